This design comes from an exercise in tuning for a short achievable clock period and few clock cycles on the open sky130 flow, not from production work. The RTL was checked by simulation tests, not by an equivalence proof against the original design. Runs are listed by start time; runs that overlapped did not see each other's results, and the first one shown may already differ from the original design. The series may have gaps, and a smaller design here may also do less where the tests do not look. Power figures rest on the tool's default switching activity, not on a simulated workload.

==> flow/run.sh <==
#!/bin/bash
# synth_recipe.tcl (not shown) runs the flow's synth.tcl, then flattens the netlist and writes it again
# the make line also repeats each setting of config.mk as NAME=value (left out here)
make -C /OpenROAD-flow-scripts/flow DESIGN_CONFIG=/design/flow/config.mk WORK_HOME=/design/flow/orfs CLKGATE_MAP_FILE= SYNTH_SCRIPT=/design/flow/synth_recipe.tcl finish
==> flow/config.mk <==
export PLATFORM = sky130hd
export DESIGN_NAME = riscvsingle
export DESIGN_NICKNAME = riscvsingle
export VERILOG_FILES = /design/flow/design.v
export SDC_FILE = /design/flow/constraint.sdc
export NUM_CORES = 4
export LEC_CHECK = 0
export CAP_MARGIN = 20
export CORE_MARGIN = 2
export CORE_UTILIZATION = 40
export SETUP_SLACK_MARGIN = 1.0
export SLEW_MARGIN = 20
==> flow/constraint.sdc <==
create_clock -name core_clock -period 29.0 [get_ports {clk}]
set_input_delay 5.8000 -clock core_clock [delete_from_list [all_inputs] [get_ports {clk}]]
set_output_delay 5.8000 -clock core_clock [all_outputs]
set_load 0.01 [all_outputs]
==> flow/design.v <==
module adder(
    a, 
    b, 
    ci, 
    sum,
    N,
    Z,
    C,
    V
);
    input [31:0] a, b;
    input ci;
    output [31:0] sum;
    output N, Z, C, V;
    wire c_msb;
    wire c_30;
    wire [2:0] w_carry;
    cla_8bit CLA_8bit_01 (.a(a[7:0]), .b(b[7:0]), .ci(ci), .s(sum[7:0]), .co(w_carry[0]), .c_30());
    cla_8bit CLA_8bit_02 (.a(a[15:8]),  .b(b[15:8]),  .ci(w_carry[0]), .s(sum[15:8]), .co(w_carry[1]), .c_30());
    cla_8bit CLA_8bit_03 (.a(a[23:16]), .b(b[23:16]), .ci(w_carry[1]), .s(sum[23:16]), .co(w_carry[2]), .c_30());
    cla_8bit CLA_8bit_04 (.a(a[31:24]), .b(b[31:24]), .ci(w_carry[2]), .s(sum[31:24]), .co(c_msb), .c_30(c_30));
    assign N = sum[31];
    assign Z = (sum == 32'h0) ? 1'b1 : 1'b0;
    assign C = c_msb;
    assign V = c_msb ^ c_30;
endmodule
module cla_8bit(
    a, 
    b, 
    ci, 
    s, 
    co,
    c_30
);
    input [7:0] a, b;
    input ci;
    output [7:0] s;
    output co, c_30;
    wire [7:0] g, p;
    wire [7:0] c;
    full_adder fa0(.a(a[0]), .b(b[0]), .ci(ci), .s(s[0]), .g(g[0]), .p(p[0]));
    full_adder fa1(.a(a[1]), .b(b[1]), .ci(c[0]), .s(s[1]), .g(g[1]), .p(p[1]));
    full_adder fa2(.a(a[2]), .b(b[2]), .ci(c[1]), .s(s[2]), .g(g[2]), .p(p[2]));
    full_adder fa3(.a(a[3]), .b(b[3]), .ci(c[2]), .s(s[3]), .g(g[3]), .p(p[3]));
    full_adder fa4(.a(a[4]), .b(b[4]), .ci(c[3]), .s(s[4]), .g(g[4]), .p(p[4]));
    full_adder fa5(.a(a[5]), .b(b[5]), .ci(c[4]), .s(s[5]), .g(g[5]), .p(p[5]));
    full_adder fa6(.a(a[6]), .b(b[6]), .ci(c[5]), .s(s[6]), .g(g[6]), .p(p[6]));
    full_adder fa7(.a(a[7]), .b(b[7]), .ci(c[6]), .s(s[7]), .g(g[7]), .p(p[7]));
    cla_unit_8bit u_cla_unit(
        .g(g), 
        .p(p), 
        .ci(ci), 
        .c(c)
    );
    assign co = c[7];
    assign c_30 = c[6];
endmodule
module cla_unit_8bit(
    g, 
    p, 
    ci, 
    c
);
    input [7:0] g, p;
    input ci;
    output [7:0] c;
    assign c[0] = g[0] | (p[0]&ci);
    assign c[1] = g[1] | (p[1]&c[0]);
    assign c[2] = g[2] | (p[2]&c[1]);
    assign c[3] = g[3] | (p[3]&c[2]);   
    assign c[4] = g[4] | (p[4]&c[3]);   
    assign c[5] = g[5] | (p[5]&c[4]);   
    assign c[6] = g[6] | (p[6]&c[5]);   
    assign c[7] = g[7] | (p[7]&c[6]); 
endmodule 
module full_adder(
    a, 
    b, 
    ci, 
    s, 
    g, 
    p
);
    input a, b, ci;
    output s, g, p;
    assign s = p^ci;
    assign g = a&b;
    assign p = a^b;
endmodule
module extend(
    ImmSrc,
    in,
    out
);
    input [2:0] ImmSrc;
    input [24:0] in;      
    output reg [31:0] out;
    always@(*) begin
        if (ImmSrc == 3'b000)                                          
            out = {{20{in[24]}}, in[24:13]};		 
        else if (ImmSrc == 3'b001)                                     
            out = {{20{in[24]}}, in[24:18], in[4:0]};		
        else if (ImmSrc == 3'b010)                                     
            out = {{20{in[24]}}, in[0], in[23:18], in[4:1], 1'b0};	 
        else if (ImmSrc == 3'b011)                                     
            out = {{12{in[24]}}, in[12:5], in[13], in[23:14], 1'b0};
		else if (ImmSrc == 3'b100)									   
			out = {in[24:5],12'h0};
		else if(ImmSrc == 3'b111)						   
			out = {{27{1'h0}},in[12:8]};							  
		else
            out = 32'h0;
    end
endmodule
module flopr(
    clk,
    n_rst,
    d,
    en,
    q
);
  parameter RESET_VALUE = 32'h0000_0033;
	input clk, n_rst;
    input [31:0] d;
    input en;
    output reg [31:0] q;	
    always@(posedge clk or negedge n_rst) begin 
        if(!n_rst) begin
            q <= RESET_VALUE;
        end
        else begin
            if(en)
                q <= d;
        end		
    end
endmodule
module mux2(
    in0,
    in1,
    sel,
    out
);
    input [31:0] in0, in1; 
    input sel;
    output [31:0] out;
	assign out = (sel) ? in1 : in0;
endmodule
module mux3(
    in0,
    in1,
    in2,
    sel,
    out
);
    input [31:0] in0, in1, in2; 
    input [1:0] sel;
    output reg [31:0] out;
    always@(*)begin
        if(sel == 2'b00)
            out = in0;
        else if(sel == 2'b01)
            out = in1;
        else if(sel == 2'b10)
            out = in2;
        else
            out = 32'h0;
    end
endmodule
module be_logic_load(
    RD,
    Addr_Last2,
    funct3,
    BE_RD
);
 input [31:0] RD;
 input [1:0] Addr_Last2;
 input [2:0] funct3;
output reg [31:0] BE_RD; 
	 always@(*) 
    begin
            if(funct3 == 3'b000)   
            begin
                if(Addr_Last2 == 2'b00) begin
                    BE_RD = {{24{RD[7]}},RD[7:0]};
                end
                else if(Addr_Last2 == 2'b01) begin
                    BE_RD = {{24{RD[15]}},RD[15:8]};
                end
                else if(Addr_Last2 == 2'b10) begin
                    BE_RD = {{24{RD[23]}},RD[23:16]};
                end
                else if(Addr_Last2 == 2'b11) begin
                    BE_RD = {{24{RD[31]}},RD[31:24]};
                end
                else begin
                    BE_RD = 32'b0;
                end
            end
            else if(funct3 == 3'b001 ) begin  
                if(Addr_Last2 == 2'b00) begin
                    BE_RD = {{16{RD[15]}},RD[15:0]};
                end
                else if(Addr_Last2 == 2'b10) begin
                    BE_RD = {{16{RD[31]}},RD[31:16]};
                end
                 else begin
                    BE_RD = 32'b0;
                end
            end
            else if(funct3 == 3'b010) begin  
                BE_RD = RD; 
            end
            else if(funct3 == 3'b100) begin  
                if(Addr_Last2 == 2'b00) begin
                    BE_RD = {24'h0,RD[7:0]}; 
				end
                else if(Addr_Last2 == 2'b01) begin
                    BE_RD = {24'h0,RD[15:8]}; 
                end
                else if(Addr_Last2 == 2'b10) begin
                    BE_RD = {24'h0,RD[23:16]}; 
                end
                else if(Addr_Last2 == 2'b11) begin
                    BE_RD = {24'h0,RD[31:24]}; 
                end
                 else begin
                    BE_RD = 32'b0;
                end
            end
            else if(funct3 == 3'b101) begin   
                if(Addr_Last2 == 2'b00) begin
                    BE_RD = {16'h0,RD[15:0]};
                end
                else if(Addr_Last2 == 2'b10) begin
                    BE_RD = {16'h0,RD[31:16]};
                 end
                 else begin
                    BE_RD = 32'b0;
                end
            end
            else begin
                BE_RD = RD;
               end      
    end
endmodule
module be_logic_store(
    WD,
    Addr_Last2,
    funct3,
    BE_WD,
	ByteEnable
);
 input [31:0] WD;
 input [1:0] Addr_Last2;
 input [2:0] funct3;
output reg [31:0] BE_WD;
output reg [3:0] ByteEnable; 
	always@(*)
	begin
		if(funct3 == 3'b000)begin  
			if(Addr_Last2 == 2'b00)begin
				BE_WD = {24'h0,WD[7:0]};
				ByteEnable = 4'b0001;
			end
			else if(Addr_Last2 == 2'b01)begin
                BE_WD = {16'h0,WD[7:0],8'h0};
				ByteEnable = 4'b0010;	
			end
			else if(Addr_Last2 == 2'b10)begin
                BE_WD = {8'h0,WD[7:0],16'h0};
				ByteEnable = 4'b0100;
			end
			else if(Addr_Last2 == 2'b11)begin
                BE_WD = {WD[7:0],24'h0};
				ByteEnable =4'b1000;
			end
			else begin
				BE_WD = 32'b0;
				ByteEnable = 4'b0000;
			end
		 end
 	   else if(funct3 == 3'b001)begin  
		   if(Addr_Last2 == 2'b00)begin
                BE_WD = {16'h0,WD[15:0]};
				ByteEnable = 4'b0011;
		   end
		   else if(Addr_Last2 == 2'b10)begin
                BE_WD = {WD[15:0],16'h0};
			    ByteEnable = 4'b1100;
		   end
		   else begin
			    BE_WD = 32'b0;
				ByteEnable = 4'b0000;
		   end
	   end
	  else if(funct3 == 3'b010)begin  
				BE_WD = WD;
				ByteEnable = 4'b1111;
	  end
	  else begin
		BE_WD = 32'b0;
		ByteEnable = 4'b0000;
	  end
	end
endmodule
module D_E_DFF #(
    parameter WIDTH = 32,
    parameter RESET_VALUE = 0
)
(
    clk,
    n_rst,
    en,
    Flush,
    din,
    dout
);
    input clk;
    input n_rst;
    input en;
    input Flush;
    input [WIDTH-1:0]din;
    output reg[WIDTH-1:0]dout;
always@(posedge clk or negedge n_rst)
begin
    if(!n_rst) 
    begin
        dout <= RESET_VALUE;
    end
    else 
    begin
        if(Flush)begin
            dout <= RESET_VALUE;
        end
        else if  (en) begin
            dout <= din;
        end
    end
end
endmodule
module E_M_DFF #(
    parameter WIDTH = 32,
    parameter RESET_VALUE = 0
)
(
    clk,
    n_rst,
    din,
    dout
);
    input clk;
    input n_rst;
    input [WIDTH-1:0]din;
    output reg[WIDTH-1:0]dout;
always@(posedge clk or negedge n_rst)
begin
    if(!n_rst) 
    begin
        dout <= RESET_VALUE;
    end
    else 
    begin
        dout <= din;
    end
end
endmodule
module F_D_DFF #(
    parameter WIDTH = 32,
    parameter RESET_VALUE = 0
)
(
    clk,
    n_rst,
    en,
    Flush,
    din,
    dout
);
    input clk;
    input n_rst;
    input en;
    input Flush;
    input [WIDTH-1:0]din;
    output reg[WIDTH-1:0]dout;
always@(posedge clk or negedge n_rst)
begin
    if(!n_rst) 
    begin
        dout <= RESET_VALUE;
    end
    else 
    begin
       if(Flush)begin
            dout <= RESET_VALUE;
        end
        else if(en)begin
            dout <= din;
        end
    end
end
endmodule
module M_W_DFF #(
    parameter WIDTH = 32,
    parameter RESET_VALUE = 0
)
(
    clk,
    n_rst,
    din,
    dout
);
    input clk;
    input n_rst;
    input [WIDTH-1:0]din;
    output reg[WIDTH-1:0]dout;
always@(posedge clk or negedge n_rst)
begin
    if(!n_rst) 
    begin
        dout <= RESET_VALUE;
    end
    else 
    begin
        dout <= din;
    end
end
endmodule
module delay #(
    parameter WIDTH = 32,
    parameter RESET_VALUE = 32'h0
)
(
    clk,
    n_rst,
    din,
    dout
);
    input clk;
    input n_rst;
    input [WIDTH-1:0]din;
    output reg[WIDTH-1:0]dout;
always@(posedge clk or negedge n_rst)
begin
    if(!n_rst) 
    begin
        dout <= RESET_VALUE;
    end
    else
    begin 
        dout <= din;
    end
end
endmodule
module sync_block (
		input [31:0]instr_temp,
		input [31:0]instr_temp_1d,
		input [31:0]PC,
		input FlushD_1d,
		input stall_1d,
		output reg[31:0]InstrD
);
always@(*)
begin
	if(FlushD_1d || PC == 32'h1000_0000)
	begin
		InstrD <= 32'h0000_0033;
	end
	else if(stall_1d)
	begin
		InstrD <= instr_temp_1d;
	end
	else
	begin 
		InstrD <= instr_temp;
	end
end
endmodule
module hazard_unit(
    input [4:0] rs1,
    input [4:0] rs2,
    input [4:0] rdm,
    input [4:0] rdw,
    input RegWriteM,
    input RegWriteW,
    output reg [1:0] ForwardAE,
    output reg [1:0] ForwardBE
);
always@(*)
begin
    if(((rs1 == rdm) && (RegWriteM)) &&(rs1 != 0))
    begin
        ForwardAE = 2'b10;
    end
    else if(((rs1 == rdw) && (RegWriteW)) &&(rs1 != 0))
    begin
        ForwardAE = 2'b01;
    end
    else
    begin
        ForwardAE = 2'b00;
    end
end
always@(*)
begin
    if(((rs2 == rdm) && (RegWriteM)) &&(rs2 != 0))
    begin
        ForwardBE = 2'b10;
    end
    else if(((rs2 == rdw) && (RegWriteW)) &&(rs2 != 0))
    begin
        ForwardBE = 2'b01;
    end
    else
    begin
        ForwardBE = 2'b00;
    end
end
endmodule
module stall(
    input [4:0] rs1,
    input [4:0] rs2,
    input [4:0] rde,
    input [1:0]ResultSrc,
    output reg  stall
);
always@(*)
begin
    if(((rs1 == rde) || (rs2 == rde)) &&(ResultSrc[0]))
    begin
        stall = 1'b1;
    end
    else
    begin
        stall = 1'b0;
    end
end
endmodule
module flush(
    input[1:0]PCSrc,
    input stall,
    output FlushD,
    output FlushE
);
assign FlushD = (PCSrc == 2'b01 || PCSrc ==2'b10)? 1'b1 : 1'b0;
assign FlushE = ((PCSrc == 2'b01 || PCSrc ==2'b10)|| (stall ==1'b1))? 1'b1 : 1'b0;
endmodule
module reg_file_async (
    input clk,
    input clkb,
    input we,
    input [4:0] ra1, ra2, wa,
    input [31:0] wd,
    output [31:0] rd1, rd2
);
    parameter DEPTH = 32;
    reg [31:0] mem [0:31];
    assign rd1 = (ra1 != 5'd0) ? mem[ra1] : 32'd0;
    assign rd2 = (ra2 != 5'd0) ? mem[ra2] : 32'd0;
    genvar i;
    generate
        for(i = 1; i < 32 ; i = i+1) begin : REG_FILE
            always @(posedge clkb) begin
                if(i == wa && we) begin
                    mem[i] <= wd;                    
                end
            end
        end
    endgenerate
endmodule
module Csr_Logic(
	input clk,
	input [6:0]opcode,
	input [2:0]funct3,
	input Csr,
	output [31:0] RD1_path,
	output [31:0] ImmExt_path,
	output reg [31:0] tohost_csr
);
always @(posedge clk)
begin
	if(Csr ==1'b1)
		begin
		case(funct3)
			3'b001: tohost_csr <= RD1_path;
			3'b101: tohost_csr <= ImmExt_path;
			default : tohost_csr <= 32'h0;
		endcase
		end
	else
		tohost_csr <= 32'h0;
end
endmodule
module alu(
    a_in,
    b_in,
    ALUControl,
    result,
    aZ,
	aN,
	aC,
	aV
);
    input [31:0] a_in, b_in;
    input [4:0] ALUControl;
    output reg [31:0] result; 
    output reg aZ,aN,aC,aV;  
    wire N, Z, C, V;
    wire [31:0] add_sub_b;
    wire [31:0] adder_result, and_result, or_result, SLT_result;
	wire [31:0] xor_result;
	wire [31:0] sll_result;
	wire [31:0] srl_result;
	wire sltu_result;
    wire signed [31:0] sra_result;
    wire signed [31:0] sra_a_in;
	wire ci;
	assign sra_a_in = a_in;
	assign add_sub_b = (ALUControl == 5'b00001 || ALUControl == 5'b00101 || ALUControl == 5'b01001) ? ~b_in : b_in;
	assign ci = (ALUControl == 5'b00001 || ALUControl == 5'b00101 || ALUControl == 5'b01001) ? 1'b1 : 1'b0;
	adder u_add_32bit_add(
        .a(a_in),
        .b(add_sub_b),
        .ci(ci),
        .sum(adder_result),
        .N(N),
        .Z(Z),
        .C(C),
        .V(V)
    );    
    always@(*)begin
        if (ALUControl == 5'b00000 || ALUControl == 5'b00001 || ALUControl == 5'b00101 || ALUControl == 5'b01001) begin
            {aN, aZ, aC, aV} = {N, Z, C, V};
        end
        else if (ALUControl == 5'b00010) begin
            aN = and_result[31];
            aZ = (and_result == 32'h0) ? 1'b1 : 1'b0;
            aC = 1'b0;
            aV = 1'b0;
        end
        else if (ALUControl == 5'b00011) begin
            aN = or_result[31];
            aZ = (or_result == 32'h0) ? 1'b1 : 1'b0;
            aC = 1'b0;
            aV = 1'b0;
        end
        else begin
            {aN, aZ, aC, aV} = 4'h0;	
        end
    end
    assign and_result = a_in & b_in;
    assign or_result = a_in | b_in;
    assign SLT_result = aN ^ aV;
	assign xor_result = a_in ^ b_in;
	assign sll_result = a_in << b_in[4:0];
	assign srl_result = a_in >> b_in[4:0];
	assign sra_result = sra_a_in >>> b_in[4:0];
	assign sltu_result = ~aC;
	always@(*) begin
        case(ALUControl)
            5'b00000 : result = adder_result;         
            5'b00001 : result = adder_result;         
            5'b00010 : result = and_result;           
            5'b00011 : result = or_result;            
		    5'b00101 : result = SLT_result;           
            5'b00100 : result = xor_result;           
            5'b00110 : result = sll_result;           
			5'b00111 : result = srl_result;           
			5'b01000 : result = sra_result;           
			5'b01001 : result ={31'b0,sltu_result};		  
			default : result = 32'h0;
        endcase
    end
endmodule
module aludec(
    opcode,
    funct3,
    funct7,
    ALUop,
    ALUControl
);
    input [6:0] opcode;
    input [2:0] funct3;
    input [1:0] ALUop;
    input funct7;
    output reg [4:0] ALUControl;
    always@(*)begin                 
        if(ALUop == 2'b00)
            ALUControl = 5'b00000;                                                                                                    
        else if(ALUop == 2'b01)begin
           	ALUControl = 5'b00001;                 
		end 						 
        else if(ALUop == 2'b10) begin
            if (funct3 == 3'b000 && ({opcode[5], funct7} == 2'b00 || {opcode[5], funct7} == 2'b01 || {opcode[5], funct7} == 2'b10))   
                ALUControl = 5'b00000;
            else if (funct3 == 3'b000 && {opcode[5], funct7} == 2'b11)																  
                ALUControl = 5'b00001;
            else if (funct3 == 3'b010)																								  
                ALUControl = 5'b00101;
            else if (funct3 == 3'b110)																								  
                ALUControl = 5'b00011;
            else if (funct3 == 3'b111)																							      
                ALUControl = 5'b00010;
			else if (funct3 == 3'b100)
				ALUControl = 5'b00100;
			else if (funct3 == 3'b001)
				ALUControl = 5'b00110;
			else if (funct3 == 3'b101 && ({opcode[5],funct7}==2'b00 || {opcode[5],funct7}==2'b10))
				ALUControl = 5'b00111;																								  
			else if (funct3 == 3'b101 && funct7 == 1'b1)
				ALUControl = 5'b01000;																							      
			else if (funct3 == 3'b011)
				ALUControl = 5'b01001;																								  
			else
                ALUControl = 5'h0;
		end
		else begin  
			if(funct3 == 3'b001)
				ALUControl = 5'b00110;																							      
			else if(funct3 == 3'b101 && funct7 == 1'b1)
				ALUControl = 5'b01000;																								  
			else if(funct3 == 3'b000 && ({opcode[5],funct7}==2'b00 || {opcode[5],funct7} == 2'b01 || {opcode[5],funct7} ==2'b10))  
				ALUControl = 5'b00000;
            else if (funct3 == 3'b000 && {opcode[5], funct7} == 2'b11)																  
                ALUControl = 5'b00001;
            else if (funct3 == 3'b010)																								  
                ALUControl = 5'b00101;
            else if (funct3 == 3'b110)																								  
				ALUControl = 5'b00011;
            else if (funct3 == 3'b111)																							      
                ALUControl = 5'b00010;
			else if (funct3 == 3'b100)
				ALUControl = 5'b00100;
			else if (funct3 == 3'b101 && ({opcode[5],funct7}==2'b00 || {opcode[5],funct7}==2'b10))
				ALUControl = 5'b00111;																								  
			else if(funct3 == 3'b011)
				ALUControl = 5'b01001;																								  
			else
				ALUControl = 5'h0;
		end
    end
endmodule
module maindec(
    opcode,
	Branch,
    ResultSrc,
    MemWrite,
    ALUSrcA,
	ALUSrcB,
    ImmSrc,
    RegWrite,
    Jump,
	Csr,
    ALUop
);
   	input [6:0] opcode;
    output reg [1:0]Jump;
    output reg Branch, MemWrite, ALUSrcB, RegWrite,Csr;
    output reg [1:0] ResultSrc,ALUSrcA;
	output reg [2:0] ImmSrc;
    output reg [1:0] ALUop;
    always@(*)begin
		if(opcode == 7'b111_0011)begin
			Csr = 1'b1;
		end
		else begin 
			Csr = 1'b0;
		end
	end
    always@(*) begin     
        case(opcode)
            7'b000_0011 : {RegWrite, ImmSrc, ALUSrcA, ALUSrcB, MemWrite, ResultSrc, Branch, ALUop, Jump} = 15'b10_0000_1001_00000;      
            7'b010_0011 : {RegWrite, ImmSrc, ALUSrcA, ALUSrcB, MemWrite, ResultSrc, Branch, ALUop, Jump} = 15'b00_0100_1100_00000;      
            7'b011_0011 : {RegWrite, ImmSrc, ALUSrcA, ALUSrcB, MemWrite, ResultSrc, Branch, ALUop, Jump} = 15'b10_0000_0000_01000;      
            7'b110_0011 : {RegWrite, ImmSrc, ALUSrcA, ALUSrcB, MemWrite, ResultSrc, Branch, ALUop, Jump} = 15'b00_1000_0000_10100;      
            7'b001_0011 : {RegWrite, ImmSrc, ALUSrcA, ALUSrcB, MemWrite, ResultSrc, Branch, ALUop, Jump} = 15'b10_0000_1000_01100;      
            7'b110_1111 : {RegWrite, ImmSrc, ALUSrcA, ALUSrcB, MemWrite, ResultSrc, Branch, ALUop, Jump} = 15'b10_1100_0010_00010;      
            7'b110_0111 : {RegWrite, ImmSrc, ALUSrcA, ALUSrcB, MemWrite, ResultSrc, Branch, ALUop, Jump} = 15'b10_0000_1010_00001;      
            7'b011_0111 : {RegWrite, ImmSrc, ALUSrcA, ALUSrcB, MemWrite, ResultSrc, Branch, ALUop, Jump} = 15'b11_0010_1000_00000;      
            7'b001_0111 : {RegWrite, ImmSrc, ALUSrcA, ALUSrcB, MemWrite, ResultSrc, Branch, ALUop, Jump} = 15'b11_0001_1000_00000;      
            7'b111_0011 : {RegWrite, ImmSrc, ALUSrcA, ALUSrcB, MemWrite, ResultSrc, Branch, ALUop, Jump} = 15'b01_1100_0000_00000;      
			default : {RegWrite, ImmSrc, ALUSrcA, ALUSrcB, MemWrite, ResultSrc, Branch, ALUop, Jump} = 15'h0;
        endcase
    end
endmodule
module controller(
    opcode,
    funct3,
    funct7,
    Branch,
	ResultSrc,
    MemWrite,
    ALUSrcA,
	ALUSrcB,
    ImmSrc,
    RegWrite,
    ALUControl,
	Csr,
    Jump
);
    input [6:0] opcode;
    input [2:0] funct3;
    input funct7;
    output Branch, MemWrite, ALUSrcB, RegWrite;
    output Csr;
    output [1:0] ResultSrc, ALUSrcA,Jump;
	output [2:0] ImmSrc;
    output [4:0] ALUControl;
    wire [1:0] ALUop;
    maindec mdec(
		.Branch(Branch),
		.opcode(opcode),
        .ResultSrc(ResultSrc),
        .MemWrite(MemWrite),
        .ALUSrcA(ALUSrcA),
		.ALUSrcB(ALUSrcB),
        .ImmSrc(ImmSrc),
        .RegWrite(RegWrite),
        .Jump(Jump),
		.Csr(Csr),
        .ALUop(ALUop)
    );
    aludec adec(
        .opcode(opcode),
        .funct3(funct3),
        .funct7(funct7),
        .ALUop(ALUop),
        .ALUControl(ALUControl)
    );
endmodule
module Branch_Logic(
    funct3,
    N,
    Z,
    C,
    V,
    Branch,
    Jump,
    PCSrc
);
    input [2:0] funct3;
    input N,Z,C,V;
    input Branch;
    input [1:0]Jump;
    reg Btaken;
    output reg [1:0] PCSrc;
    always@(*) begin
        if(Branch == 1'h1) begin
            if((funct3 == 3'b000) && (Z == 1'h1)) begin  
                Btaken = 1'h1;
            end  
            else if((funct3 == 3'b001) && (Z == 1'h0)) begin  
                Btaken = 1'h1;
            end  
			else if((funct3 == 3'b100) &&(N!=V))begin
				Btaken =1'h1;
			end  
			else if((funct3 == 3'b110) && (C== 1'h0))begin
				Btaken = 1'h1;
			end  
			else if((funct3 == 3'b111) && (C == 1'h1))begin
				Btaken = 1'h1;
			end  
			else if((funct3 == 3'b101) && (N==V))begin
				Btaken = 1'h1;
			end 
            else begin
                Btaken = 1'h0;
            end
        end
        else begin
            Btaken = 1'h0;
        end
    end
always@(*)
begin
	if(Btaken == 1'h1 || (Jump == 2'b10))begin
		PCSrc = 2'b01;
	end
	else if (Jump == 2'b01)begin
		PCSrc = 2'b10;
	end
	else begin
		PCSrc = 2'b00;
	end 
end
endmodule
module datapath(
    clk,
    n_rst,
    Instr,          
    ReadData,       
    PCSrc,          
    ResultSrc,
    ALUControl,
    ALUSrcA,
    ALUSrcB,
    ImmSrc,
    RegWrite,
    PC,             
    ALUResult,      
    WriteData,
    ByteEnable,
	N,
    Z,
    C,
    V,
    stall,
    FlushD,
    FlushE,
	Csr
);
	parameter RESET_PC = 32'h1000_0000;
    input clk, n_rst,  ALUSrcB, RegWrite;
    input [31:0] Instr, ReadData;
    input [1:0] ResultSrc, ALUSrcA, PCSrc; 
    input [2:0] ImmSrc;
    input [4:0] ALUControl;
    input Csr;
    input FlushD;
    input FlushE;
    output [31:0] PC, ALUResult;
    output [31:0] WriteData;
    output N,Z,C,V;
    output [3:0] ByteEnable;
    output stall;
    wire [31:0] PC_next, PC_target, PC_plus4;
    wire [31:0] ImmExt;                       
    wire [31:0] SrcA, bef_SrcB;
    wire [31:0] bef_SrcA, SrcB;
    wire [31:0] Result;
    wire [31:0] BE_WD,BE_RD;
	wire [31:0] tohost_csr;
    assign WriteData = BE_WD;
    wire [31:0] PCD;
    wire [31:0] PCE;
    wire [31:0] InstrE;
    wire [31:0] ImmExtE;
    wire [31:0] bef_SrcAE;
    wire [31:0] bef_SrcBE;
    wire [31:0] RdE;
    wire RegWriteE;
    wire [1:0] ResultSrcE;
    wire CsrE;
	wire [31:0] PC_plus4M;
    wire [31:0] InstrM;
    wire [31:0] WriteDataM;
    wire [31:0] ALUResultM;
    wire [31:0] RdM;
    wire RegWriteM;
    wire [1:0]ResultSrcM;
    wire [31:0]PCM;
    wire [31:0] PC_plus4W;
    wire [31:0] InstrW;
    wire [31:0] ALUResultW;
    wire [31:0] RdW;
    wire RegWriteW;
    wire [1:0]ResultSrcW;
    wire [1:0] ForwardAE;
    wire [1:0] ForwardBE;
    wire [1:0] ForwardAD;
    wire [1:0] ForwardBD;
    wire [31:0] bef_SrcAhz;
    wire [31:0] bef_SrcBhz;
    wire [31:0] hz_SrcA;
    wire [31:0] hz_SrcB;
    wire stall;
    mux3 u_pc_next_mux3(
        .in0(PC_plus4),
        .in1(PC_target),
        .in2(ALUResult),
        .sel(PCSrc),
        .out(PC_next)
    );
    flopr #(
		.RESET_VALUE(RESET_PC)
	)	u_pc_register(
        .clk(clk),
        .n_rst(n_rst),
        .en(~stall),
        .d(PC_next),
        .q(PC)
    );
    adder u_pc_plus4(
        .a(PC), 
        .b(32'h4), 
        .ci(1'b0), 
        .sum(PC_plus4),
        .N(),
        .Z(),
        .C(),
        .V()
    );
    F_D_DFF #(.WIDTH(32),.RESET_VALUE(RESET_PC)) PCF_D(.clk(clk),.n_rst(n_rst),.en(~stall),.Flush(FlushD),.din(PC),.dout(PCD));
    D_E_DFF #(.WIDTH(32),.RESET_VALUE(RESET_PC)) PCD_E(.clk(clk),.n_rst(n_rst),.en(~stall),.Flush(FlushE),.din(PCD),.dout(PCE));
    D_E_DFF #(.WIDTH(32),.RESET_VALUE(32'h0000_0033)) InstrD_E(.clk(clk),.n_rst(n_rst),.en(~stall),.Flush(FlushE),.din(Instr),.dout(InstrE));
    D_E_DFF #(.WIDTH(32),.RESET_VALUE(32'h0)) ImmExtD_E(.clk(clk),.n_rst(n_rst),.en(~stall),.Flush(FlushE),.din(ImmExt),.dout(ImmExtE));
    D_E_DFF #(.WIDTH(32),.RESET_VALUE(32'h0)) bef_SrcAD_E(.clk(clk),.n_rst(n_rst),.en(~stall),.Flush(FlushE),.din(bef_SrcAhz),.dout(bef_SrcAE)); 
    D_E_DFF #(.WIDTH(32),.RESET_VALUE(32'h0)) bef_SrcBD_E(.clk(clk),.n_rst(n_rst),.en(~stall),.Flush(FlushE),.din(bef_SrcBhz),.dout(bef_SrcBE)); 
    D_E_DFF #(.WIDTH(32),.RESET_VALUE(32'h0000_0033)) RdD_E(.clk(clk),.n_rst(n_rst),.en(~stall),.Flush(FlushE),.din(Instr),.dout(RdE));
    D_E_DFF #(.WIDTH(1),.RESET_VALUE(1'h0)) RegWriteD_E(.clk(clk),.n_rst(n_rst),.en(~stall),.Flush(FlushE),.din(RegWrite),.dout(RegWriteE));
    D_E_DFF #(.WIDTH(2),.RESET_VALUE(2'h0)) ResultSrcD_E(.clk(clk),.n_rst(n_rst),.en(~stall),.Flush(FlushE),.din(ResultSrc),.dout(ResultSrcE));
    D_E_DFF #(.WIDTH(1),.RESET_VALUE(1'h0)) CsrD_E(.clk(clk),.n_rst(n_rst),.en(~stall),.Flush(FlushE),.din(Csr),.dout(CsrE));
    E_M_DFF #(.WIDTH(32),.RESET_VALUE(32'h0000_0033)) InstrE_M(.clk(clk),.n_rst(n_rst),.din(InstrE),.dout(InstrM));
    E_M_DFF #(.WIDTH(32),.RESET_VALUE(32'h0)) WriteDataE_M(.clk(clk),.n_rst(n_rst),.din(hz_SrcB),.dout(WriteDataM));
    E_M_DFF #(.WIDTH(32),.RESET_VALUE(32'h0)) ALUResultE_M(.clk(clk),.n_rst(n_rst),.din(ALUResult),.dout(ALUResultM));
    E_M_DFF #(.WIDTH(32),.RESET_VALUE(32'h0000_0033)) RdE_M(.clk(clk),.n_rst(n_rst),.din(RdE),.dout(RdM));
    E_M_DFF #(.WIDTH(1),.RESET_VALUE(1'h0)) RegWriteE_M(.clk(clk),.n_rst(n_rst),.din(RegWriteE),.dout(RegWriteM));
    E_M_DFF #(.WIDTH(2),.RESET_VALUE(2'h0)) ResultSrcE_M(.clk(clk),.n_rst(n_rst),.din(ResultSrcE),.dout(ResultSrcM));
    E_M_DFF #(.WIDTH(32),.RESET_VALUE(RESET_PC)) PCE_M(.clk(clk),.n_rst(n_rst),.din(PCE),.dout(PCM));
    M_W_DFF #(.WIDTH(32),.RESET_VALUE(32'h0)) PC_plus4M_W(.clk(clk),.n_rst(n_rst),.din(PC_plus4M),.dout(PC_plus4W));
    M_W_DFF #(.WIDTH(32),.RESET_VALUE(32'h0)) ALUResultM_W(.clk(clk),.n_rst(n_rst),.din(ALUResultM),.dout(ALUResultW));
    M_W_DFF #(.WIDTH(32),.RESET_VALUE(32'h0000_0033)) InstrM_W(.clk(clk),.n_rst(n_rst),.din(InstrM),.dout(InstrW));
    M_W_DFF #(.WIDTH(32),.RESET_VALUE(32'h0000_0033)) RdM_W(.clk(clk),.n_rst(n_rst),.din(RdM),.dout(RdW));
    M_W_DFF #(.WIDTH(1),.RESET_VALUE(1'h0)) RegWriteM_W(.clk(clk),.n_rst(n_rst),.din(RegWriteM),.dout(RegWriteW));
    M_W_DFF #(.WIDTH(2),.RESET_VALUE(2'h0)) ResultSrcM_W(.clk(clk),.n_rst(n_rst),.din(ResultSrcM),.dout(ResultSrcW));
    hazard_unit u_hazardD_unit(.rs1(Instr[19:15]),.rs2(Instr[24:20]),.rdm(RdM[11:7]),.rdw(RdW[11:7]),.RegWriteM(RegWriteM),.RegWriteW(RegWriteW),.ForwardAE(ForwardAD),.ForwardBE(ForwardBD));
    mux3 hzD_alu_mux3(.in0(bef_SrcA),.in1(Result),.in2(ALUResultM),.sel(ForwardAD),.out(bef_SrcAhz));
    mux3 hzD_alu_mux2(.in0(bef_SrcB),.in1(Result),.in2(ALUResultM),.sel(ForwardBD),.out(bef_SrcBhz));
    mux3 hzE_alu_mux3(.in0(bef_SrcAE),.in1(Result),.in2(ALUResultM),.sel(ForwardAE),.out(hz_SrcA));
    mux3 hzE_alu_mux2(.in0(bef_SrcBE),.in1(Result),.in2(ALUResultM),.sel(ForwardBE),.out(hz_SrcB));
    hazard_unit u_hazardE_unit(.rs1(InstrE[19:15]),.rs2(InstrE[24:20]),.rdm(RdM[11:7]),.rdw(RdW[11:7]),.RegWriteM(RegWriteM),.RegWriteW(RegWriteW),.ForwardAE(ForwardAE),.ForwardBE(ForwardBE));
    stall u_stall(.rs1(Instr[19:15]),.rs2(Instr[24:20]),.rde(RdE[11:7]),.ResultSrc(ResultSrcE),.stall(stall));
    extend u_Extend(
        .ImmSrc(ImmSrc),
        .in(Instr[31:7]),
        .out(ImmExt)
    );
	Csr_Logic u_Csr_Logic(
        .clk(clk),
		.opcode(InstrE[6:0]),
		.funct3(InstrE[14:12]),
		.Csr(CsrE),
		.RD1_path(hz_SrcA),
		.ImmExt_path(ImmExtE),
		.tohost_csr(tohost_csr)
	);
	adder u_pc_target(
        .a(PCE), 
        .b(ImmExtE), 
        .ci(1'b0), 
        .sum(PC_target),
        .N(),
        .Z(),
        .C(),
        .V()
    );
    adder u_pc_plus4M(
        .a(PCM), 
        .b(32'h4), 
        .ci(1'b0), 
        .sum(PC_plus4M),
        .N(),
        .Z(),
        .C(),
        .V()
    );
    reg_file_async rf(
        .clk(clk),
		.clkb(clk),
        .ra1(Instr[19:15]),
        .ra2(Instr[24:20]),
        .we(RegWriteW),
        .wa(RdW[11:7]),
        .wd(Result),
        .rd1(bef_SrcA),
        .rd2(bef_SrcB)
    );
    mux3 u_alu_mux3(
        .in0(hz_SrcA),
        .in1(PCE),
        .in2(32'h0),
        .sel(ALUSrcA),
        .out(SrcA)
    );
    mux2 u_alu_mux2(
        .in0(hz_SrcB),
        .in1(ImmExtE),
        .sel(ALUSrcB),
        .out(SrcB)
    );
    alu u_ALU(
        .a_in(SrcA),
        .b_in(SrcB),
        .ALUControl(ALUControl),
        .result(ALUResult),
        .aN(N),
        .aZ(Z),
        .aC(C),
        .aV(V)
    );
    be_logic_load u_be_load(
        .RD(ReadData),
        .Addr_Last2(ALUResultW[1:0]),
        .funct3(InstrW[14:12]),
        .BE_RD(BE_RD)
    );
    be_logic_store u_be_store(
        .WD(WriteDataM),
        .Addr_Last2(ALUResultM[1:0]),
        .funct3(InstrM[14:12]),
        .BE_WD(BE_WD),
		.ByteEnable(ByteEnable)
    );
    mux3 u_result_mux3(
        .in0(ALUResultW),
        .in1(BE_RD),
        .in2(PC_plus4W),
        .sel(ResultSrcW),
        .out(Result)
    );
endmodule
module riscvsingle(
    clk,
    n_rst,
    PC,
    Instr,
    MemWriteE,
    ALUResult,
    WriteData,
	ByteEnable,
    ReadData
);
	parameter RESET_PC = 32'h1000_0000;
    input clk, n_rst;
    input [31:0] Instr, ReadData;
    output [31:0] PC, ALUResult, WriteData;
    output [3:0]ByteEnable;
	wire Branch, ALUSrcB, RegWrite, MemWrite, N, Z, C ,V;
    wire Csr; 
    wire [1:0] PCSrc,ALUSrcA,Jump;  
    wire [1:0] ResultSrc;
    wire [2:0] ImmSrc;
	wire [4:0] ALUControl;
    wire [31:0] InstrD;
    wire stall_1d;
    wire FlushD_1d;
    wire [31:0]instr_temp_1d;
    output MemWriteE;
    wire [31:0] InstrE;
    wire BranchE;
    wire [1:0] JumpE;
    wire [4:0]ALUControlE;
    wire [1:0] ALUSrcAE;
    wire ALUSrcBE;
    wire stall;
    wire FlushD;
    wire FlushE;
flush u_flush(.PCSrc(PCSrc),.stall(stall),.FlushD(FlushD),.FlushE(FlushE));
sync_block u_sync_block(.instr_temp(Instr),.instr_temp_1d(instr_temp_1d),.PC(PC),.FlushD_1d(FlushD_1d),.stall_1d(stall_1d),.InstrD(InstrD));
delay #(.WIDTH(1),.RESET_VALUE(1'h0)) u_stall_1d(.clk(clk),.n_rst(n_rst),.din(stall),.dout(stall_1d));
delay #(.WIDTH(1),.RESET_VALUE(1'h0)) u_FlushD_1d(.clk(clk),.n_rst(n_rst),.din(FlushD),.dout(FlushD_1d));
delay #(.WIDTH(32),.RESET_VALUE(32'h0000_0033)) InstrD_1d(.clk(clk),.n_rst(n_rst),.din(Instr),.dout(instr_temp_1d));
    controller u_controller(
		.Branch(Branch),
        .opcode(InstrD[6:0]),
        .funct3(InstrD[14:12]),
        .funct7(InstrD[30]),
        .ResultSrc(ResultSrc),
        .MemWrite(MemWrite),
        .ALUSrcA(ALUSrcA),
		.ALUSrcB(ALUSrcB),
        .ImmSrc(ImmSrc),
        .RegWrite(RegWrite),
        .ALUControl(ALUControl),
        .Csr(Csr),
		.Jump(Jump)
    );
D_E_DFF #(.WIDTH(32),.RESET_VALUE(32'h0000_0033)) InstrD_E(.clk(clk),.n_rst(n_rst),.en(~stall),.Flush(FlushE),.din(InstrD),.dout(InstrE));
D_E_DFF #(.WIDTH(1),.RESET_VALUE(1'h0)) BranchD_E(.clk(clk),.n_rst(n_rst),.en(~stall),.Flush(FlushE),.din(Branch),.dout(BranchE));
D_E_DFF #(.WIDTH(2),.RESET_VALUE(2'h0)) JumpD_E(.clk(clk),.n_rst(n_rst),.en(~stall),.Flush(FlushE),.din(Jump),.dout(JumpE));
D_E_DFF #(.WIDTH(1),.RESET_VALUE(1'h0)) MemWriteD_E(.clk(clk),.n_rst(n_rst),.en(~stall),.Flush(FlushE),.din(MemWrite),.dout(MemWriteE));
D_E_DFF #(.WIDTH(5),.RESET_VALUE(5'h0)) ALUControlD_E(.clk(clk),.n_rst(n_rst),.en(~stall),.Flush(FlushE),.din(ALUControl),.dout(ALUControlE));
D_E_DFF #(.WIDTH(2),.RESET_VALUE(2'h0)) ALUSrcAD_E(.clk(clk),.n_rst(n_rst),.en(~stall),.Flush(FlushE),.din(ALUSrcA),.dout(ALUSrcAE));
D_E_DFF #(.WIDTH(1),.RESET_VALUE(1'h0)) ALUSrcBD_E(.clk(clk),.n_rst(n_rst),.en(~stall),.Flush(FlushE),.din(ALUSrcB),.dout(ALUSrcBE));
	Branch_Logic u_branch(
		.funct3(InstrE[14:12]),
		.N(N),
		.Z(Z),
		.C(C),
		.V(V),
		.Branch(BranchE),
        .Jump(JumpE),
        .PCSrc(PCSrc)
	);
    datapath #(
			.RESET_PC(RESET_PC)
	) i_datapath(
        .clk(clk),
        .n_rst(n_rst),
        .Instr(InstrD),        
        .ReadData(ReadData),    
        .PCSrc(PCSrc),      
        .ResultSrc(ResultSrc),
        .ALUControl(ALUControlE),
        .ALUSrcA(ALUSrcAE),
        .ALUSrcB(ALUSrcBE),
		.ImmSrc(ImmSrc),
        .RegWrite(RegWrite),
        .PC(PC),            
        .ALUResult(ALUResult),   
        .WriteData(WriteData),      
        .ByteEnable(ByteEnable),
		.N(N),
        .Z(Z),
        .C(C),
        .V(V),
        .stall(stall),
        .FlushD(FlushD),
        .FlushE(FlushE),
		.Csr(Csr)
    );
endmodule
==> results of run 1 <==
==> worst max-delay path, delay by kind of cell <==
family	cells	cell delay, ps
and+or+nand+nor	4	710
AOI/OAI and AO/OA	9	1940
buffers and inverters	4	880
adders and majority gates	31	12080
xor gates and xnor gates	1	190
==> placed cells by master (no fill, tap or decap), drive strengths merged, types with 79 or more instances in the layout <==
cell type / n
nand3: 115
ha: 123
o21ai: 161
a21oi: 227
edfxtp: 992
nor2: 323
a22oi: 491
a221oi: 257
buf: 300
a22o: 219
clkbuf: 201
mux2i: 187
clkdlybuf4s50: 164
nand2: 313
dfrtp: 432
a211oi: 79
inv: 123
nand4: 175
==> routing by layer <==
metal  share of wire [%]  global-route usage [%]  wire [µm]  vias up
met3                  15                    16.7      58400     1998
met4                  11                    33.9      40700       40
met1                  33                    48.9     127000    30775
met2                  41                    59.6     157000     6344
met5               0.098                   0.242        375        -
li1                    -                       -          -    23350
==> flip-flops by register name, summed over array words and instances (netlist names), 18 cells and up <==
signal                        cells
InstrD_1d.dout                   32
i_datapath.ALUResultE_M.dout     32
i_datapath.ALUResultM_W.dout     32
i_datapath.ImmExtD_E.dout        32
i_datapath.InstrD_E.dout         18
i_datapath.PCD_E.dout            32
i_datapath.PCE_M.dout            32
i_datapath.PCF_D.dout            32
i_datapath.PC_plus4M_W.dout      32
i_datapath.WriteDataE_M.dout     32
i_datapath.bef_SrcAD_E.dout      32
i_datapath.bef_SrcBD_E.dout      32
i_datapath.rf.mem               992
i_datapath.u_pc_register.q       32
==> cells by family after synthesis <==
group,Yosys count
buffers and inverters,585
XOR/XNOR,73
flip-flops,1432
multiplexers,265
AND/OR/NAND/NOR,1259
adder cells (fa/ha/maj),185
AO/OA/AOI/OAI,1927
==> report_power, final <==
part / internal, mW / total (mW) / switching (mW)
Combinational: 0.584 / 1.93 / 1.35
Clock: 1.15 / 2.05 / 0.902
Sequential: 2.57 / 2.82 / 0.242
==> path summary, 6_finish.rpt <==
path                                            startpoint                         endpoint  slack (ps)
max                                           ReadData[24]                     ALUResult[0]        1570
min                               i_datapath.PCE_M.dout[0]   i_datapath.PC_plus4M_W.dout[0]         350
max reg2reg                i_datapath.ResultSrcM_W.dout[1]   i_datapath.bef_SrcBD_E.dout[7]        9360
min reg2reg                       i_datapath.PCE_M.dout[0]   i_datapath.PC_plus4M_W.dout[0]         350
max in group asynchronous                            n_rst  i_datapath.bef_SrcBD_E.dout[10]       22020
min in group asynchronous                            n_rst   i_datapath.PC_plus4M_W.dout[0]        4960
==> area by class of cell <==
type	count	area, µm²
well taps	2325	2910
inverters	119	453
fillers	15625	92600
clock buffers	201	4230
multi-input cells	3709	28200
flip-flops and latches	1432	40800
repair buffers	465	3950
diodes	15	37.5
clock inverters	79	956
==> timing repair <==
| item | 4_1_cts | 5_1_grt |
|---|---|---|
| gates cloned | 0 | 0 |
| resized for setup | 24 | 10 |
| endpoints found under the hold margin | 0 | 0 |
| buffers inserted | 1 | 0 |
| setup endpoints to repair | 3 | 2 |
| pin swaps | 10 | 9 |
==> impl_results.md, run 1 <==
- Final WS setup: around 1600 ps
- I/O pins: 167
- Main combinational cell family by area after synthesis: compound AO/OA/AOI/OAI gates
- Critical path arrival: between 20,000 and 25,000 ps
- Antenna-violating nets left: 0
- Outcome: complete, no violations
- Slowest cell on crit path: fa_1
- Root buf cell: clkbuf_16
- Final worst path period need: 27,430 ps
- # hold bufs at CTS: 0
- Die Width: 423 µm
- CTS buffer count: 157
- Yosys warnings: 65
- Primary FF master, synth: edfxtp_1
- Wire per inst: 45.9 µm
- Final core occ: ~47%
- CTS tree: yes
- GRT Util Overall: 41.5%
- Layout area overhead: 16.2%
- Most common cell in the netlist: edfxtp_1
- DRC: 0
- Final Hold Slack: 351 ps
- Remaining global-route overflow: 0
- Fin. Hold Viols: 0
- Via count: 62,507
- Fin Setup TNS: 0 ps
- Share of the synthesized area in the top cell type: 42.4%
- Largest net degree at the start of global routing: 85
- Crit-path max FO: 3
- First drt pass iteration count: 10
- Adder-Cell Fraction of Synth Area: 3.94%
- Detailed placer's ending HPWL: 240,000 µm
- Floorplan core area: 174,000 µm²
- Yosys reg bits: 1,432
- Synth Area in Compound Gates: between 20% and 30%
- # nets final: 6,134
- H-tree Lvls: 4
- Most instantiated cells after synthesis: edfxtp_1 (992), a22oi_1 (491), dfrtp_1 (432)
- Synth area leader: edfxtp_1
- Leak: roughly 29 nW
- RePlAce Congestion: between 1 and 1.5
- Row count: 153
- Min-Delay Path Class: register to register
- Avg Inst Size Synth: 12.3 µm²
- Synth area leaders: edfxtp_1 (42%), dfrtp_1 (15%), a22oi_1 (5.2%)
- Clock buffer depth: 3
- CP max stage delay: 470 ps
- Final instance area: 81,600 µm²
- Clock Skew: about 88 ps
- Cell Area, Synth: 70,200 µm²
- Quantity of I/O buffers inserted on ports: 166
- Reg clk slew, reported paths: around 50 ps
- Tot Pwr: 6.80 mW
- Worst slew margin: 11.1%
- Fmax: 0.0365 GHz
- Initial Util: about two fifths
- Initial DRC count: approximately 13,000
- Power per cell area: 83.4 nW/µm²
- Slew @ Worst Pin: 1320 ps
- Max cap viols: 0
- Worst reg2reg path depth: 54
- CP dominant cell by count: fa_2
- Vias in the first global route: 58,728
- Clk sinks: 1,432
- Later-pin clock latency in the skew report: 880 ps
- Final period utilization: 94.6%
- Setup violators final: 0
- Critical path data required time: 23,200 ps
- Antenna violations before repair: 34
- Worst Hold Depth: 0
- Vias per inst: approximately 7.5
- Final std cells w/o fill: 8,345
- Fraction of registers with async set/reset: 30.7%
- Crit end category: output pin
- Post-Syn Instances: around 5,700
- Post-synthesis sequential area ratio: 58.1%
- Pins Over Slew Limit: 0
- Crit start category: input pin
- Post-synth EDFFs: just under 1,000
- First-pass GRT wire length: 510,000 µm
- Yosys cell types: 94
- RSZ-0062 raised after global routing: false
- Placed Instance Area: 76,100 µm²
- Pre-CTS WS: -286 ps
- XOR/XNOR share of the synthesized area: less than 1%
- Vert. Die Dim: 423 µm
- Placed Cells incl. Taps: between 8,000 and 9,000
- CP Class: input pin to output pin
- Die Area: 179,000 µm²
- Mux contribution to synthesized area: 3.95%
- Wirelength, routed: 383,000 µm
- Share of layout cells above drive strength 1: 14.1%
- Synth Area in Simple Gates: 8.84%
- VDD IR max: 54.9 µV
Testbench counts, summed over its fixed seeds: cycles 274,908.
==> run 2: changes to the inputs <==
==> flow/design.v (replaced) <==
module riscvsingle(
    clk,
    n_rst,
    PC,
    Instr,
    MemWriteE,
    ALUResult,
    WriteData,
    ByteEnable,
    ReadData
);
    parameter RESET_PC = 32'h1000_0000;
    input clk, n_rst;
    input [31:0] Instr, ReadData;
    output [31:0] PC, ALUResult, WriteData;
    output [3:0] ByteEnable;
    output MemWriteE;
    localparam [6:0] OP_LUI = 7'b0110111, OP_AUIPC = 7'b0010111,
                     OP_JAL = 7'b1101111, OP_JALR = 7'b1100111,
                     OP_BR = 7'b1100011, OP_LOAD = 7'b0000011,
                     OP_STORE = 7'b0100011, OP_IMM = 7'b0010011,
                     OP_REG = 7'b0110011;
    reg  [31:0] pc_f;           
    reg  [31:0] pc_i;           
    reg         kill_i;         
    reg  [31:0] sk, pc_sk;      
    reg         sk_v;
    reg         stall_1d;
    reg  [31:0] ir, pc_x;       
    reg         v_x;
    wire        stall;
    wire        redirect;
    wire [31:0] target;
    assign PC = pc_f;
    always @(posedge clk or negedge n_rst) begin
        if (!n_rst) begin
            pc_f     <= RESET_PC;
            pc_i     <= RESET_PC;
            kill_i   <= 1'b1;
            stall_1d <= 1'b0;
            sk_v     <= 1'b0;
            v_x      <= 1'b0;
        end else begin
            if (redirect)   pc_f <= target;
            else if (!stall) pc_f <= pc_f + 32'd4;
            pc_i     <= pc_f;
            kill_i   <= redirect;
            stall_1d <= stall;
            if (!stall_1d) sk_v <= ~kill_i;
            if (redirect)      v_x <= 1'b0;
            else if (!stall)   v_x <= stall_1d ? sk_v : ~kill_i;
        end
    end
    always @(posedge clk) begin
        if (!stall_1d) begin
            sk    <= Instr;
            pc_sk <= pc_i;
        end
        if (!stall) begin
            ir   <= stall_1d ? sk : Instr;
            pc_x <= stall_1d ? pc_sk : pc_i;
        end
    end
    wire [6:0] opc = ir[6:0];
    wire [2:0] f3  = ir[14:12];
    wire [4:0] rs1 = ir[19:15];
    wire [4:0] rs2 = ir[24:20];
    wire [4:0] rd  = ir[11:7];
    wire is_lui   = opc == OP_LUI;
    wire is_auipc = opc == OP_AUIPC;
    wire is_jal   = opc == OP_JAL;
    wire is_jalr  = opc == OP_JALR;
    wire is_br    = opc == OP_BR;
    wire is_load  = opc == OP_LOAD;
    wire is_store = opc == OP_STORE;
    wire is_imm   = opc == OP_IMM;
    wire is_reg   = opc == OP_REG;
    wire use1 = is_jalr | is_br | is_load | is_store | is_imm | is_reg;
    wire use2 = is_br | is_store | is_reg;
    wire wr_rd = (is_lui | is_auipc | is_jal | is_jalr | is_imm | is_reg) & (rd != 5'd0);
    wire ld_rd = is_load & (rd != 5'd0);
    wire [31:0] imm_i = {{20{ir[31]}}, ir[31:20]};
    wire [31:0] imm_s = {{20{ir[31]}}, ir[31:25], ir[11:7]};
    wire [31:0] imm_b = {{20{ir[31]}}, ir[7], ir[30:25], ir[11:8], 1'b0};
    wire [31:0] imm_j = {{12{ir[31]}}, ir[19:12], ir[20], ir[30:21], 1'b0};
    wire [31:0] imm_u = {ir[31:12], 12'h0};
    reg        m1_ld, m2_ld, m3_ld, m4_ld;
    reg [4:0]  m1_rd, m2_rd, m3_rd, m4_rd;
    reg [2:0]  m1_f3, m2_f3, m3_f3, m4_f3;
    reg [1:0]  m2_a, m3_a, m4_a;
    reg [31:0] rd_q;
    reg  [31:0] ld_data;
    wire [31:0] ld_w = rd_q >> {m4_a, 3'b000};
    always @(*) begin
        case (m4_f3)
            3'b000: ld_data = {{24{ld_w[7]}}, ld_w[7:0]};
            3'b001: ld_data = {{16{ld_w[15]}}, ld_w[15:0]};
            3'b100: ld_data = {24'h0, ld_w[7:0]};
            3'b101: ld_data = {16'h0, ld_w[15:0]};
            default: ld_data = rd_q;
        endcase
    end
    reg [31:0] rf [1:31];
    wire [31:0] rf1 = (rs1 == 5'd0) ? 32'h0 : rf[rs1];
    wire [31:0] rf2 = (rs2 == 5'd0) ? 32'h0 : rf[rs2];
    wire fw1 = m4_ld & (m4_rd == rs1);
    wire fw2 = m4_ld & (m4_rd == rs2);
    wire [31:0] a = fw1 ? ld_data : rf1;
    wire [31:0] b = fw2 ? ld_data : rf2;
    function automatic pend(input [4:0] r, input l1, input [4:0] r1,
                            input l2, input [4:0] r2, input l3, input [4:0] r3);
        pend = (r != 5'd0) & ((l1 & (r1 == r)) | (l2 & (r2 == r)) | (l3 & (r3 == r)));
    endfunction
    assign stall = v_x & ((use1 & pend(rs1, m1_ld, m1_rd, m2_ld, m2_rd, m3_ld, m3_rd)) |
                          (use2 & pend(rs2, m1_ld, m1_rd, m2_ld, m2_rd, m3_ld, m3_rd)));
    wire fire = v_x & ~stall;
    wire [31:0] opb = is_reg ? b : imm_i;
    wire        sub = is_reg & ir[30];
    wire [31:0] sum = a + (sub ? ~opb : opb) + {31'h0, sub};
    wire        lt  = {~a[31], a[30:0]} < {~opb[31], opb[30:0]};
    wire        ltu = a < opb;
    wire [4:0]  sh  = opb[4:0];
    wire [63:0] sra64 = {{32{a[31]}}, a} >> sh;
    wire [31:0] sra = sra64[31:0];
    wire [31:0] srl = a >> sh;
    reg  [31:0] alu;
    always @(*) begin
        case (f3)
            3'b000: alu = sum;
            3'b001: alu = a << sh;
            3'b010: alu = {31'h0, lt};
            3'b011: alu = {31'h0, ltu};
            3'b100: alu = a ^ opb;
            3'b101: alu = ir[30] ? sra : srl;
            3'b110: alu = a | opb;
            default: alu = a & opb;
        endcase
    end
    wire [31:0] pc4 = pc_x + 32'd4;
    reg  [31:0] res;
    always @(*) begin
        if (is_lui)                 res = imm_u;
        else if (is_auipc)          res = pc_x + imm_u;
        else if (is_jal | is_jalr)  res = pc4;
        else                        res = alu;
    end
    wire beq  = a == b;
    wire blt  = {~a[31], a[30:0]} < {~b[31], b[30:0]};
    wire bltu = a < b;
    reg  taken;
    always @(*) begin
        case (f3)
            3'b000: taken = beq;
            3'b001: taken = ~beq;
            3'b100: taken = blt;
            3'b101: taken = ~blt;
            3'b110: taken = bltu;
            3'b111: taken = ~bltu;
            default: taken = 1'b0;
        endcase
    end
    wire [31:0] jalr_t = a + imm_i;
    assign target = is_jalr ? {jalr_t[31:1], 1'b0} : pc_x + (is_jal ? imm_j : imm_b);
    assign redirect = fire & (is_jal | is_jalr | (is_br & taken));
    wire x_we = fire & wr_rd;
    wire x_wl = fire & (wr_rd | ld_rd);    
    genvar gi;
    generate
        for (gi = 1; gi < 32; gi = gi + 1) begin : RF
            always @(posedge clk) begin
                if (x_we && rd == gi)
                    rf[gi] <= res;
                else if (m4_ld && m4_rd == gi)
                    rf[gi] <= ld_data;
            end
        end
    endgenerate
    reg [31:0] addr_q;
    reg        mwe_q;
    reg [31:0] sd_q;
    reg [2:0]  sf3_q;
    reg [31:0] wd_q;
    reg [3:0]  be_q;
    assign ALUResult = addr_q;
    assign MemWriteE = mwe_q;
    assign WriteData = wd_q;
    assign ByteEnable = be_q;
    wire [31:0] addr_x = a + (is_store ? imm_s : imm_i);
    always @(posedge clk or negedge n_rst) begin
        if (!n_rst) begin
            mwe_q <= 1'b0;
            m1_ld <= 1'b0;
            m2_ld <= 1'b0;
            m3_ld <= 1'b0;
            m4_ld <= 1'b0;
        end else begin
            mwe_q <= fire & is_store;
            m1_ld <= fire & ld_rd;
            m2_ld <= m1_ld & ~(x_wl & (rd == m1_rd));
            m3_ld <= m2_ld & ~(x_wl & (rd == m2_rd));
            m4_ld <= m3_ld & ~(x_wl & (rd == m3_rd));
        end
    end
    always @(posedge clk) begin
        addr_q <= addr_x;
        sd_q   <= b;
        sf3_q  <= f3;
        m1_rd  <= rd;
        m1_f3  <= f3;
        m2_rd  <= m1_rd;  m2_f3 <= m1_f3;  m2_a <= addr_q[1:0];
        m3_rd  <= m2_rd;  m3_f3 <= m2_f3;  m3_a <= m2_a;
        m4_rd  <= m3_rd;  m4_f3 <= m3_f3;  m4_a <= m3_a;
        rd_q   <= ReadData;
        case (sf3_q)
            3'b000: begin
                wd_q <= {24'h0, sd_q[7:0]} << {addr_q[1:0], 3'b000};
                be_q <= 4'b0001 << addr_q[1:0];
            end
            3'b001: begin
                wd_q <= addr_q[1] ? {sd_q[15:0], 16'h0} : {16'h0, sd_q[15:0]};
                be_q <= addr_q[1] ? 4'b1100 : 4'b0011;
            end
            3'b010: begin
                wd_q <= sd_q;
                be_q <= 4'b1111;
            end
            default: begin
                wd_q <= 32'h0;
                be_q <= 4'b0000;
            end
        endcase
    end
endmodule
==> run 2 against run 1 <==
Still clean. Combinational power shrank 9%. Final cell count grew 38%. Critical path depth shrank 23. Sequential power shrank 15%. Sequential share of layout area shrank 9.3 points. Core utilization shrank 1.4 points. Global-route usage grew 4.2 points.
==> impl_results.md, run 2 <==
- Outcome: complete, no violations
- Worst reg2reg path depth: 26
- Max cap viols: 0
- Leak: 35.6 nW
- Yosys cell types: approximately 110
- Largest Register: rf
- CTS tree: yes
- Post-CTS setup repair buffer count: 0
- Adder-Cell Fraction of Synth Area: 3.85%
- Placed Cells incl. Taps: 11,218
- Yosys warnings: 34
- Vias per inst: 7.35
- Setup violators final: 0
- Avg Inst Size Synth: 9.42 µm²
- Wirelength, routed: 499,000 µm
- XOR/XNOR share of the synthesized area: between 2 and 2.5%
- Synth area leader: edfxtp_1
- Worst slew margin: 9.12%
- First drt pass iteration count: 14
- Final period utilization: 36.4%
- Share of layout cells above drive strength 1: between 10% and 20%
- Vert. Die Dim: 459 µm
- Antenna-violating nets left: 0
- Resize count post-CTS: 0
- Max reg flops: 992
- Post-synthesis sequential area ratio: 46.1%
- Floorplan core area: roughly 210,000 µm²
- First-pass GRT wire length: about 660,000 µm
- I/O pins: 167
- Crit start category: register
- Min-Delay Path Class: register to register
- CP Class: register to register
- Reg clk slew, reported paths: approximately 60 ps
- Largest net degree at the start of global routing: 66
- CP startpoint: ir[16]
- Final std cells w/o fill: around 12,000
- Later-pin clock latency in the skew report: 920 ps
- GR Util met2: 64.1%
- GRT Util Overall: between 40% and 50%
- Worst Hold Depth: 0
- Clk sinks: 1,363
- Crit-path max FO: 65
- Clock buffer depth: 3
- Final worst path period need: 10,560 ps
- Initial DRC count: 18,620
- Share of the synthesized area in the top cell type: 38.2%
- Fin Setup TNS: 0 ps
- Startpoint of the worst hold path: m3_f3[1]
- Via count: 84,889
- Most common cell after layout, fill and taps aside: edfxtp_1
- CTS buffer count: ~160
- Die Area: 211,000 µm²
- GRT busiest layer: met2
- Clock Skew: 104 ps
- Grt met3 use: 19.8%
- Pins Over Slew Limit: 0
- Synth Area in Compound Gates: about 22%
- Synth area leaders: edfxtp_1 (38%), a22oi_1 (6.0%), dfxtp_1 (5.7%)
- # hold bufs at CTS: 0
- Yosys reg bits: 1,363
- Main combinational cell family by area after synthesis: compound AO/OA/AOI/OAI gates
- Mux contribution to synthesized area: between 5 and 6%
- Worst r2r src: ir[16]
- Most frequent cells in the layout: edfxtp_1 (1,056), nand2_1 (850), a21oi_1 (792), nor2_1 (683), a22oi_1 (662)
- Cell Area, Synth: slightly above 80,000 µm²
- Quantity of I/O buffers inserted on ports: 166
- Detailed placer's ending HPWL: 322,000 µm
- Slew @ Worst Pin: around 1400 ps
- Fraction of registers with async set/reset: between 5 and 6%
- DRC: 0
- Root buf cell: clkbuf_16
- Row count: 167
- Fin. Hold Viols: 0
- H-tree Lvls: 4
- # nets final: 8,993
- Fmax: approximately 0.095 GHz
- Wire per inst: around 43 µm
- Antenna violations before repair: 41
- Layout area overhead: 13.2%
- RSZ-0062 raised after global routing: false
- Post-Syn Instances: approximately 8,800
- VDD IR max: 68.9 µV
- Post-synth EDFFs: 1,056
- Crit end category: register
- RePlAce Congestion: 1.08
- Primary FF master, synth: edfxtp_1
- Remaining global-route overflow: 0
- Critical path arrival: 11,240 ps
- Initial Util: between 40% and 50%
- Most instantiated cells after synthesis: edfxtp_1 (1,056), nand2_1 (853), a21oi_1 (804)
- Vias in the first global route: 77,504
- Power per cell area: about 66 nW/µm²
- Critical path data required time: 29,680 ps
- Die Width: between 400 and 500 µm
- Global routing met1 resource utilization: a little under three fifths
- Synth Area in Simple Gates: 15.1%
- Most common cell in the netlist: edfxtp_1
[run 2: routing by layer]
layer,share of wire [%],up-vias
met1,35,40570
met3,16,2760
met2,40,8803
li1,-,32726
met4,10,30
met5,0.057,-
[run 2: layout make-up]
cell class	instances	area [µm²]
fillers	19522	113000
repair buffers	543	4570
clock buffers	197	4210
well taps	2704	3380
diodes	42	105
inverters	173	649
multi-input cells	6437	41700
clock inverters	91	958
flip-flops and latches	1363	38200
[run 2: cells by family (layout without fill, tap and decap cells)]
logic type	after synthesis	in the layout
muxes	436	436
and+or+nand+nor	2695	2695
xor gates and xnor gates	203	203
AOI/OAI and AO/OA	2851	2851
DFF	1363	1363
adders and majority gates	252	252
buffers and inverters	1003	1004
other	0	42
[run 2: report_power, final]
group	internal, mW	switching, mW	leakage [nW]
sequential	2.28	0.135	12.5
clock	1.11	0.934	2.49
combinational	0.602	1.15	20.6
total	3.99	2.22	35.6
[run 2: final timing paths]
kind / slack [ps] / endpoint
worst max-delay path: 18440 / pc_f[31]
worst min-delay path: 330 / m4_f3[1]
worst max register to register: 18440 / pc_f[31]
worst min register to register: 330 / m4_f3[1]
max in group asynchronous: 23030 / stall_1d
min in group asynchronous: 4780 / pc_i[9]
[run 2: critical path, cell delays in order (launching register included)]
cell       delay (ps)
edfxtp_1          320
buf_4             260
buf_4             560
and4b_1           640
and2_1            590
buf_4             450
a2111oi_0         480
nand3_1           140
nor4_1            970
buf_4             260
a2bb2oi_2         780
inv_1             310
ha_1              400
a21o_1            160
a21o_1            170
a21oi_1           160
nor2b_1            70
o21ai_0           380
o2111ai_1         220
nor4_1            360
o31ai_1           210
o31ai_4           310
buf_4             610
inv_1             530
nor2_1            640
a311o_1           270
a31oi_1            40
[run 2: metrics by stage]
step	total power [mW]	util [%]	hold WS (ps)	area, µm²	setup slack, ps
global placement	4.10	42.8	311	88400	19300
detailed placement	4.12	42.8	314	88500	19170
finish	6.21	45.4	326	93800	18440
CTS	6.13	45.3	328	93700	19100
floorplan	3.40	-	310	82900	22640
global route	6.36	45.4	333	93700	18270
Testbench counts for the RTL of run 2, summed over its fixed seeds: cycles 283,359.
==> run 3: changes to the inputs <==
--- a/flow/design.v
+++ b/flow/design.v
@@ -21,5 +21,8 @@
                      OP_STORE = 7'b0100011, OP_IMM = 7'b0010011,
                      OP_REG = 7'b0110011;
-    reg  [31:0] pc_f;           
+    reg  [31:0] pc_fn;          
+    wire [31:0] pc_f = ~pc_fn;
+    reg  [31:0] pc_o;           
+    reg  [31:0] pc_nx;
     reg  [31:0] pc_i;           
     reg         kill_i;         
@@ -31,9 +34,29 @@
     wire        stall;
     wire        redirect;
-    wire [31:0] target;
-    assign PC = pc_f;
+    assign PC = pc_o;
+    localparam BB = 4, NB = 1 << BB, TW = 10;
+    reg  [NB-1:0] btb_v;
+    reg  [TW-1:0] btb_tag [0:NB-1];
+    reg  [31:0]   btb_tgt [0:NB-1];
+    wire [BB-1:0] fidx = pc_f[BB+1:2];
+    wire          hit = btb_v[fidx] & (btb_tag[fidx] == pc_f[BB+TW+1:BB+2]);
+    wire [31:0]   pred_f = hit ? btb_tgt[fidx] : pc_f + 32'd4;
+    reg  [31:0]   pred_i, pred_sk, pred_x;    
+    reg           hit_i;
+    wire        i_jal = Instr[6:0] == OP_JAL;
+    wire        i_bbr = (Instr[6:0] == OP_BR) & Instr[31];
+    wire [31:0] i_imm_j = {{12{Instr[31]}}, Instr[19:12], Instr[20], Instr[30:21], 1'b0};
+    wire [31:0] i_imm_b = {{20{Instr[31]}}, Instr[7], Instr[30:25], Instr[11:8], 1'b0};
+    wire [31:0] i_tgt_j = pc_i + i_imm_j;
+    wire [31:0] i_tgt_b = pc_i + i_imm_b;
+    wire        er = (i_jal | i_bbr) & ~kill_i & ~hit_i & ~stall_1d & ~stall & ~redirect;
+    reg         er_x;
+    wire          btb_we;
+    wire [31:0]   npc_x;       
+    wire          taken_x;
     always @(posedge clk or negedge n_rst) begin
         if (!n_rst) begin
-            pc_f     <= RESET_PC;
+            pc_fn    <= ~RESET_PC;
+            pc_o     <= RESET_PC;
             pc_i     <= RESET_PC;
             kill_i   <= 1'b1;
@@ -41,23 +64,40 @@
             sk_v     <= 1'b0;
             v_x      <= 1'b0;
+            btb_v    <= {NB{1'b0}};
         end else begin
-            if (redirect)   pc_f <= target;
-            else if (!stall) pc_f <= pc_f + 32'd4;
+            pc_fn    <= ~pc_nx;
+            pc_o     <= pc_nx;
             pc_i     <= pc_f;
-            kill_i   <= redirect;
+            kill_i   <= redirect | er;
             stall_1d <= stall;
             if (!stall_1d) sk_v <= ~kill_i;
             if (redirect)      v_x <= 1'b0;
             else if (!stall)   v_x <= stall_1d ? sk_v : ~kill_i;
-        end
+            if (btb_we) btb_v[pc_x[BB+1:2]] <= taken_x;
+        end
+    end
+    always @(*) begin
+        if (redirect)    pc_nx = npc_x;
+        else if (stall)  pc_nx = pc_f;
+        else if (er)     pc_nx = i_jal ? i_tgt_j : i_tgt_b;
+        else             pc_nx = pred_f;
     end
     always @(posedge clk) begin
+        pred_i <= pred_f;
+        hit_i  <= hit;
         if (!stall_1d) begin
-            sk    <= Instr;
-            pc_sk <= pc_i;
+            sk      <= Instr;
+            pc_sk   <= pc_i;
+            pred_sk <= pred_i;
         end
         if (!stall) begin
-            ir   <= stall_1d ? sk : Instr;
-            pc_x <= stall_1d ? pc_sk : pc_i;
+            ir     <= stall_1d ? sk : Instr;
+            pc_x   <= stall_1d ? pc_sk : pc_i;
+            pred_x <= stall_1d ? pred_sk : pred_i;
+            er_x   <= stall_1d ? 1'b0 : er;
+        end
+        if (btb_we) begin
+            btb_tag[pc_x[BB+1:2]] <= pc_x[BB+TW+1:BB+2];
+            btb_tgt[pc_x[BB+1:2]] <= npc_x;
         end
     end
@@ -161,6 +201,14 @@
     end
     wire [31:0] jalr_t = a + imm_i;
-    assign target = is_jalr ? {jalr_t[31:1], 1'b0} : pc_x + (is_jal ? imm_j : imm_b);
-    assign redirect = fire & (is_jal | is_jalr | (is_br & taken));
+    wire [31:0] tgt_r  = {jalr_t[31:1], 1'b0};
+    wire [31:0] tgt_bj = pc_x + (is_jal ? imm_j : imm_b);
+    assign taken_x = is_jal | is_jalr | (is_br & taken);
+    assign npc_x = taken_x ? (is_jalr ? tgt_r : tgt_bj) : pc4;
+    wire eq_seq = pred_x == pc4;
+    wire eq_bj  = pred_x == tgt_bj;
+    wire eq_r   = pred_x == tgt_r;
+    wire pred_ok = er_x ? taken_x : taken_x ? (is_jalr ? eq_r : eq_bj) : eq_seq;
+    assign redirect = fire & ~pred_ok;
+    assign btb_we = fire & (is_jal | is_jalr | is_br);
     wire x_we = fire & wr_rd;
     wire x_wl = fire & (wr_rd | ld_rd);    
==> flow/flow/run.sh (new file) <==
#!/bin/bash
# The standard layout, with timing repair aimed well below the clock period:
# repair_timing works on every path whose slack is under SETUP_SLACK_MARGIN,
# so a margin of 22 ns at the 29 ns clock makes it shorten paths to about 7 ns.
# The clock, constraints and synthesis are the standard flow's own.
set -uo pipefail
bash standard.sh SETUP_SLACK_MARGIN=22 finish > standard_flow.log 2>&1
==> flow/standard.sh (new file) <==
#!/bin/bash
# synth_recipe.tcl (not shown) runs the flow's synth.tcl, then flattens the netlist and writes it again
# the make line also repeats each setting of config.mk as NAME=value (left out here)
make -C /OpenROAD-flow-scripts/flow DESIGN_CONFIG=/design/flow/config.mk WORK_HOME=/design/flow/orfs CLKGATE_MAP_FILE= SYNTH_SCRIPT=/design/flow/synth_recipe.tcl "${@:-finish}"
--- a/flow/config.mk
+++ b/flow/config.mk
@@ -6,4 +6,5 @@
 export NUM_CORES = 4
 export LEC_CHECK = 0
+export ABC_CLOCK_PERIOD_IN_PS = 5000
 export CAP_MARGIN = 20
 export CORE_MARGIN = 2
removed: flow/run.sh
==> run 3 against run 2 <==
Wire length grew 38%. Synthesized area grew 41%. First-iteration DRC count grew 13%. Count of clock-buffer cells in the layout grew 116. Clock power grew 53%. Global-route usage shrank 1.1 points. Cell area grew 55%. Register-to-register slack gained 1900 ps. Die area grew 41%. Combinational power grew 120%. Final cell count grew 35%.
==> impl_results.md, run 3 <==
- Outcome: complete, no violations
- Initial DRC count: 20,970
- P_int: approximately 7.0 mW
- Final worst path period need: 9450 ps
- Critical path arrival: 10,350 ps
- Worst Hold Depth: 0
- Later-pin clock latency in the skew report: between 1000 and 1500 ps
- Most instantiated cells after synthesis: edfxtp_1 (1,761), nor2_1 (1,020), nand2_1 (997)
- Max reg flops: 992
- Fin. Hold Viols: 0
- Yosys warnings: 34
- Floorplan core area: around 290,000 µm²
- Max cap viols: 0
- Yosys cell types: 114
- RePlAce Congestion: 1.03
- DRC: 0
- Layout area overhead: 24.4%
- VDD IR max: approximately 87 µV
- Final period utilization: 32.6%
- CP Class: input pin to register
- Share of layout cells above drive strength 1: 25.3%
- Crit end category: register
- Wirelength, routed: roughly 690,000 µm
- Root buf cell: clkbuf_16
- Share of the synthesized area in the top cell type: 45.2%
- Crit start category: input pin
- Fraction of registers with async set/reset: under 10%
- Synth area leader: edfxtp_1
- Switching share of total power: 36.0%
- Leak: 53.3 nW
- Most common cell after layout, fill and taps aside: edfxtp_1
- Antenna-violating nets left: 0
- I/O pins: 167
- Antenna violations before repair: 51
- Largest Register: rf
- Most common cell in the netlist: edfxtp_1
- Initial Util: 40.2%
- GRT Util Overall: 44.6%
- Slew @ Worst Pin: 1330 ps
- Vias per inst: 7.12
- CTS tree: yes
- Placed Cells incl. Taps: 14,514
- CTS buffer count: 240
- Crit-path max FO: 3
- Min-Delay Path Class: register to register
- Die Area: 297,000 µm²
- Yosys reg bits: around 2,200
- H-tree Lvls: 4
- Pins Over Slew Limit: 0
- Largest net degree at the start of global routing: 76
- Quantity of I/O buffers inserted on ports: 166
- Worst reg2reg path depth: 38
- Fmax: 0.106 GHz
- Clock power frac: about 29%
- First drt pass iteration count: 10
- Vias in the first global route: 100,377
- Remaining global-route overflow: 0
- Wire per inst: about 44 µm
- Clk sinks: about 2,200
- Clock Skew: 133 ps
- Final std cells w/o fill: 15,567
- Flop pwr share: a little over a third
- Post-Syn Instances: 10,953
- Row count: 198
- First-pass GRT wire length: between 800,000 and 900,000 µm
- Critical path data required time: 29,900 ps
- Post-synthesis sequential area ratio: 53.0%
- Die Width: 545 µm
- Primary FF master, synth: edfxtp_1
- # hold bufs at CTS: 0
- Avg Inst Size Synth: around 11 µm²
- Via count: 110,873
- Post-synth EDFFs: 1,761
- Power per cell area: around 75 nW/µm²
- Clock buffer depth: 4
- Cell Area, Synth: 117,000 µm²
- Psw: ~4 mW
- Worst slew margin: ~11%
- Detailed placer's ending HPWL: 414,000 µm
- Combinational power share: 34.8%
- Fin Setup TNS: 0 ps
- Reg clk slew, reported paths: 60 ps
- Most frequent cells in the layout: edfxtp_1 (1,761), nand2_1 (976), nor2_1 (918), a21oi_1 (741), a22oi_1 (686)
- Setup violators final: 0
- RSZ-0062 raised after global routing: true
- Synth area leaders: edfxtp_1 (45%), dfxtp_1 (5.1%), a22oi_1 (4.6%)
- Vert. Die Dim: 545 µm
- # nets final: 11,751
-- run 3: cell count changes after synthesis, moves of 80 or more --
cell / change
edfxtp_1: +705
nor2_1: +275
mux4_2: +214
clkbuf_1: +177
nand2_1: +144
a21oi_1: +134
buf_2: -80
-- run 3: power by group through the flow --
stage               clock (mW)  combinational (mW)  sequential [mW]
finish                    3.13                3.82             4.02
global route              3.26                3.96             4.03
CTS                       3.14                3.53             4.00
detailed placement           0                3.05             4.06
global placement             0                3.03             4.06
floorplan                    0                1.89             3.94
-- run 3: final timing paths --
kind	startpoint	end	slack, ps
min in group asynchronous	n_rst	pc_o[29]	4860
worst min register to register	m3_a[1]	m4_a[1]	320
worst max-delay path	Instr[9]	pc_o[30]	19550
worst max register to register	ir[18]	pc_o[30]	20340
max in group asynchronous	n_rst	pc_o[27]	22860
worst min-delay path	m3_a[1]	m4_a[1]	320
-- run 3: timing repair --
| item | in CTS | in global routing |
|---|---|---|
| cloned | 68 | 21 |
| endpoints found under the setup margin | 1873 | 1010 |
| setup buffers | 367 | 82 |
| gates resized for setup | 1567 | 481 |
| pin swaps | 242 | 217 |
-- run 3: worst max-delay path, cell delays in order --
cell and delay (ps):
clkdlybuf4s50_1 630, mux2_4 400, ha_4 220, a211oi_2 230, nor2_2 80, nor4_2 270
nor3_1 90, a211o_1 290, o41ai_4 350, o21ai_2 140, o41ai_4 400, o31ai_2 120
a221o_1 380, a41oi_2 200, a21oi_2 100, a21oi_2 140, xor2_1 180, o21ai_2 90
o211a_1 220
-- run 3: logic make-up after synthesis --
| kind of cell | share of synthesized area [%] |
|---|---|
| buffers and inverters | 3.95 |
| muxes | 7.48 |
| xor gates and xnor gates | 2.01 |
| AOI/OAI and AO/OA | 17.4 |
| and+or+nand+nor | 13.1 |
| adders and majority gates | 3.12 |
| DFF | 53.0 |
-- run 3: cell type report --
class	instances	area, µm²
antenna	66	165
sequential	2181	62000
fill	25754	145000
clock buffer	313	6490
multi-input combinational	7593	56600
clock inverter	133	1340
timing repair buffer	1146	12900
tap	3900	4880
inverter	235	972
-- run 3: per-layer routing --
metal	wire length, µm	GRT usage [%]	vias to the layer above
li1	-	-	42429
met1	252000	57.2	54897
met2	272000	61.3	10599
met3	101000	17.1	2922
met4	62500	31.7	26
met5	568	0.0487	-
-- run 3: metrics by stage --
| step | total power [mW] | area [µm²] | hold slack, ps | worst slack [ps] | utilization (%) |
|---|---|---|---|---|---|
| final | 11.0 | 145000 | 324 | 19550 | 50.0 |
| after global routing | 11.2 | 145000 | 331 | 19380 | 49.9 |
| after CTS | 10.7 | 142000 | 326 | 19630 | 48.9 |
| after detailed placement | 7.12 | 125000 | 312 | 17060 | 42.9 |
| after global placement | 7.09 | 125000 | 313 | 17350 | 42.9 |
| after floorplan | 5.83 | 117000 | 310 | 19070 | - |
Testbench counts for the RTL of run 3, summed over its fixed seeds: cycles 241,221.
==> run 4: changes to the inputs <==
==> flow/design.v (replaced) <==
module ks_adder #(
    parameter W = 32
) (
    input  [W-1:0] x,
    input  [W-1:0] y,
    input          c,
    output [W-1:0] s,
    output         co
);
    wire [W-1:0] p = x ^ y;
    wire [W-1:0] g0 = x & y;
    reg  [W-1:0] gg, pp;
    integer i, d;
    always @(*) begin
        gg = g0;
        pp = p;
        gg[0] = g0[0] | (p[0] & c);
        for (d = 1; d < W; d = d * 2)
            for (i = W - 1; i >= d; i = i - 1) begin
                gg[i] = gg[i] | (pp[i] & gg[i-d]);
                pp[i] = pp[i] & pp[i-d];
            end
    end
    assign s  = p ^ {gg[W-2:0], c};
    assign co = gg[W-1];
endmodule
module riscvsingle(
    clk,
    n_rst,
    PC,
    Instr,
    MemWriteE,
    ALUResult,
    WriteData,
    ByteEnable,
    ReadData
);
    parameter RESET_PC = 32'h1000_0000;
    input clk, n_rst;
    input [31:0] Instr, ReadData;
    output [31:0] PC, ALUResult, WriteData;
    output [3:0] ByteEnable;
    output MemWriteE;
    localparam [6:0] OP_LUI = 7'b0110111, OP_AUIPC = 7'b0010111,
                     OP_JAL = 7'b1101111, OP_JALR = 7'b1100111,
                     OP_BR = 7'b1100011, OP_LOAD = 7'b0000011,
                     OP_STORE = 7'b0100011, OP_IMM = 7'b0010011,
                     OP_REG = 7'b0110011;
    function automatic [32:0] ks_add(input [31:0] x, input [31:0] y, input c);
        reg [31:0] g, p, gg, pp;
        integer i, d;
        begin
            g = x & y;
            p = x ^ y;
            gg = g;
            pp = p;
            gg[0] = g[0] | (p[0] & c);
            for (d = 1; d < 32; d = d * 2)
                for (i = 31; i >= d; i = i - 1) begin
                    gg[i] = gg[i] | (pp[i] & gg[i-d]);
                    pp[i] = pp[i] & pp[i-d];
                end
            ks_add[0] = p[0] ^ c;
            for (i = 1; i < 32; i = i + 1)
                ks_add[i] = p[i] ^ gg[i-1];
            ks_add[32] = gg[31];
        end
    endfunction
    function automatic sum_is(input [31:0] x, input [31:0] y, input [31:0] t);
        reg [31:0] k;
        reg ok;
        integer i;
        begin
            for (i = 1; i < 32; i = i + 1)
                k[i] = (x[i] & y[i]) | ((x[i] ^ y[i]) & ~t[i]);
            k[0] = x[0] & y[0];
            ok = 1'b1;
            for (i = 1; i < 32; i = i + 1)
                ok = ok & ((x[i] ^ y[i] ^ t[i]) == k[i-1]);
            sum_is = ok;
        end
    endfunction
    function automatic [31:0] onehot(input [4:0] r);
        onehot = 32'h1 << r;
    endfunction
    reg  [31:0] pc_fn;          
    wire [31:0] pc_f = ~pc_fn;
    reg  [31:0] pc_o;           
    reg  [31:0] pc_nx;
    reg  [31:0] pc_i;           
    reg         kill_i;         
    reg  [31:0] sk, pc_sk;      
    reg         sk_v;
    reg         stall_1d;
    wire        stall;
    wire        redirect;
    assign PC = pc_o ^ 32'h1000_0000;
    localparam BB = 4, NB = 1 << BB, TW = 10;
    reg  [NB-1:0] btb_v;
    reg  [TW-1:0] btb_tag [0:NB-1];
    reg  [31:0]   btb_tgt [0:NB-1];
    wire [BB-1:0] fidx = pc_f[BB+1:2];
    wire          hit = btb_v[fidx] & (btb_tag[fidx] == pc_f[BB+TW+1:BB+2]);
    wire [31:0]   pc_f4 = pc_f + 32'd4;
    wire [31:0]   pred_f = hit ? btb_tgt[fidx] : pc_f4;
    reg  [31:0]   pred_i, pred_sk;    
    reg           hit_i;
    wire          btb_we;
    wire [31:0]   npc_x;              
    wire          taken_x;
    reg  [31:0]   pc_x;
    always @(*) begin
        if (redirect)   pc_nx = npc_x;
        else if (stall) pc_nx = pc_f;
        else            pc_nx = pred_f;
    end
    reg  [31:0] ir;             
    reg         v_x;            
    reg  [31:0] pred_x;         
    reg  [31:1] s1_x, s2_x;     
    reg         jal_x, jalr_x, br_x, load_x, store_x, reg_x, imm_x, lui_x, auipc_x;
    reg         use1_x, use2_x, wr_x, ld_x;
    wire [31:0] in_w  = stall_1d ? sk : Instr;
    wire [6:0]  in_op = in_w[6:0];
    wire [4:0]  in_rd = in_w[11:7];
    wire        in_jal = in_op == OP_JAL, in_jalr = in_op == OP_JALR,
                in_br = in_op == OP_BR, in_load = in_op == OP_LOAD,
                in_store = in_op == OP_STORE, in_reg = in_op == OP_REG,
                in_imm = in_op == OP_IMM, in_lui = in_op == OP_LUI,
                in_auipc = in_op == OP_AUIPC;
    wire [31:0] in_s1 = onehot(in_w[19:15]);
    wire [31:0] in_s2 = onehot(in_w[24:20]);
    always @(posedge clk or negedge n_rst) begin
        if (!n_rst) begin
            pc_fn    <= ~RESET_PC;
            pc_o     <= RESET_PC ^ 32'h1000_0000;
            pc_i     <= RESET_PC;
            kill_i   <= 1'b1;
            stall_1d <= 1'b0;
            sk_v     <= 1'b0;
            v_x      <= 1'b0;
            btb_v    <= {NB{1'b0}};
        end else begin
            pc_fn    <= ~pc_nx;
            pc_o     <= pc_nx ^ 32'h1000_0000;
            pc_i     <= pc_f;
            kill_i   <= redirect;
            stall_1d <= stall;
            if (!stall_1d) sk_v <= ~kill_i;
            if (redirect)      v_x <= 1'b0;
            else if (!stall)   v_x <= stall_1d ? sk_v : ~kill_i;
            if (btb_we) btb_v[pc_x[BB+1:2]] <= taken_x;
        end
    end
    always @(posedge clk) begin
        pred_i <= pred_f;
        if (!stall_1d) begin
            sk      <= Instr;
            pc_sk   <= pc_i;
            pred_sk <= pred_i;
        end
        if (!stall) begin
            ir      <= in_w;
            pc_x    <= stall_1d ? pc_sk : pc_i;
            pred_x  <= stall_1d ? pred_sk : pred_i;
            s1_x    <= in_s1[31:1];
            s2_x    <= in_s2[31:1];
            jal_x   <= in_jal;
            jalr_x  <= in_jalr;
            br_x    <= in_br;
            load_x  <= in_load;
            store_x <= in_store;
            reg_x   <= in_reg;
            imm_x   <= in_imm;
            lui_x   <= in_lui;
            auipc_x <= in_auipc;
            use1_x  <= in_jalr | in_br | in_load | in_store | in_imm | in_reg;
            use2_x  <= in_br | in_store | in_reg;
            wr_x    <= (in_lui | in_auipc | in_jal | in_jalr | in_imm | in_reg) & (in_rd != 5'd0);
            ld_x    <= in_load & (in_rd != 5'd0);
        end
        if (btb_we) begin
            btb_tag[pc_x[BB+1:2]] <= pc_x[BB+TW+1:BB+2];
            btb_tgt[pc_x[BB+1:2]] <= npc_x;
        end
    end
    wire [2:0] f3  = ir[14:12];
    wire [4:0] rs1 = ir[19:15];
    wire [4:0] rs2 = ir[24:20];
    wire [4:0] rd  = ir[11:7];
    wire [31:0] imm_i = {{20{ir[31]}}, ir[31:20]};
    wire [31:0] imm_s = {{20{ir[31]}}, ir[31:25], ir[11:7]};
    wire [31:0] imm_b = {{20{ir[31]}}, ir[7], ir[30:25], ir[11:8], 1'b0};
    wire [31:0] imm_j = {{12{ir[31]}}, ir[19:12], ir[20], ir[30:21], 1'b0};
    wire [31:0] imm_u = {ir[31:12], 12'h0};
    reg        m1_ld, m2_ld, m3_ld, m4_ld;
    reg [4:0]  m1_rd, m2_rd, m3_rd, m4_rd;
    reg [2:0]  m1_f3, m2_f3, m3_f3, m4_f3;
    reg [1:0]  m2_a, m3_a, m4_a;
    reg [31:0] rd_q;
    reg  [31:0] ld_data;
    wire [31:0] ld_w = rd_q >> {m4_a, 3'b000};
    always @(*) begin
        case (m4_f3)
            3'b000: ld_data = {{24{ld_w[7]}}, ld_w[7:0]};
            3'b001: ld_data = {{16{ld_w[15]}}, ld_w[15:0]};
            3'b100: ld_data = {24'h0, ld_w[7:0]};
            3'b101: ld_data = {16'h0, ld_w[15:0]};
            default: ld_data = rd_q;
        endcase
    end
    reg [31:0] rf [1:31];
    reg [31:0] rf1, rf2;
    integer ri;
    always @(*) begin
        rf1 = 32'h0;
        rf2 = 32'h0;
        for (ri = 1; ri < 32; ri = ri + 1) begin
            rf1 = rf1 | ({32{s1_x[ri]}} & rf[ri]);
            rf2 = rf2 | ({32{s2_x[ri]}} & rf[ri]);
        end
    end
    wire fw1 = m4_ld & (m4_rd == rs1);
    wire fw2 = m4_ld & (m4_rd == rs2);
    wire [31:0] a = fw1 ? ld_data : rf1;
    wire [31:0] b = fw2 ? ld_data : rf2;
    function automatic pend(input [4:0] r, input l1, input [4:0] r1,
                            input l2, input [4:0] r2, input l3, input [4:0] r3);
        pend = (r != 5'd0) & ((l1 & (r1 == r)) | (l2 & (r2 == r)) | (l3 & (r3 == r)));
    endfunction
    assign stall = v_x & ((use1_x & pend(rs1, m1_ld, m1_rd, m2_ld, m2_rd, m3_ld, m3_rd)) |
                          (use2_x & pend(rs2, m1_ld, m1_rd, m2_ld, m2_rd, m3_ld, m3_rd)));
    wire fire = v_x & ~stall;
    wire [31:0] opb = reg_x ? b : imm_i;
    wire        sub = (reg_x & ir[30] & (f3 == 3'b000)) | (f3 == 3'b010) | (f3 == 3'b011);
    wire [32:0] sum;
    ks_adder #(.W(32)) u_alu(.x(a), .y(sub ? ~opb : opb), .c(sub), .s(sum[31:0]), .co(sum[32]));
    wire        ltu = ~sum[32];
    wire        lt  = (a[31] ^ opb[31]) ? a[31] : sum[31];
    wire [4:0]  sh  = opb[4:0];
    wire [63:0] sra64 = {{32{a[31]}}, a} >> sh;
    wire [31:0] srl = a >> sh;
    wire [31:0] sll = a << sh;
    reg  [31:0] alu;
    always @(*) begin
        case (f3)
            3'b000: alu = sum[31:0];
            3'b001: alu = sll;
            3'b010: alu = {31'h0, lt};
            3'b011: alu = {31'h0, ltu};
            3'b100: alu = a ^ opb;
            3'b101: alu = ir[30] ? sra64[31:0] : srl;
            3'b110: alu = a | opb;
            default: alu = a & opb;
        endcase
    end
    wire [32:0] pc4 = ks_add(pc_x, 32'd4, 1'b0);
    wire [32:0] auipc_v = ks_add(pc_x, imm_u, 1'b0);
    reg  [31:0] res;
    always @(*) begin
        if (lui_x)                 res = imm_u;
        else if (auipc_x)          res = auipc_v[31:0];
        else if (jal_x | jalr_x)   res = pc4[31:0];
        else                       res = alu;
    end
    wire [32:0] cmp;
    ks_adder #(.W(32)) u_cmp(.x(a), .y(~b), .c(1'b1), .s(cmp[31:0]), .co(cmp[32]));
    wire        bltu = ~cmp[32];
    wire        blt  = bltu ^ a[31] ^ b[31];
    wire        beq  = a == b;
    reg  cond;
    always @(*) begin
        case (f3)
            3'b000: cond = beq;
            3'b001: cond = ~beq;
            3'b100: cond = blt;
            3'b101: cond = ~blt;
            3'b110: cond = bltu;
            3'b111: cond = ~bltu;
            default: cond = 1'b0;
        endcase
    end
    wire [32:0] jalr_s;
    ks_adder #(.W(32)) u_jalr(.x(a), .y(imm_i), .c(1'b0), .s(jalr_s[31:0]), .co(jalr_s[32]));
    wire [31:0] tgt_r  = {jalr_s[31:1], 1'b0};
    wire [32:0] bj_s   = ks_add(pc_x, jal_x ? imm_j : imm_b, 1'b0);
    wire [31:0] tgt_bj = bj_s[31:0];
    assign taken_x = jal_x | jalr_x | (br_x & cond);
    assign npc_x = taken_x ? (jalr_x ? tgt_r : tgt_bj) : pc4[31:0];
    wire [31:0] pred = pred_x;
    wire eq_seq = pred == pc4[31:0];
    wire eq_bj  = pred == tgt_bj;
    wire eq_r   = sum_is(a, imm_i, pred);
    wire pred_ok = taken_x ? (jalr_x ? eq_r : eq_bj) : eq_seq;
    assign redirect = fire & ~pred_ok;
    assign btb_we = fire & (jal_x | jalr_x | br_x);
    wire x_we = fire & wr_x;
    wire x_wl = fire & (wr_x | ld_x);    
    genvar gi;
    generate
        for (gi = 1; gi < 32; gi = gi + 1) begin : RF
            always @(posedge clk) begin
                if (x_we && rd == gi)
                    rf[gi] <= res;
                else if (m4_ld && m4_rd == gi)
                    rf[gi] <= ld_data;
            end
        end
    endgenerate
    reg [31:0] addr_q;
    reg        mwe_q;
    reg [31:0] sd_q;
    reg [2:0]  sf3_q;
    reg [31:0] wd_q;
    reg [3:0]  be_q;
    assign ALUResult = addr_q;
    assign MemWriteE = mwe_q;
    assign WriteData = wd_q;
    assign ByteEnable = be_q;
    wire [32:0] addr_x;
    ks_adder #(.W(32)) u_addr(.x(a), .y(store_x ? imm_s : imm_i), .c(1'b0), .s(addr_x[31:0]), .co(addr_x[32]));
    always @(posedge clk or negedge n_rst) begin
        if (!n_rst) begin
            mwe_q <= 1'b0;
            m1_ld <= 1'b0;
            m2_ld <= 1'b0;
            m3_ld <= 1'b0;
            m4_ld <= 1'b0;
        end else begin
            mwe_q <= fire & store_x;
            m1_ld <= fire & ld_x;
            m2_ld <= m1_ld & ~(x_wl & (rd == m1_rd));
            m3_ld <= m2_ld & ~(x_wl & (rd == m2_rd));
            m4_ld <= m3_ld & ~(x_wl & (rd == m3_rd));
        end
    end
    always @(posedge clk) begin
        addr_q <= addr_x[31:0];
        sd_q   <= b;
        sf3_q  <= f3;
        m1_rd  <= rd;
        m1_f3  <= f3;
        m2_rd  <= m1_rd;  m2_f3 <= m1_f3;  m2_a <= addr_q[1:0];
        m3_rd  <= m2_rd;  m3_f3 <= m2_f3;  m3_a <= m2_a;
        m4_rd  <= m3_rd;  m4_f3 <= m3_f3;  m4_a <= m3_a;
        rd_q   <= ReadData;
        case (sf3_q)
            3'b000: begin
                wd_q <= {24'h0, sd_q[7:0]} << {addr_q[1:0], 3'b000};
                be_q <= 4'b0001 << addr_q[1:0];
            end
            3'b001: begin
                wd_q <= addr_q[1] ? {sd_q[15:0], 16'h0} : {16'h0, sd_q[15:0]};
                be_q <= addr_q[1] ? 4'b1100 : 4'b0011;
            end
            3'b010: begin
                wd_q <= sd_q;
                be_q <= 4'b1111;
            end
            default: begin
                wd_q <= 32'h0;
                be_q <= 4'b0000;
            end
        endcase
    end
endmodule
==> flow/flow/run.sh (replaced) <==
#!/bin/bash
# The standard layout, with two changes:
# - timing repair aims well below the clock period: repair_timing works on
#   every path whose slack is under SETUP_SLACK_MARGIN, so a margin of 22 ns
#   at the 29 ns clock makes it shorten paths to about 7 ns;
# - after global placement, each register that drives an output port's
#   buffer is moved next to that buffer (pull_out_regs.tcl), to shorten the
#   register's output wire; detailed placement then legalizes it.
# Clock, constraints, synthesis and every other step are the standard flow's own.
set -uo pipefail
RES=$PWD/orfs/results/sky130hd/riscvsingle/base
bash standard.sh SETUP_SLACK_MARGIN=22 $RES/3_3_place_gp.odb > standard_to_gp.log 2>&1 || exit 1
IN_ODB=$RES/3_3_place_gp.odb OUT_ODB=$RES/3_3_place_gp.odb \
  openroad -no_init -exit flow/pull_out_regs.tcl > pull_out_regs.log 2>&1 || exit 1
bash standard.sh SETUP_SLACK_MARGIN=22 finish > standard_finish.log 2>&1
==> flow/flow/pull_out_regs.tcl (new file) <==
# Move each register that drives an output port's buffer (directly or
# through one inverter) next to that buffer, so that the register's output
# wire is short. Detailed placement legalizes the result afterwards.
read_db $::env(IN_ODB)
set block [ord::get_db_block]

proc driver_of {net} {
  foreach it [$net getITerms] {
    if {[$it isOutputSignal]} { return $it }
  }
  return ""
}
proc sinks_of {net} {
  set n 0
  foreach it [$net getITerms] {
    if {![$it isOutputSignal]} { incr n }
  }
  return $n
}
proc input_net {inst} {
  foreach it [$inst getITerms] {
    if {[$it isInputSignal]} { return [$it getNet] }
  }
  return "NULL"
}

set moved 0
foreach bterm [$block getBTerms] {
  if {[$bterm getIoType] ne "OUTPUT"} { continue }
  set net [$bterm getNet]
  if {$net eq "NULL"} { continue }
  set d [driver_of $net]
  if {$d eq ""} { continue }
  set buf [$d getInst]
  set loc [$buf getLocation]
  set innet [input_net $buf]
  if {$innet eq "NULL" || [sinks_of $innet] != 1} { continue }
  set d [driver_of $innet]
  if {$d eq ""} { continue }
  set inst [$d getInst]
  set chain {}
  if {[string match "*__inv_*" [[$inst getMaster] getName]]} {
    lappend chain $inst
    set innet [input_net $inst]
    if {$innet eq "NULL" || [sinks_of $innet] != 1} { continue }
    set d [driver_of $innet]
    if {$d eq ""} { continue }
    set inst [$d getInst]
  }
  if {![[$inst getMaster] isSequential]} { continue }
  lappend chain $inst
  foreach i $chain {
    $i setLocation [lindex $loc 0] [lindex $loc 1]
    $i setPlacementStatus PLACED
  }
  incr moved
}
puts "pull_out_regs: moved $moved registers next to their output buffers"
write_db $::env(OUT_ODB)
--- a/flow/config.mk
+++ b/flow/config.mk
@@ -6,5 +6,4 @@
 export NUM_CORES = 4
 export LEC_CHECK = 0
-export ABC_CLOCK_PERIOD_IN_PS = 5000
 export CAP_MARGIN = 20
 export CORE_MARGIN = 2
@@ -12,2 +11,4 @@
 export SETUP_SLACK_MARGIN = 1.0
 export SLEW_MARGIN = 20
+export SYNTH_HIERARCHICAL = 1
+export SYNTH_MINIMUM_KEEP_SIZE = 0
==> run 4 against run 3 <==
Critical endpoint is now PC[28]. Largest cell class unchanged. Combinational power shrank 16%. Clock power grew 4%. Via count shrank 9.2%. The layout now fails its checks (capacitance limit, slew limit). Maximum frequency grew 29%. Final cell count shrank 7.5%. Synthesized cell count shrank 6.7%.
==> impl_results.md, run 4 <==
- Outcome: finished with violations
- Failed Checks: capacitance limit, slew limit
- Vias in the first global route: 93,269
- Final core occ: a little under half
- Share of layout cells above drive strength 1: between 10% and 20%
- Critical path data required time: ~23,000 ps
- Worst Hold Depth: 0
- Final std cells w/o fill: 14,405
- Leak: 48.5 nW
- DRC: 0
- Fin. Hold Viols: 0
- Via count: 100,725
- Largest net degree at the start of global routing: between 70 and 80
- Crit-path max FO: 2
- GRT Util Overall: between 30% and 40%
- Antenna-violating nets left: 0
- Max reg flops: 992
- Most common cell after layout, fill and taps aside: edfxtp_1
- Final period utilization: 25.2%
- # hold bufs at CTS: 0
- Antenna violations before repair: 43
- Clock power frac: 30.7%
- Combinational power share: between 30% and 40%
- H-tree Lvls: 4
- Post-Syn Instances: approximately 10,000
- Crit start category: register
- Detailed placer's ending HPWL: about 370,000 µm
- Fin Setup TNS: 0 ps
- Later-pin clock latency in the skew report: 980 ps
- CTS tree: yes
- RePlAce Congestion: 1.04
- Reg clk slew, reported paths: about 60 ps
- First drt pass iteration count: 17
- Wirelength, routed: 596,000 µm
- Placed Cells incl. Taps: 13,844
- Die Width: 544 µm
- VDD IR max: 65.9 µV
- Initial DRC count: roughly 21,000
- Pins Over Slew Limit: 3
- Setup violators final: 0
- Remaining global-route overflow: 0
- P_int: between 6 and 7 mW
- # fillers: 26,042
- Largest Register: rf
- Psw: 3.63 mW
- Root buf cell: clkbuf_16
- Vias per inst: 6.99
- Switching share of total power: 34.3%
- Flop pwr share: 38.9%
- Final worst path period need: 7310 ps
- I/O pins: 167
- CTS buffer count: 240
- CP Class: register to output pin
- Min-Delay Path Class: register to register
- Layout area overhead: 15.6%
- RSZ-0062 raised after global routing: true
- Row count: roughly 200
- # nets final: 10,620
- Floorplan core area: 291,000 µm²
- Die Area: between 200,000 and 300,000 µm²
- First-pass GRT wire length: 791,000 µm
- Max cap viols: 1
- Critical path arrival: ~1500 ps
- Clock Skew: roughly 110 ps
- Final Hold Slack: 322 ps
- Slew @ Worst Pin: 2790 ps
- Cell Area, Synth: 117,000 µm²
- Vert. Die Dim: between 500 and 600 µm
- Initial Util: 40.2%
- Avg Inst Size Synth: ~11 µm²
- Power per cell area: 78.4 nW/µm²
- Clk sinks: 2,244
- Clock buffer depth: 4
- Wire per inst: 41.4 µm
- Quantity of I/O buffers inserted on ports: 166
- Tot Pwr: 10.6 mW
- Most frequent cells in the layout: edfxtp_1 (1,826), nand2_1 (849), nor2_1 (835), a21oi_1 (792), o21ai_0 (645)
- Yosys warnings: 9
- Fmax: 0.137 GHz
- Worst slew margin: -88.1%
- Crit end category: output pin
- Worst reg2reg path depth: 23
-- run 4: cell types whose count changed in the layout (fill, tap and decap cells not counted), sizes merged, moves of 51 or more --
cell	previous run	this run
nand2	999	857
buf	1039	596
a222oi	25	76
nor3	162	99
a22oi	719	280
and3	223	53
a21oi	939	827
nor2	1020	884
a221oi	64	345
edfxtp	1761	1826
a2111oi	66	5
xnor2	149	248
a22o	39	345
nand3	272	137
-- run 4: path summary, 6_finish.rpt --
path / startpoint / to / slack [ps]
worst max-delay path: register / PC[28] / 21690
worst min-delay path: m3_a[1] / m4_a[1] / 320
worst max register to register: s1_x[27] / rf[13][30] / 21800
worst min register to register: m3_a[1] / m4_a[1] / 320
max in group asynchronous: n_rst / stall_1d / 22520
min in group asynchronous: n_rst / pc_o[31] / 4880
-- run 4: power groups by stage --
stage	registers (mW)	logic, mW	clock network [mW]
after floorplan	4.08	1.89	0
after global placement	4.18	2.93	0
after detailed placement	4.17	2.98	0
after CTS	4.11	3.08	3.26
after global routing	4.13	3.37	3.38
final	4.12	3.21	3.25
-- run 4: area by class of cell --
cell class,count,area [µm²],share of cell area [%]
Antenna cell,27,67.6,0.0501
Clock inverter,155,1680,1.24
Sequential cell,2244,63900,47.4
Timing Repair Buffer,669,6420,4.76
Clock buffer,295,6540,4.85
Multi-Input combinational cell,6884,50500,37.4
Tap cell,3900,4880,3.62
Inverter,231,903,0.670
-- run 4: repair_timing --
action | CTS | global route
gates resized for setup | 710 | 172
cloned | 10 | 4
pin swaps | 30 | 32
setup buffers | 39 | 26
setup endpoints to repair | 1606 | 1161
-- run 4: worst max-delay path, cell delays in order, from the launching register on --
cell and delay [ps]:
dfrtp_2 430, inv_4 80, buf_6 100
-- run 4: routing by layer --
| layer | wire length [µm] | GRT usage (%) | up-vias |
|---|---|---|---|
| li1 | - | - | 39302 |
| met1 | 206000 | 46.7 | 49137 |
| met5 | 920 | 0.828 | - |
| met4 | 57000 | 28.4 | 34 |
| met2 | 247000 | 56.3 | 9339 |
| met3 | 85300 | 14.9 | 2913 |
-- run 4: metrics by stage --
stage	cell area [µm²]	worst slack, ps
final	135000	21690
after global routing	135000	21650
after CTS	134000	21640
after detailed placement	124000	20020
after global placement	124000	20090
after floorplan	117000	22010
Testbench counts for the RTL of run 4, summed over its fixed seeds: cycles 245,272.
==> run 5: changes to the inputs <==
--- a/flow/design.v
+++ b/flow/design.v
@@ -25,4 +25,42 @@
     assign co = gg[W-1];
 endmodule
+module next_pc (
+    input         redirect,
+    input  [31:0] npc_x,    
+    input         er,       
+    input         isj,      
+    input  [31:0] keep,     
+    input  [8:1]  lo,       
+    input  [31:9] hi,       
+    input  [31:9] hi_up,    
+    input  [31:9] hi_dn,    
+    input  [8:1]  off_j,    
+    input  [8:1]  off_b,    
+    input         neg,      
+    output [31:0] pc_nx
+);
+    wire [7:0] sj, sb;
+    wire       cj, cb;
+    ks_adder #(.W(8)) u_j(.x(lo), .y(off_j), .c(1'b0), .s(sj), .co(cj));
+    ks_adder #(.W(8)) u_b(.x(lo), .y(off_b), .c(1'b0), .s(sb), .co(cb));
+    wire [31:9] hj1 = neg ? hi : hi_up;
+    wire [31:9] hj0 = neg ? hi_dn : hi;
+    wire [31:9] u1 = redirect ? npc_x[31:9] : ~er ? keep[31:9] : isj ? hj1 : hi;
+    wire [31:9] u0 = redirect ? npc_x[31:9] : ~er ? keep[31:9] : isj ? hj0 : hi_dn;
+    wire        c  = isj ? cj : cb;
+    carry_select #(.W(23)) u_cs(.c(c), .a1(u1), .a0(u0), .y(pc_nx[31:9]));
+    assign pc_nx[8:1]  = redirect ? npc_x[8:1] : ~er ? keep[8:1] : isj ? sj : sb;
+    assign pc_nx[0]    = redirect ? npc_x[0] : ~er & keep[0];
+endmodule
+module carry_select #(
+    parameter W = 23
+) (
+    input          c,
+    input  [W-1:0] a1,
+    input  [W-1:0] a0,
+    output [W-1:0] y
+);
+    assign y = c ? a1 : a0;
+endmodule
 module riscvsingle(
     clk,
@@ -84,6 +122,7 @@
         onehot = 32'h1 << r;
     endfunction
-    reg  [31:0] pc_fn;          
-    wire [31:0] pc_f = ~pc_fn;
+    localparam [31:0] FN_INV = ~32'h1000_0000;
+    reg  [31:0] pc_fn;
+    wire [31:0] pc_f = pc_fn ^ FN_INV;
     reg  [31:0] pc_o;           
     reg  [31:0] pc_nx;
@@ -110,12 +149,20 @@
     wire          taken_x;
     reg  [31:0]   pc_x;
-    always @(*) begin
-        if (redirect)   pc_nx = npc_x;
-        else if (stall) pc_nx = pc_f;
-        else            pc_nx = pred_f;
-    end
+    wire        i_jal = Instr[6:0] == OP_JAL;
+    wire        i_bbr = (Instr[6:0] == OP_BR) & Instr[31];
+    wire [8:1]  i_lo_j = Instr[28:21];
+    wire [8:1]  i_lo_b = {Instr[28:25], Instr[11:8]};
+    reg  [31:9] pcu_i, pcd_i;
+    wire        er = (i_jal | i_bbr) & ~kill_i & ~hit_i & ~stall_1d & ~stall;
+    wire [31:0] keep = stall ? pc_f : pred_f;
+    wire [31:0] pc_nx_w;
+    next_pc u_next_pc(.redirect(redirect), .npc_x(npc_x), .er(er), .isj(Instr[3]), .keep(keep),
+                      .lo(pc_i[8:1]), .hi(pc_i[31:9]), .hi_up(pcu_i), .hi_dn(pcd_i),
+                      .off_j(i_lo_j), .off_b(i_lo_b), .neg(Instr[31]), .pc_nx(pc_nx_w));
+    always @(*) pc_nx = pc_nx_w;
     reg  [31:0] ir;             
     reg         v_x;            
     reg  [31:0] pred_x;         
+    reg         er_x;           
     reg  [31:1] s1_x, s2_x;     
     reg         jal_x, jalr_x, br_x, load_x, store_x, reg_x, imm_x, lui_x, auipc_x;
@@ -133,5 +180,5 @@
     always @(posedge clk or negedge n_rst) begin
         if (!n_rst) begin
-            pc_fn    <= ~RESET_PC;
+            pc_fn    <= RESET_PC ^ FN_INV;
             pc_o     <= RESET_PC ^ 32'h1000_0000;
             pc_i     <= RESET_PC;
@@ -142,8 +189,8 @@
             btb_v    <= {NB{1'b0}};
         end else begin
-            pc_fn    <= ~pc_nx;
+            pc_fn    <= pc_nx ^ FN_INV;
             pc_o     <= pc_nx ^ 32'h1000_0000;
             pc_i     <= pc_f;
-            kill_i   <= redirect;
+            kill_i   <= redirect | er;
             stall_1d <= stall;
             if (!stall_1d) sk_v <= ~kill_i;
@@ -155,4 +202,7 @@
     always @(posedge clk) begin
         pred_i <= pred_f;
+        hit_i  <= hit;
+        pcu_i  <= pc_f[31:9] + 23'd1;
+        pcd_i  <= pc_f[31:9] - 23'd1;
         if (!stall_1d) begin
             sk      <= Instr;
@@ -164,4 +214,5 @@
             pc_x    <= stall_1d ? pc_sk : pc_i;
             pred_x  <= stall_1d ? pred_sk : pred_i;
+            er_x    <= er;
             s1_x    <= in_s1[31:1];
             s2_x    <= in_s2[31:1];
@@ -199,15 +250,18 @@
     reg [1:0]  m2_a, m3_a, m4_a;
     reg [31:0] rd_q;
-    reg  [31:0] ld_data;
-    wire [31:0] ld_w = rd_q >> {m4_a, 3'b000};
-    always @(*) begin
-        case (m4_f3)
-            3'b000: ld_data = {{24{ld_w[7]}}, ld_w[7:0]};
-            3'b001: ld_data = {{16{ld_w[15]}}, ld_w[15:0]};
-            3'b100: ld_data = {24'h0, ld_w[7:0]};
-            3'b101: ld_data = {16'h0, ld_w[15:0]};
-            default: ld_data = rd_q;
-        endcase
-    end
+    function automatic [31:0] align(input [31:0] w, input [2:0] lf3, input [1:0] la);
+        reg [31:0] sw;
+        begin
+            sw = w >> {la, 3'b000};
+            case (lf3)
+                3'b000: align = {{24{sw[7]}}, sw[7:0]};
+                3'b001: align = {{16{sw[15]}}, sw[15:0]};
+                3'b100: align = {24'h0, sw[7:0]};
+                3'b101: align = {16'h0, sw[15:0]};
+                default: align = w;
+            endcase
+        end
+    endfunction
+    wire [31:0] ld_data = align(rd_q, m4_f3, m4_a);
     reg [31:0] rf [1:31];
     reg [31:0] rf1, rf2;
@@ -230,5 +284,8 @@
     endfunction
     assign stall = v_x & ((use1_x & pend(rs1, m1_ld, m1_rd, m2_ld, m2_rd, m3_ld, m3_rd)) |
-                          (use2_x & pend(rs2, m1_ld, m1_rd, m2_ld, m2_rd, m3_ld, m3_rd)));
+                          (use2_x & (store_x ? pend(rs2, m1_ld, m1_rd, 1'b0, m1_rd, 1'b0, m1_rd)
+                                             : pend(rs2, m1_ld, m1_rd, m2_ld, m2_rd, m3_ld, m3_rd))));
+    wire sfw2 = (rs2 != 5'd0) & m2_ld & (m2_rd == rs2);
+    wire sfw3 = (rs2 != 5'd0) & m3_ld & (m3_rd == rs2);
     wire fire = v_x & ~stall;
     wire [31:0] opb = reg_x ? b : imm_i;
@@ -288,5 +345,5 @@
     assign taken_x = jal_x | jalr_x | (br_x & cond);
     assign npc_x = taken_x ? (jalr_x ? tgt_r : tgt_bj) : pc4[31:0];
-    wire [31:0] pred = pred_x;
+    wire [31:0] pred = er_x ? pc_f : pred_x;
     wire eq_seq = pred == pc4[31:0];
     wire eq_bj  = pred == tgt_bj;
@@ -312,4 +369,5 @@
     reg [31:0] sd_q;
     reg [2:0]  sf3_q;
+    reg        sfw2_q, sfw3_q;    
     reg [31:0] wd_q;
     reg [3:0]  be_q;
@@ -318,4 +376,5 @@
     assign WriteData = wd_q;
     assign ByteEnable = be_q;
+    wire [31:0] sdata = sfw2_q ? align(ReadData, m3_f3, m3_a) : sfw3_q ? ld_data : sd_q;
     wire [32:0] addr_x;
     ks_adder #(.W(32)) u_addr(.x(a), .y(store_x ? imm_s : imm_i), .c(1'b0), .s(addr_x[31:0]), .co(addr_x[32]));
@@ -339,4 +398,6 @@
         sd_q   <= b;
         sf3_q  <= f3;
+        sfw2_q <= sfw2;
+        sfw3_q <= sfw3;
         m1_rd  <= rd;
         m1_f3  <= f3;
@@ -347,13 +408,13 @@
         case (sf3_q)
             3'b000: begin
-                wd_q <= {24'h0, sd_q[7:0]} << {addr_q[1:0], 3'b000};
+                wd_q <= {24'h0, sdata[7:0]} << {addr_q[1:0], 3'b000};
                 be_q <= 4'b0001 << addr_q[1:0];
             end
             3'b001: begin
-                wd_q <= addr_q[1] ? {sd_q[15:0], 16'h0} : {16'h0, sd_q[15:0]};
+                wd_q <= addr_q[1] ? {sdata[15:0], 16'h0} : {16'h0, sdata[15:0]};
                 be_q <= addr_q[1] ? 4'b1100 : 4'b0011;
             end
             3'b010: begin
-                wd_q <= sd_q;
+                wd_q <= sdata;
                 be_q <= 4'b1111;
             end
==> run 5 against run 4 <==
Now clean on timing, DRC and antenna. Power rose by 6.8%. Sequential share of layout area fell by 2.5 points. Non-clock buffer count rose by 207. Largest power group unchanged.
==> impl_results.md, run 5 <==
- Later-pin clock latency in the skew report: 960 ps
- Min-Delay Path Class: register to register
- Vias per inst: 7.04
- Antenna violations before repair: 48
- CP max stage delay: 380 ps
- Final WS setup: 21,670 ps
- RePlAce Congestion: 1.07
- Wirelength, routed: 644,000 µm
- Fin. Hold Viols: 0
- Avg Inst Size Synth: 11.2 µm²
- VDD IR max: around 73 µV
- Fmax: 0.136 GHz
- Reg clk slew, reported paths: 60 ps
- Initial DRC count: 23,058
- GRT Util Overall: 39.5%
- Detailed placer's ending HPWL: between 300,000 and 400,000 µm
- Layout area overhead: 17.7%
- Quantity of I/O buffers inserted on ports: between 150 and 200
- Clock buffer depth: 4
- Crit end category: register
- Vias in the first global route: 101,251
- Placed Cells incl. Taps: 14,746
- Outcome: complete, no violations
- Critical path data required time: 29,770 ps
- Largest net degree at the start of global routing: 125
- First drt pass iteration count: 31
- Leak: 52.0 nW
- Critical path arrival: roughly 8000 ps
- Antenna-violating nets left: 0
- CTS tree: yes
- Clk sinks: 2,294
- Largest Register: rf
- Max cap viols: 0
- Wire per inst: 41.3 µm
- Slew @ Worst Pin: around 1300 ps
- Slowest cell on crit path: dlygate4sd2_1
- Share of layout cells above drive strength 1: 20.5%
- Cell Area, Synth: 123,000 µm²
- Via count: roughly 110k
- H-tree Lvls: 5
- Initial Util: 40.2%
- Pins Over Slew Limit: 0
- First-pass GRT wire length: 848,000 µm
- CTS buffer count: 265
- Die Width: 558 µm
- Die Area: 312,000 µm²
- Most frequent cells in the layout: edfxtp_1 (1,827), nor2_1 (890), nand2_1 (859), a21oi_1 (726), o21ai_0 (654)
- Final worst path period need: 7330 ps
- Max reg flops: ~990
- Floorplan core area: 306,000 µm²
- Most common cell after layout, fill and taps aside: edfxtp_1
- Row count: 203
- Tot Pwr: 11.3 mW
- Final period utilization: 25.3%
- CP Class: input pin to register
- Vert. Die Dim: 558 µm
- Setup violators final: 0
- Power per cell area: 78.1 nW/µm²
- Clock Skew: 99.9 ps
- Remaining global-route overflow: 0
- # nets final: 11,576
- Final Hold Slack: 324 ps
- Crit-path max FO: 6
- I/O pins: 167
- Final std cells w/o fill: 15,584
- DRC: 0
- Post-Syn Instances: 11,008
- Yosys warnings: 10
- Worst slew margin: between 10 and 15%
- Fin Setup TNS: 0 ps
- RSZ-0062 raised after global routing: true
- Crit start category: input pin
- Root buf cell: clkbuf_16
- CP cell instances: dlygate4sd2_1 > ha_2 > or3_1 > a211oi_2 > a21oi_2 > buf_12 > mux2_4 > buf_12 > mux2_4
- Pre-CTS WS: 19,620 ps
run 5: worst paths after layout:
| path | startpoint | to | slack [ps] | depth (start not counted) |
|---|---|---|---|---|
| max | Instr[27] | pc_o[24] | 21670 | 9 |
| min | m2_a[0] | m3_a[0] | 320 | 0 |
| max reg2reg | s1_x[23] | rf[7][30] | 21790 | 25 |
| min reg2reg | m2_a[0] | m3_a[0] | 320 | 0 |
| max in group asynchronous | n_rst | stall_1d | 22440 | 2 |
| min in group asynchronous | n_rst | pc_i[25] | 4960 | 1 |
run 5: per-stage QoR:
step / area (µm²) / util (%)
finish: 145000 / 47.3
global route: 145000 / 47.3
CTS: 141000 / 46.1
detailed placement: 130000 / 42.5
global placement: 130000 / 42.5
floorplan: 123000 / -
run 5: routing by layer:
layer | up-vias | global-route usage [%] | part of all wire (%)
li1 | 42234 | - | -
met1 | 53022 | 46.3 | 33
met2 | 10734 | 56.4 | 41
met3 | 3734 | 17.3 | 15
met4 | 49 | 30.0 | 11
met5 | - | 3.38 | 0.37
run 5: worst max-delay path, delay by kind of cell:
family	cells	cell delay [ps]
and+or+nand+nor	1	380
AOI/OAI and AO/OA	2	310
muxes	2	630
adders and majority gates	1	280
buffers and inverters	3	690
run 5: report_power, final:
part	total [mW]	internal (mW)	switching [mW]
clock	3.42	1.95	1.47
combinational	3.71	1.40	2.31
sequential	4.17	3.96	0.210
total	11.3	7.31	3.99
run 5: repair_timing:
action | CTS | global route
hold buffers | 0 | 0
buffers inserted | 93 | 160
setup endpoints to repair | 1473 | 952
pin swaps | 41 | 99
resized for setup | 846 | 517
cloned | 16 | 18
run 5: area by class of cell:
type | instances | area [µm²]
inverters | 275 | 1110
repair buffers | 876 | 8890
multi-input cells | 7494 | 55700
well taps | 4100 | 5130
clock buffers | 346 | 7230
diodes | 64 | 160
clock inverters | 135 | 1460
fillers | 27557 | 161000
flip-flops and latches | 2294 | 65000
Testbench counts for the RTL of run 5, summed over its fixed seeds: cycles 240,451.
==> run 6: changes to the inputs <==
--- a/flow/design.v
+++ b/flow/design.v
@@ -168,5 +168,7 @@
     reg         jal_x, jalr_x, br_x, load_x, store_x, reg_x, imm_x, lui_x, auipc_x;
     reg         use1_x, use2_x, wr_x, ld_x;
-    wire [31:0] in_w  = stall_1d ? sk : Instr;
+    reg         lb_v, er_b_1d, inj_1d;
+    reg  [31:0] lb_w, lb_a;
+    wire [31:0] in_w  = inj_1d ? lb_w : stall_1d ? sk : Instr;
     wire [6:0]  in_op = in_w[6:0];
     wire [4:0]  in_rd = in_w[11:7];
@@ -187,4 +189,7 @@
             sk_v     <= 1'b0;
             v_x      <= 1'b0;
+            lb_v     <= 1'b0;
+            er_b_1d  <= 1'b0;
+            inj_1d   <= 1'b0;
             btb_v    <= {NB{1'b0}};
         end else begin
@@ -196,5 +201,8 @@
             if (!stall_1d) sk_v <= ~kill_i;
             if (redirect)      v_x <= 1'b0;
-            else if (!stall)   v_x <= stall_1d ? sk_v : ~kill_i;
+            else if (!stall)   v_x <= inj_1d | (stall_1d ? sk_v : ~kill_i);
+            er_b_1d  <= er & i_bbr & ~redirect;
+            inj_1d   <= inj;
+            if (er_b_1d) lb_v <= 1'b1;
             if (btb_we) btb_v[pc_x[BB+1:2]] <= taken_x;
         end
@@ -205,4 +213,8 @@
         pcu_i  <= pc_f[31:9] + 23'd1;
         pcd_i  <= pc_f[31:9] - 23'd1;
+        if (er_b_1d) begin
+            lb_w <= Instr;
+            lb_a <= pc_i;
+        end
         if (!stall_1d) begin
             sk      <= Instr;
@@ -212,6 +224,6 @@
         if (!stall) begin
             ir      <= in_w;
-            pc_x    <= stall_1d ? pc_sk : pc_i;
-            pred_x  <= stall_1d ? pred_sk : pred_i;
+            pc_x    <= inj_1d ? lb_a : stall_1d ? pc_sk : pc_i;
+            pred_x  <= inj_1d ? pc_f : stall_1d ? pred_sk : pred_i;
             er_x    <= er;
             s1_x    <= in_s1[31:1];
@@ -313,4 +325,5 @@
     end
     wire [32:0] pc4 = ks_add(pc_x, 32'd4, 1'b0);
+    wire [32:0] pc8 = ks_add(pc_x, 32'd8, 1'b0);
     wire [32:0] auipc_v = ks_add(pc_x, imm_u, 1'b0);
     reg  [31:0] res;
@@ -344,5 +357,6 @@
     wire [31:0] tgt_bj = bj_s[31:0];
     assign taken_x = jal_x | jalr_x | (br_x & cond);
-    assign npc_x = taken_x ? (jalr_x ? tgt_r : tgt_bj) : pc4[31:0];
+    wire lb_match = lb_v & (lb_a == pc4[31:0]);
+    assign npc_x = taken_x ? (jalr_x ? tgt_r : tgt_bj) : lb_match ? pc8[31:0] : pc4[31:0];
     wire [31:0] pred = er_x ? pc_f : pred_x;
     wire eq_seq = pred == pc4[31:0];
@@ -351,4 +365,5 @@
     wire pred_ok = taken_x ? (jalr_x ? eq_r : eq_bj) : eq_seq;
     assign redirect = fire & ~pred_ok;
+    wire inj = redirect & ~taken_x & lb_match;
     assign btb_we = fire & (jal_x | jalr_x | br_x);
     wire x_we = fire & wr_x;
==> flow/flow/run.sh (replaced) <==
#!/bin/bash
# The standard layout, with three changes:
# - timing repair aims well below the clock period: repair_timing works on
#   every path whose slack is under SETUP_SLACK_MARGIN, so a margin of 22 ns
#   at the 29 ns clock makes it shorten paths to about 7 ns;
# - after global placement, each register that drives an output port's
#   buffer is moved next to that buffer (pull_out_regs.tcl), to shorten the
#   register's output wire; detailed placement then legalizes it;
# - timing repair does not clone gates (SKIP_GATE_CLONING): a clone placed
#   far from its inputs' drivers can leave a slew violation behind, since no
#   repair_design follows the repair after global routing.
# Clock, constraints, synthesis and every other step are the standard flow's own.
set -uo pipefail
RES=$PWD/orfs/results/sky130hd/riscvsingle/base
bash standard.sh SETUP_SLACK_MARGIN=22 SKIP_GATE_CLONING=1 $RES/3_3_place_gp.odb > standard_to_gp.log 2>&1 || exit 1
IN_ODB=$RES/3_3_place_gp.odb OUT_ODB=$RES/3_3_place_gp.odb \
  openroad -no_init -exit flow/pull_out_regs.tcl > pull_out_regs.log 2>&1 || exit 1
bash standard.sh SETUP_SLACK_MARGIN=22 SKIP_GATE_CLONING=1 finish > standard_finish.log 2>&1
--- a/flow/flow/pull_out_regs.tcl
+++ b/flow/flow/pull_out_regs.tcl
@@ -35,5 +35,8 @@
   set loc [$buf getLocation]
   set innet [input_net $buf]
-  if {$innet eq "NULL" || [sinks_of $innet] != 1} { continue }
+  if {$innet eq "NULL" || [sinks_of $innet] != 1} {
+    puts "pull_out_regs: [$bterm getName]: buffer input has other loads"
+    continue
+  }
   set d [driver_of $innet]
   if {$d eq ""} { continue }
@@ -43,10 +46,16 @@
     lappend chain $inst
     set innet [input_net $inst]
-    if {$innet eq "NULL" || [sinks_of $innet] != 1} { continue }
+    if {$innet eq "NULL" || [sinks_of $innet] != 1} {
+      puts "pull_out_regs: [$bterm getName]: inverter input has other loads"
+      continue
+    }
     set d [driver_of $innet]
     if {$d eq ""} { continue }
     set inst [$d getInst]
   }
-  if {![[$inst getMaster] isSequential]} { continue }
+  if {![[$inst getMaster] isSequential]} {
+    puts "pull_out_regs: [$bterm getName]: driver [$inst getName] is not a register"
+    continue
+  }
   lappend chain $inst
   foreach i $chain {
@@ -54,4 +63,5 @@
     $i setPlacementStatus PLACED
   }
+  puts "pull_out_regs: [$bterm getName]: moved [llength $chain] cell(s) next to [$buf getName]"
   incr moved
 }
==> run 6 against run 5 <==
Maximum frequency decreased by 0.72%. Worst setup slack got worse by 53 ps. Core utilization decreased by 0.62 points. Sequential cell count increased by 67. Largest power group unchanged. Clock power increased by 5.8%. Register-to-register slack got worse by 170 ps. Synthesized cell count increased by 4.9%. Still clean. Die area increased by 3.4%. Global-route usage decreased by 0.24 points. Cell area increased by 1.8%. Critical endpoint is now pc_fn[31]. Non-clock buffer count decreased by 86. Power increased by 4.5%.
==> impl_results.md, run 6 <==
- Detailed placer's ending HPWL: 409,000 µm
- Wirelength, routed: 660,000 µm
- Antenna violations before repair: 30
- Clock buffer depth: 4
- Post-Syn Instances: around 12,000
- Placed Cells incl. Taps: 15,326
- # fillers: 28,566
- Largest net degree at the start of global routing: between 100 and 150
- Vert. Die Dim: 568 µm
- Leak: approximately 53 nW
- First drt pass iteration count: 17
- Fin Setup TNS: 0 ps
- Final std cells w/o fill: 16,015
- CTS tree: yes
- Via count: 113,128
- Reg clk slew, reported paths: ~60 ps
- Fin. Hold Viols: 0
- Max reg flops: 992
- Initial DRC count: around 23,000
- Outcome: complete, no violations
- RePlAce Congestion: 1.04
- DRC: 0
- Largest Register: rf
- Vias in the first global route: 104,623
- GRT Util Overall: 39.2%
- # hold bufs at CTS: 0
- Pins Over Slew Limit: 0
- Layout area overhead: 15.9%
- Power per cell area: ~80 nW/µm²
- Quantity of I/O buffers inserted on ports: 166
- Critical path data required time: 29,880 ps
- Clock Skew: 76.8 ps
- Floorplan core area: ~320,000 µm²
- Row count: 206
- # nets final: 11,979
- Die Width: 568 µm
- Root buf cell: clkbuf_16
- Antenna-violating nets left: 0
- VDD IR max: 97.0 µV
- RSZ-0062 raised after global routing: true
- Final worst path period need: 7380 ps
- Later-pin clock latency in the skew report: 970 ps
- Wire per inst: 41.2 µm
- Clk sinks: 2,361
- Cell Area, Synth: approximately 130,000 µm²
- Slew @ Worst Pin: 1350 ps
- First-pass GRT wire length: 878,000 µm
- CTS buffer count: 272
- Most common cell after layout, fill and taps aside: edfxtp_1
- CP Class: register to register
- Setup violators final: 0
- Crit start category: register
- H-tree Lvls: 5
- Die Area: approximately 320,000 µm²
- Max cap viols: 0
- Multi-input gate area: roughly 57,000 µm²
- Final period utilization: 25.5%
- Worst slew margin: slightly below 10%
- Remaining global-route overflow: 0
- Crit-path max FO: 22
- Fmax: 0.135 GHz
- Most frequent cells in the layout: edfxtp_1 (1,891), nor2_1 (1,033), nand2_1 (951), a21oi_1 (847), o21ai_0 (642)
- Avg Inst Size Synth: roughly 11 µm²
- Yosys warnings: 10
- Initial Util: 40.3%
- Vias per inst: 7.06
- Crit end category: register
- I/O pins: ~170
- Reg area: 66,900 µm²
- Min-Delay Path Class: register to register
- Critical path arrival: 8270 ps
- Share of layout cells above drive strength 1: a little under a fifth
[run 6: area by class of cell]
class / instances / share of cell area (%)
Multi-Input combinational cell: 7934 / 38.9
Tap cell: 4160 / 3.53
Clock inverter: 140 / 1.23
Inverter: 248 / 0.677
Sequential cell: 2361 / 45.5
Timing Repair Buffer: 790 / 5.18
Clock buffer: 349 / 4.96
Antenna cell: 33 / 0.0561
[run 6: timing repair]
action | in CTS | in global routing
gates resized for setup | 800 | 252
setup endpoints to repair | 1631 | 900
setup buffers | 103 | 64
pin swaps | 42 | 41
[run 6: final timing paths]
path / to / start / depth (start not counted) / slack (ps)
min in group asynchronous: pc_o[17] / n_rst / 1 / 4980
worst min register to register: m3_a[0] / m2_a[0] / 0 / 320
max in group asynchronous: inj_1d / n_rst / 2 / 22290
worst max register to register: pc_fn[31] / s1_x[31] / 22 / 21620
worst max-delay path: pc_fn[31] / s1_x[31] / 22 / 21620
worst min-delay path: m3_a[0] / m2_a[0] / 0 / 320
[run 6: metal layers]
metal  vias up  global-route usage (%)  share of wire [%]
li1      43843                       -                  -
met1     55189                    47.1                 34
met2     10694                    56.8                 41
met3      3376                    15.5                 14
met4        26                    28.8                9.9
met5         -                   0.818               0.10
[run 6: report_power, final]
part           switching [mW]  internal, mW
logic                    2.44          1.44
clock network            1.53          2.09
registers               0.237          4.07
total                    4.21          7.60
[run 6: through the flow]
stage / util, % / setup slack (ps) / total power, mW / area [µm²] / hold slack, ps
2_1_floorplan: - / 21500 / 6.53 / 127000 / 310
5_1_grt: 46.7 / 21560 / 12.1 / 147000 / 326
3_3_place_gp: 42.6 / 19770 / 7.88 / 134000 / 310
4_1_cts: 46.1 / 21680 / 11.6 / 145000 / 323
6_report: 46.7 / 21620 / 11.8 / 147000 / 322
3_5_place_dp: 42.6 / 19500 / 7.94 / 134000 / 312
[run 6: critical path, cell delays in order, from the launching register on]
cell      delay (ps)
edfxtp_1         360
buf_4            350
buf_4            400
a22oi_1          220
nand4_1          120
or3_1            350
o22ai_2          430
inv_1            150
buf_4            270
ha_1             330
a211o_1          280
a21oi_1          690
a211o_1          370
a21oi_1          190
or3_1            450
a221oi_1         690
nand2b_1         430
o211ai_1         180
o21ai_2          340
nand2_1          150
o31ai_1          120
mux2_4           260
inv_2             40
Testbench counts for the RTL of run 6, summed over its fixed seeds: cycles 236,559.
==> run 7: changes to the inputs <==
--- a/flow/design.v
+++ b/flow/design.v
@@ -156,9 +156,12 @@
     wire        er = (i_jal | i_bbr) & ~kill_i & ~hit_i & ~stall_1d & ~stall;
     wire [31:0] keep = stall ? pc_f : pred_f;
-    wire [31:0] pc_nx_w;
+    reg         jr_pend;
+    reg  [31:0] jr_tgt;
+    wire [31:0] tgt_r;          
+    wire [31:0] pc_nx_a;
+    always @(*) pc_nx = jr_pend ? jr_tgt : pc_nx_a;
     next_pc u_next_pc(.redirect(redirect), .npc_x(npc_x), .er(er), .isj(Instr[3]), .keep(keep),
                       .lo(pc_i[8:1]), .hi(pc_i[31:9]), .hi_up(pcu_i), .hi_dn(pcd_i),
-                      .off_j(i_lo_j), .off_b(i_lo_b), .neg(Instr[31]), .pc_nx(pc_nx_w));
-    always @(*) pc_nx = pc_nx_w;
+                      .off_j(i_lo_j), .off_b(i_lo_b), .neg(Instr[31]), .pc_nx(pc_nx_a));
     reg  [31:0] ir;             
     reg         v_x;            
@@ -192,4 +195,5 @@
             er_b_1d  <= 1'b0;
             inj_1d   <= 1'b0;
+            jr_pend  <= 1'b0;
             btb_v    <= {NB{1'b0}};
         end else begin
@@ -197,5 +201,6 @@
             pc_o     <= pc_nx ^ 32'h1000_0000;
             pc_i     <= pc_f;
-            kill_i   <= redirect | er;
+            kill_i   <= redirect | er | jr_pend;
+            jr_pend  <= redirect & jalr_x;
             stall_1d <= stall;
             if (!stall_1d) sk_v <= ~kill_i;
@@ -213,4 +218,5 @@
         pcu_i  <= pc_f[31:9] + 23'd1;
         pcd_i  <= pc_f[31:9] - 23'd1;
+        jr_tgt <= tgt_r;
         if (er_b_1d) begin
             lb_w <= Instr;
@@ -245,5 +251,5 @@
         if (btb_we) begin
             btb_tag[pc_x[BB+1:2]] <= pc_x[BB+TW+1:BB+2];
-            btb_tgt[pc_x[BB+1:2]] <= npc_x;
+            btb_tgt[pc_x[BB+1:2]] <= jalr_x ? tgt_r : npc_x;
         end
     end
@@ -353,10 +359,10 @@
     wire [32:0] jalr_s;
     ks_adder #(.W(32)) u_jalr(.x(a), .y(imm_i), .c(1'b0), .s(jalr_s[31:0]), .co(jalr_s[32]));
-    wire [31:0] tgt_r  = {jalr_s[31:1], 1'b0};
+    assign tgt_r = {jalr_s[31:1], 1'b0};
     wire [32:0] bj_s   = ks_add(pc_x, jal_x ? imm_j : imm_b, 1'b0);
     wire [31:0] tgt_bj = bj_s[31:0];
     assign taken_x = jal_x | jalr_x | (br_x & cond);
     wire lb_match = lb_v & (lb_a == pc4[31:0]);
-    assign npc_x = taken_x ? (jalr_x ? tgt_r : tgt_bj) : lb_match ? pc8[31:0] : pc4[31:0];
+    assign npc_x = taken_x ? (jalr_x ? pc4[31:0] : tgt_bj) : lb_match ? pc8[31:0] : pc4[31:0];
     wire [31:0] pred = er_x ? pc_f : pred_x;
     wire eq_seq = pred == pc4[31:0];
==> run 7 against run 6 <==
Maximum frequency down 2.6%. Count of clock-buffer cells in the layout increased by 12. Wire length shrank 2.1%. Worst setup slack lost 200 ps. Power shrank 0.73%. Sequential share of layout area about the same. Critical path depth decreased by 7. Clock skew increased by 1.7 ps. Global-route usage is 1.1 points lower. Highest routed layer unchanged.
==> impl_results.md, run 7 <==
- Yosys warnings: 10
- Worst slew margin: 12.2%
- Critical path arrival: 8370 ps
- Floorplan core area: between 300,000 and 400,000 µm²
- Initial Util: 40.1%
- Wire per inst: 40.0 µm
- Placed Instance Area: 136,000 µm²
- Worst R2R End: pc_o[16]
- Die Width: 571 µm
- Crit start category: input pin
- Initial DRC count: 22,260
- Detailed placer's ending HPWL: 397,000 µm
- Largest delay share family, worst path: multiplexers
- Worst Hold Endpoint: m3_f3[1]
- Wirelength, routed: 646,000 µm
- CP bufs+invs: 5
- Vert. Die Dim: 571 µm
- Remaining global-route overflow: 0
- Share of layout cells above drive strength 1: 18.3%
- Reg area: 67,600 µm²
- CP max stage delay: between 300 and 400 ps
- Pins Over Slew Limit: 0
- # hold bufs at CTS: 0
- Via count: 113,294
- Die Area: around 330,000 µm²
- Min-Delay Path Class: register to register
- Reg clk slew, reported paths: 70 ps
- Fin Setup TNS: 0 ps
- Most common cell after layout, fill and taps aside: edfxtp_1
- Clk sinks: 2,393
- Final core occ: a little under half
- Root buf cell: clkbuf_16
- Critical path data required time: roughly 30,000 ps
- GRT Util Overall: 38.1%
- I/O pins: 167
- CTS buffer count: between 200 and 300
- Largest net degree at the start of global routing: 108
- Final worst path period need: roughly 7600 ps
- Final period utilization: 26.1%
- CP Class: input pin to register
- Fin. Hold Viols: 0
- Vias in the first global route: ~100k
- VDD IR max: 78.3 µV
- Row count: 208
- Fmax: 0.132 GHz
- Most frequent cells in the layout: edfxtp_1 (1,891), nand2_1 (1,052), o21ai_0 (801), nor2_1 (744), a21oi_1 (618)
- Worst r2r src: s1_x[17]
- RSZ-0062 raised after global routing: true
- # nets final: 11,953
- Worst reg2reg setup slack: 21,570 ps
- Leak: 54.4 nW
- Antenna violations before repair: 41
- Vias per inst: 7.02
- Post-Syn Instances: 11,562
- Multi-input gate area: 58,400 µm²
- Slowest cell on crit path: fa_2
- CTS tree: yes
- RePlAce Congestion: 1.02
- Antenna-violating nets left: 0
- DRC: 0
- # fillers: ~29,000
- Worst reg2reg path depth: 22
- Clock Skew: between 70 and 80 ps
- Crit-path max FO: 6
- Worst Hold Depth: 0
- Layout area overhead: 15.7%
- Cell Area, Synth: 129,000 µm²
- Crit end category: register
- Later-pin clock latency in the skew report: 960 ps
- Power per cell area: 78.8 nW/µm²
- Outcome: complete, no violations
- Max cap viols: 0
- CP cell instances: buf_8 > fa_2 > inv_2 > fa_2 > nor2b_4 > o21ai_2 > a21oi_2 > a211oi_2 > a21oi_2 > mux2_8 > buf_16 > buf_12 > mux2_4 > mux2i_2 > inv_1
- Final instance area: 149,000 µm²
- Avg Inst Size Synth: about 11 µm²
- H-tree Lvls: 5
- Slew @ Worst Pin: 1320 ps
- Startpoint of the worst hold path: m2_f3[1]
- Quantity of I/O buffers inserted on ports: 166
- Clock buffer depth: 4
- First drt pass iteration count: 15
- Largest Register: rf
- First-pass GRT wire length: 865,000 µm
- Setup violators final: 0
- Max reg flops: around 990
[run 7: timing repair]
action                     in CTS  in global routing
resized for setup             794                275
setup endpoints to repair    1642               1101
pin swaps                      31                 38
setup buffers                  87                 58
[run 7: worst max path at each step]
| stage | from | to | slack, ps | depth (start not counted) |
|---|---|---|---|---|
| after global routing | Instr[8] | pc_o[18] | 21360 | 15 |
| after floorplan | Instr[27] | pc_o[10] | 21310 | 9 |
| final | Instr[21] | pc_o[18] | 21420 | 15 |
| after CTS | Instr[25] | pc_o[17] | 21450 | 12 |
| after detailed placement | Instr[5] | pc_o[31] | 18090 | 10 |
| after global placement | Instr[5] | pc_o[30] | 18300 | 11 |
[run 7: area by class of cell]
type	instances	share of cell area, %
diodes	36	0.0606
clock buffers	361	5.08
clock inverters	133	0.816
inverters	288	0.760
multi-input cells	7868	39.3
flip-flops and latches	2393	45.4
well taps	4305	3.62
repair buffers	758	4.95
[run 7: metal layers]
metal  global-route usage [%]  part of all wire [%]  up-vias
met5                    0.794                 0.089        -
met4                     27.6                   9.6       37
met3                     15.0                    14     3280
met2                     54.4                    41    10828
met1                     46.6                    35    55214
li1                         -                     -    43935
[run 7: per-stage QoR]
step	setup WS, ps	power [mW]	instances	hold slack (ps)
2_1_floorplan	21310	6.58	11564	310
3_3_place_gp	18300	7.90	15461	310
3_5_place_dp	18090	7.96	15464	313
4_1_cts	21450	11.5	16045	326
5_1_grt	21360	12.0	16110	332
6_report	21420	11.7	16142	326
[run 7: where the power goes]
| group | internal, mW | total, mW | switching [mW] |
|---|---|---|---|
| Sequential | 4.13 | 4.40 | 0.271 |
| Combinational | 1.46 | 3.84 | 2.38 |
| Clock | 1.98 | 3.48 | 1.50 |
| Total | 7.57 | 11.7 | 4.15 |
Testbench counts for the RTL of run 7, summed over its fixed seeds: cycles 237,044.

[port drivers added, routing unchanged]
The flow's constraints put no driver on any port. The routed layouts listed below were extracted and timed again, unchanged, in two steps. Step 1 sets driving cells, clkbuf_16 on the clock port and buf_2 on the other inputs (assumed; they add their load-dependent delay and slew). Step 2 also shifts input and output timing later by t, the mid clock arrival at the registers, as if the neighbouring blocks saw the same clock. Three values: no drivers, after step 1, after step 2; two values: the first two.
run	shift t [ns]	setup WS [ns]	hold slack, ns
run 1	0.928	1.572 / 1.544 / 1.544	0.351 / 0.351 / 0.351
run 2	0.966	18.443 / 18.443 / 18.443	0.326 / 0.326 / 0.326
run 3	1.058	19.545 / 19.639 / 18.580	0.324 / 0.324 / 0.324
run 4	1.023	21.688 / 21.588 / 21.025	0.322 / 0.322 / 0.322
run 5	1.017	21.669 / 21.667 / 20.667	0.324 / 0.324 / 0.324
run 6	1.034	21.616 / 21.616 / 20.659	0.322 / 0.322 / 0.322
run 7	1.026	21.418 / 21.396 / 20.371	0.326 / 0.326 / 0.326
For run 7, which loses most, drivers alone change the setup slack by -0.022 ns; drivers and shift together by -1.047 ns.
